From an optimization exercise on the open Yosys and OpenROAD flow, aimed at small area; shortcuts taken in it are not production practice. RTL that was checked went through simulation tests only; none was proved equivalent to the original. Order is by start time. A run may have started before the one above it ended, and the first run may already hold edits. Not every run is shown, and edits may drop behaviour that the tests do not exercise. No functional check of the RTL was part of runs 5 to 8. The clock input has no modelled driver; a real chip could not lean on it and would need a root buffer or a full tree.

### config.mk
export PLATFORM = sky130hd
export DESIGN_NAME = ParkingController
export DESIGN_NICKNAME = ParkingController
export VERILOG_FILES = /design/flow/design.v
export SDC_FILE = /design/flow/constraint.sdc
export NUM_CORES = 4
export LEC_CHECK = 0
export CAP_MARGIN = 20
export CORE_MARGIN = 2
export CORE_UTILIZATION = 40
export SLEW_MARGIN = 20
### constraint.sdc
create_clock -name core_clock -period 35.0 [get_ports {clk}]
set_input_delay 7.0000 -clock core_clock [delete_from_list [all_inputs] [get_ports {clk}]]
set_output_delay 7.0000 -clock core_clock [all_outputs]
set_load 0.01 [all_outputs]
### design.v
module ParkingController (
    input clk,
    input rst,
    input car_entered,
    input is_uni_car_entered,
    input car_exited,
    input is_uni_car_exited,
    output reg [9:0] uni_parked_cars,
    output reg [9:0] parked_cars,
    output reg [9:0] uni_vacated_space,
    output reg [9:0] vacated_space,
    output uni_is_vacated_space,
    output is_vacated_space
);
integer second;
integer total_others_space;
assign uni_is_vacated_space = (uni_vacated_space > 0);
assign is_vacated_space = (vacated_space > 0);
always @(posedge clk) begin
    if (rst) begin
        second  = 8 * 3600;
        uni_parked_cars = 0;
        parked_cars = 0;
        uni_vacated_space = 500;
        vacated_space = 200;
        total_others_space = 200;
    end
    else begin
    if (second % 3600 == 0)
        if (second == (24 + 8) * 3600) begin
            second  = 8 * 3600;
            total_others_space = 200;
            uni_vacated_space = 700 - total_others_space - uni_parked_cars;
            parked_cars = (parked_cars > total_others_space) ? total_others_space : parked_cars;
            vacated_space = total_others_space - parked_cars;            
        end
        else if (second == 13 * 3600 || second == 14 * 3600 || second == 15 * 3600)
            total_others_space = total_others_space + 50;
        else if (second == 16 * 3600)
            total_others_space = total_others_space + 150;
        uni_parked_cars = (uni_parked_cars > 700 - total_others_space) ? (700 - total_others_space) : uni_parked_cars;
        uni_vacated_space = 700 - total_others_space - uni_parked_cars;
        vacated_space = total_others_space - parked_cars;
    second = second + 1;
    if (car_entered) begin
        if (is_uni_car_entered && uni_vacated_space > 0) begin
            uni_parked_cars = uni_parked_cars + 1;
            uni_vacated_space = uni_vacated_space - 1;
        end
        else if (~is_uni_car_entered && vacated_space > 0) begin
            parked_cars = parked_cars + 1;
            vacated_space = vacated_space - 1;
        end
    end
    if (car_exited) begin
        if (is_uni_car_exited && uni_parked_cars > 0) begin
            uni_parked_cars = uni_parked_cars - 1;
            uni_vacated_space = uni_vacated_space + 1;
        end
        else if (~is_uni_car_exited && parked_cars > 0) begin
            parked_cars = parked_cars - 1;
            vacated_space = vacated_space + 1;
        end
    end
    end
end
endmodule
### run.sh
#!/bin/bash
# synth_recipe.tcl (not shown) runs the flow's synth.tcl, then flattens the netlist and writes it again
# the make line also repeats each setting of config.mk as NAME=value (left out here)
make -C /OpenROAD-flow-scripts/flow DESIGN_CONFIG=/design/flow/config.mk WORK_HOME=/design/flow/orfs CLKGATE_MAP_FILE= SYNTH_SCRIPT=/design/flow/synth_recipe.tcl finish
==> results of run 1 <==
metrics by stage:
stage                     instance area (um2)  util [%]  setup WS, ns
after global routing                    19000      42.9          3.29
after detailed placement                18700      42.2          5.72
after global placement                  18700      42.2          6.22
final                                   19000      42.9          5.49
after CTS                               19000      42.9          5.62
after floorplan                         18000         -         10.99
kinds of logic after synthesis:
| kind of cell | count (synthesis) |
|---|---|
| XOR/XNOR | 242 |
| multiplexers | 68 |
| AND/OR/NAND/NOR | 1111 |
| flip-flops | 104 |
| adder cells (fa/ha/maj) | 51 |
| buffers and inverters | 203 |
| AO/OA/AOI/OAI | 793 |
metal layers:
layer	vias to the layer above	share of wire, %	track usage (%)
li1	9652	-	-
met1	9521	45	31.5
met2	777	48	41.9
met3	86	5.3	2.02
met4	0	1.8	5.75
met5	-	0	0
state kept, by name (all words and copies together) (netlist names):
name / count
parked_cars: 10
second: 32
total_others_space: 32
uni_parked_cars: 10
uni_vacated_space: 10
vacated_space: 10
synth_stat cells (all sizes together), types with 35 or more instances:
library cell	n
a211oi	39
a21oi	156
a31oi	52
and3	44
buf	53
clkbuf	78
dfxtp	104
ha	35
inv	71
mux2i	55
nand2	234
nand3	108
nand4	51
nor2	296
nor3	108
nor4	55
o211ai	35
o21ai	142
or3	44
xnor2	165
xor2	76
worst paths after layout:
check	cells after the start	to	startpoint	slack, ns
setup / recovery	85	uni_parked_cars[1]	second[3]	5.49
hold / removal	2	second[30]	second[30]	0.56
setup reg to reg	85	uni_parked_cars[1]	second[3]	5.49
hold reg to reg	2	second[30]	second[30]	0.56
final cells by class:
cell class	instances	area, um2	share of cell area, %
inverters	72	270	1.42
well taps	592	741	3.89
clock inverters	6	73.8	0.388
flip-flops and latches	104	2080	10.9
multi-input cells	2265	15000	79.0
repair buffers	63	586	3.08
clock buffers	10	239	1.26
worst register-to-register path: cells and delay by family (launching register included):
family                   cells  cell delay (ns)
flip-flops                   1             0.46
buffers and inverters        6             1.06
multiplexers                 6             3.35
XOR/XNOR                     1             0.28
AND/OR/NAND/NOR             27            10.21
adder cells (fa/ha/maj)      4             0.97
AO/OA/AOI/OAI               41            13.11
==> metrics.md, run 1 <==
| Metric | Value |
|---|---|
| Share of cells above drive strength 1 | `6.43%` |
| Post-Synth Simple-Gate Area | `~31%` |
| Setup Fix Bufs, Post-CTS | `0` |
| Post-synthesis mux area share | `3.94%` |
| Htree depth | `3` |
| Number of synthesized flops with an enable pin | `0` |
| Post-synthesis share of cell area spent on full adders, half adders and majority gates | `3.44%` |
| Nature of the critical path endpoint | `flop` |
| FF+latch count, synth | `104` |
| Buf/Inv on CP | `6` |
| Avg Vias per Cell | `6.44` |
| Crit start category | `flop` |
| Max-Cap Viols | `0` |
| CTS Sinks | `104` |
| Min Tclk post-route | `slightly below 30 ns` |
| Skew final | `0.0116 ns` |
| Commonest non-fill, non-tap cell in the layout | `nor2_1` |
| Root Driver | `clkbuf_16` |
| Status | `timing/DRC/antenna clean` |
| HPWL Detailed | `44,600 um` |
| Slew HR | `28.3%` |
| Ys Warns | `1` |
| Core ar. | `~44,000 um2` |
| Wirelength per Cell | `18.6 um` |
| GRT Util Overall | `a little under a quarter` |
| Largest family of logic cells by synthesized area | `compound AO/OA/AOI/OAI gates` |
| RSZ-0062 raised after global routing | `no` |
| Slew at the pin closest to its max-slew limit | `about 1.1 ns` |
| Worst-Skew Late Latency | `0.37 ns` |
| Initial DRC Count | `1,860` |
| Post-detailed-route count of antenna-violating nets | `0` |
| Prevailing post-synth register cell | `dfxtp_1` |
| Antenna fix cells | `0` |
| Critical path's largest stage delay | `0.77 ns` |
| Top post-synthesis cells by area | `dfxtp_1, xnor2_1, nor2_1, nand2_1, a21oi_1` |
| Peak fanout along the critical path | `30` |
| CTS tree | `built` |
| Seq/Total Area, Yosys | `11.6%` |
| Cts bufs inserted | `9` |
| CTS Hold Bufs | `0` |
| Mean post-synth cell area | `between 6 and 7 um2` |
| Post-route DRC | `0` |
| CP delay by family, top | `compound AO/OA/AOI/OAI gates` |
| FP Rows | `77` |
| Die Ht | `216 um` |
| Final-layout fill cell count | `4,533` |
| Placed insts | `3,096` |
| Top cell type's share of synthesized area | `11.6%` |
| Crit path DAT | `roughly 30 ns` |
| Synthesized area | `about 18,000 um2` |
| Cell mode on critical path | `or4_1` |
| Placer Congestion | `0.922` |
| Commonest cells after routing, fill and taps aside | `nor2_1, nand2_1, xnor2_1` |
| Post-CTS sizing | `0` |
| Post-synthesis compound-gate area fraction | `33.0%` |
| Final std cells w/o fill | `3,112` |
| Final hold violations | `0` |
| Fin crit share | `84.3%` |
| Final hold slack | `0.555 ns` |
| IO Port Bufs | `47` |
| Total congestion overflow | `0` |
| Deepest clock path buffer count | `2` |
| Critical path type | `flop to flop` |
| Slew Limit Fails | `0` |
| Die area | `46,600 um2` |
| Min-delay worst type | `flop to flop` |
| CP max-delay cell | `mux2i_1` |
| Async SR Flop Fraction | `0%` |
| Max Freq | `0.0339 GHz` |
| Leading area contributor after synthesis | `dfxtp_1` |
| Pin count of the biggest net entering global routing | `80` |
| Area Growth Syn to Fin | `5.93%` |
| Die Wd | `216 um` |
| Final nets | `2,558` |
| Initial Utilization | `40.5%` |
| Post-Synth XOR/XNOR Area | `12.0%` |
| IO Count | `48` |
| Sum of negative setup slack | `0 ns` |
| Final setup viols | `0` |
| Yosys cell types | `130` |
| Initial antenna violation count | `0` |
| Gate count of the mapped netlist | `about 2,600` |
| Number of global-route vias before repair | `18,700` |
| First-pass GRT wire length | `about 95,000 um` |
| Vias | `20,000` |
| Worst-path clk slew | `about 0.080 ns` |
| DR pass1 iterations | `8` |
| Worst Path Required | `35.30 ns` |
| Routed Wire Length | `roughly 58,000 um` |
Power of run 1 is not shown: the default activity estimate is doubtful for this run.
==> run 2, diff against run 1 <==
==> design.v (replaced) <==
module ParkingController (
    input clk,
    input rst,
    input car_entered,
    input is_uni_car_entered,
    input car_exited,
    input is_uni_car_exited,
    output [9:0] uni_parked_cars,
    output [9:0] parked_cars,
    output [9:0] uni_vacated_space,
    output [9:0] vacated_space,
    output uni_is_vacated_space,
    output is_vacated_space
);
reg [11:0] s;
reg [4:0]  g;
reg [8:0]  q, p;
function [8:0] rsub;
    input [8:0] k, x;
    integer i;
    reg b;
    begin
        b = 1'b0;
        for (i = 0; i < 9; i = i + 1) begin
            rsub[i] = k[i] ^ x[i] ^ b;
            b = (~k[i] & (x[i] | b)) | (x[i] & b);
        end
    end
endfunction
function [8:0] rud;
    input [8:0] x;
    input up, dn;
    integer i;
    reg c;
    begin
        c = up;
        for (i = 0; i < 9; i = i + 1) begin
            rud[i] = x[i] ^ dn ^ c;
            c = (x[i] & dn) | (x[i] & c) | (dn & c);
        end
    end
endfunction
function lt;
    input [8:0] x, k;
    integer i;
    reg eq;
    begin
        lt = 1'b0;
        eq = 1'b1;
        for (i = 8; i >= 0; i = i - 1) begin
            lt = lt | (eq & k[i] & ~x[i]);
            eq = eq & ~(k[i] ^ x[i]);
        end
    end
endfunction
function [11:0] inc12;
    input [11:0] x;
    integer i;
    reg c;
    begin
        c = 1'b1;
        for (i = 0; i < 12; i = i + 1) begin
            inc12[i] = x[i] ^ c;
            c = x[i] & c;
        end
    end
endfunction
wire swrap = &{s[11:9], s[3:0]};    
wire h12 = ~g[4] & (g[3:0] == 4'd12);
wire h13 = ~g[4] & (g[3:0] == 4'd13);
wire h14 = ~g[4] & (g[3:0] == 4'd14);
wire h15 = ~g[4] & (g[3:0] == 4'd15);
wire [8:0] c_d = g[4] ? 9'd500 : h13 ? 9'd250 : h14 ? 9'd300 : h15 ? 9'd350 : 9'd200;
wire [8:0] u_d = g[4] ? 9'd200 : h13 ? 9'd450 : h14 ? 9'd400 : h15 ? 9'd350 : 9'd500;
wire [8:0] fu = rsub(u_d, q);
wire [8:0] fo = rsub(c_d, p);
wire nzu = |fu;
wire nzo = |fo;
wire tu50  = swrap & (h12 | h13 | h14);
wire tu150 = swrap & h15;
wire tu300 = swrap & (&g);
wire [8:0] un = h12 ? 9'd450 : h13 ? 9'd400 : h14 ? 9'd350 : 9'd200;
wire eu = car_entered & is_uni_car_entered;
wire eo = car_entered & ~is_uni_car_entered;
wire xu = car_exited & is_uni_car_exited;
wire xo = car_exited & ~is_uni_car_exited;
wire u_clamp = (tu50 & lt(fu, 9'd50)) | (tu150 & lt(fu, 9'd150));
wire u_ok = tu50 ? ~lt(fu, 9'd51) : tu150 ? ~lt(fu, 9'd151) : (nzu | tu300);
wire u_inc = eu & u_ok;
wire u_up = u_inc & ~xu;
wire u_dn = ~u_inc & xu & (|q);
wire o_clamp = tu300 & lt(fo, 9'd300);
wire o_ok = tu300 ? ~lt(fo, 9'd301) : (nzo | swrap & (h12 | h13 | h14 | h15));
wire o_inc = eo & o_ok;
wire o_up = o_inc & ~xo;
wire o_dn = ~o_inc & xo & (|p);
wire [8:0] un_x = un - {8'd0, xu};
always @(posedge clk) begin
    if (rst) begin
        s <= 12'd3599;
        g <= 5'd7;
        q <= 9'd0;
        p <= 9'd0;
    end else begin
        s <= swrap ? 12'd0 : inc12(s);
        if (swrap) g <= (g + 5'd1) | {1'b0, &g, 3'b0};
        q <= u_clamp ? un_x : rud(q, u_up, u_dn);
        p <= o_clamp ? (xo ? 9'd199 : 9'd200) : rud(p, o_up, o_dn);
    end
end
assign uni_parked_cars = {1'b0, q};
assign parked_cars = {1'b0, p};
assign uni_vacated_space = {1'b0, fu};
assign vacated_space = {1'b0, fo};
assign uni_is_vacated_space = nzu;
assign is_vacated_space = nzo;
endmodule
--- a/config.mk
+++ b/config.mk
@@ -6,4 +6,5 @@
 export NUM_CORES = 4
 export LEC_CHECK = 0
+export ABC_AREA = 1
 export CAP_MARGIN = 20
 export CORE_MARGIN = 2
==> run 2 against run 1 <==
Against the previous run:
- still clean
- synthesized cell count decreased by 86%
- sequential share of layout area increased by 9.1 points
- count of clock-buffer cells in the layout decreased by 4
- cell area decreased by 82%
- utilization increased by 5.8 points
- wire length decreased by 89%
- maximum frequency increased by 140%
- via count decreased by 88%
- non-clock buffer count decreased by 20
- highest routed layer unchanged
==> metrics.md, run 2 <==
| Metric | Value |
|---|---|
| Status | `timing/DRC/antenna clean` |
| Die Ht | `89.5 um (-59%)` |
| Pin count of the biggest net entering global routing | `24 (-70%)` |
| Post-route DRC | `0 (unchanged)` |
| Placer Congestion | `0.848 (-8.0%)` |
| Worst-Skew Late Latency | `0.29 ns (-0.08 ns)` |
| Max-Cap Viols | `0 (unchanged)` |
| Top-count cell post-synth | `inv_1` |
| Commonest cells after routing, fill and taps aside | `inv_1, nand2_1, nor2_1` |
| IO Count | `48 (unchanged)` |
| Synthesized area | `2920 um2 (-84%)` |
| Top reg by flops | `s` |
| Die Wd | `89.5 um (-59%)` |
| Core ar. | `7180 um2 (-84%)` |
| Cts bufs inserted | `5 (-4)` |
| First-pass GRT wire length | `10,900 um (-89%)` |
| Share of cells above drive strength 1 | `10.6% (+4.2 points)` |
| Prevailing post-synth register cell | `dfxtp_1` |
| Ys Warns | `1 (unchanged)` |
| Critical path type | `flop to output port` |
| Top post-synthesis cells by area | `dfxtp_1, fa_1, inv_1, ha_1, nand2_1` |
| GRT Util Overall | `17.7% (-6.2 points)` |
| CTS Hold Bufs | `0 (unchanged)` |
| Crit path DAT | `5.54 ns (-24.27 ns)` |
| Worst-path clk slew | `0.07 ns (about the same)` |
| Fin crit share | `35.8% (-49 points)` |
| Cells on worst reg2reg path | `40 (-53%)` |
| Worst Path Required | `28.00 ns (-7.30 ns)` |
| Nature of the critical path endpoint | `output port` |
| Number of synthesized flops with an enable pin | `0 (unchanged)` |
| HPWL Detailed | `5160 um (-88%)` |
| CTS Sinks | `35 (-66%)` |
| FP Rows | `31 (-60%)` |
| Crit start category | `flop` |
| Synth cell count leaders | `inv_1, nand2_1, nor2_1, dfxtp_1, fa_1` |
| Leading area contributor after synthesis | `dfxtp_1` |
| Post-CTS sizing | `0 (unchanged)` |
| Post-detailed-route count of antenna-violating nets | `0 (unchanged)` |
| Total congestion overflow | `0 (unchanged)` |
| Final setup viols | `0 (unchanged)` |
| Top cell type's share of synthesized area | `24.0% (+12 points)` |
| Min Tclk post-route | `12.54 ns (-16.98 ns)` |
| Mean post-synth cell area | `8.09 um2 (+16%)` |
| Slew at the pin closest to its max-slew limit | `0.945 ns (-0.122 ns)` |
| RSZ-0062 raised after global routing | `no` |
| Root Driver | `clkbuf_8` |
| Avg Vias per Cell | `4.60 (-29%)` |
| CTS tree | `built` |
| Commonest non-fill, non-tap cell in the layout | `inv_1` |
| Final hold violations | `0 (unchanged)` |
| Max FFs per register | `12` |
| Async SR Flop Fraction | `0% (unchanged)` |
| Routed Wire Length | `6250 um (-89%)` |
| FF+latch count, synth | `35 (-66%)` |
| Slew HR | `36.8% (+8.4 points)` |
| Peak fanout along the critical path | `5 (-83%)` |
| Htree depth | `2 (-1)` |
| Initial DRC Count | `90 (-95%)` |
| Slew Limit Fails | `0 (unchanged)` |
| Wirelength per Cell | `12.4 um (-33%)` |
| Final nets | `458 (-82%)` |
| Deepest clock path buffer count | `2 (unchanged)` |
| Setup Fix Bufs, Post-CTS | `0 (unchanged)` |
| DR pass1 iterations | `4 (-4)` |
| Vias | `2,312 (-88%)` |
| Skew final | `0.00942 ns (-0.00214 ns)` |
| Area Growth Syn to Fin | `19.7%` |
| Max Freq | `0.0798 GHz (+140%)` |
| Worst hold path depth | `1 (-1)` |
| Seq/Total Area, Yosys | `24.0% (+12 points)` |
| Min-delay worst type | `flop to flop` |
| Sum of negative setup slack | `0 ns (unchanged)` |
| IO Port Bufs | `43 (-8.5%)` |
| Antenna fix cells | `0 (unchanged)` |
| R2R Setup Slk | `26.11 ns (+20.62 ns)` |
| Yosys cell types | `35 (-73%)` |
| Initial Utilization | `40.7% (+0.18 points)` |
| Gate count of the mapped netlist | `361 (-86%)` |
| Initial antenna violation count | `0 (unchanged)` |
| Number of global-route vias before repair | `2,381 (-87%)` |
| Die area | `8000 um2 (-83%)` |
-- run 2: cell types whose count changed after synthesis, moves of 99 or more --
cell	change
o21ai_0	-100
xnor2_1	-158
nand2_1	-177
nor2_1	-251
nor3_1	-99
a21oi_1	-141
-- run 2: routing by layer --
layer	routed length (um)	vias up	part of all wire [%]	GRT usage, %
met1	2930	1072	47	23.4
met4	102	0	1.6	4.88
met5	0	-	0	0
met3	251	10	4.0	3.32
met2	2960	51	47	29.6
li1	-	1179	-	-
-- run 2: layout make-up --
class                   count  area [um2]
fillers                   725        3680
multi-input cells         247        1890
flip-flops and latches     35         701
repair buffers             43         430
inverters                  71         267
well taps                  99         124
clock buffers               6        72.6
clock inverters             2        12.5
-- run 2: critical path, cell delays in order, from the launching register on --
cell,delay (ns)
dfxtp_1,0.40
ha_1,0.19
inv_1,0.06
nor2_1,0.16
ha_1,0.26
inv_1,0.14
nor2_1,0.12
inv_1,0.06
a21oi_1,0.34
fa_1,0.25
inv_1,0.05
fa_1,0.38
fa_1,0.37
inv_1,0.07
fa_1,0.16
inv_1,0.05
fa_1,0.36
inv_1,0.08
fa_1,0.19
fa_1,0.44
nor2_1,0.20
nand2_1,0.10
nor4_1,0.26
nand2_1,0.09
clkdlybuf4s50_1,0.48
-- run 2: cells by family (layout without fill, tap and decap cells) --
family | after synthesis | after routing | synth area share, %
simple gates | 151 | 151 | 25.6
flops | 35 | 35 | 24.0
fa+ha+maj | 49 | 49 | 28.7
buf+inv | 82 | 122 | 11.7
other cells | 1 | 4 | 0.128
compound gates | 34 | 34 | 7.20
xor+xnor | 9 | 9 | 2.70
-- run 2: final timing paths --
path                                         end  start
worst min register to register              s[0]   s[0]
worst min-delay path                        s[0]   s[0]
worst max register to register              q[8]   g[0]
worst max-delay path            is_vacated_space   g[0]
-- run 2: metrics by stage --
stage               instances  hold slack [ns]  util (%)  area (um2)  setup slack, ns
floorplan                 364            0.430         -        2930            23.55
global placement          495            0.451      47.5        3410            23.00
detailed placement        495            0.498      47.5        3410            22.82
CTS                       503            0.509      48.7        3500            22.47
global route              503            0.564      48.7        3500            21.95
finish                    503            0.499      48.7        3500            22.46
Power of run 2 is not shown: the default activity estimate is doubtful for this run.
==> run 3, diff against run 2 <==
==> flow/run.sh (new file) <==
#!/bin/bash
bash standard.sh > standard.log 2>&1
==> standard.sh (new file) <==
#!/bin/bash
# synth_recipe.tcl (not shown) runs the flow's synth.tcl, then flattens the netlist and writes it again
# the make line also repeats each setting of config.mk as NAME=value (left out here)
make -C /OpenROAD-flow-scripts/flow DESIGN_CONFIG=/design/flow/config.mk WORK_HOME=/design/flow/orfs CLKGATE_MAP_FILE= SYNTH_SCRIPT=/design/flow/synth_recipe.tcl "${@:-finish}"
removed: run.sh
==> run 3 against run 2 <==
Against the previous run:
- maximum frequency did not move
- non-clock buffer count did not move
- first-iteration DRC count did not move
==> metrics.md, run 3 <==
| Metric | Value |
|---|---|
| Status | `timing/DRC/antenna clean` |
| Total congestion overflow | `0 (unchanged)` |
| Final std cells w/o fill | `503 (unchanged)` |
| Die Wd | `89.5 um (unchanged)` |
| Antenna fix cells | `0 (unchanged)` |
| Placer Congestion | `0.848 (unchanged)` |
| Top-count cell post-synth | `inv_1` |
| Ys Warns | `1 (unchanged)` |
| Nature of the critical path endpoint | `output port` |
| Final hold slack | `0.499 ns (unchanged)` |
| Initial antenna violation count | `0 (unchanged)` |
| Top cell type's share of synthesized area | `24.0% (unchanged)` |
| Final nets | `458 (unchanged)` |
| Area Growth Syn to Fin | `19.7% (unchanged)` |
| Htree depth | `2 (unchanged)` |
| Deepest clock path buffer count | `2 (unchanged)` |
| Post-CTS sizing | `0 (unchanged)` |
| Critical path launch point | `g[0]` |
| Root Driver | `clkbuf_8` |
| Top reg by flops | `s` |
| Worst Path Required | `28.00 ns (about the same)` |
| Routed Wire Length | `6250 um (unchanged)` |
| Final hold violations | `0 (unchanged)` |
| Synth cell count leaders | `inv_1, nand2_1, nor2_1, dfxtp_1, fa_1` |
| Die Ht | `89.5 um (unchanged)` |
| Slew HR | `36.8% (unchanged)` |
| Setup Fix Bufs, Post-CTS | `0 (unchanged)` |
| Pin count of the biggest net entering global routing | `24 (unchanged)` |
| Placed insts | `495 (unchanged)` |
| Worst-Skew Late Latency | `0.29 ns (about the same)` |
| Max-Cap Viols | `0 (unchanged)` |
| Cts bufs inserted | `5 (unchanged)` |
| Core ar. | `7180 um2 (unchanged)` |
| Fin crit share | `35.8% (unchanged)` |
| Peak fanout along the critical path | `5 (unchanged)` |
| Slew at the pin closest to its max-slew limit | `0.945 ns (unchanged)` |
| Synthesized area | `2920 um2 (unchanged)` |
| Capturing point of the worst reg2reg path | `q[8]` |
| Sum of negative setup slack | `0 ns (unchanged)` |
| IO Port Bufs | `43 (unchanged)` |
| Top post-synthesis cells by area | `dfxtp_1, fa_1, inv_1, ha_1, nand2_1` |
| Seq/Total Area, Yosys | `24.0% (unchanged)` |
| CTS Hold Bufs | `0 (unchanged)` |
| Vias | `2,312 (unchanged)` |
| FP Rows | `31 (unchanged)` |
| Post-route DRC | `0 (unchanged)` |
| RSZ-0062 raised after global routing | `no` |
| First-pass GRT wire length | `10,900 um (unchanged)` |
| Mean post-synth cell area | `8.09 um2 (unchanged)` |
| Crit start category | `flop` |
| Leading area contributor after synthesis | `dfxtp_1` |
| Reg-to-reg startpoint | `g[0]` |
| Crit path DAT | `5.54 ns (about the same)` |
| Worst-path clk slew | `0.07 ns (about the same)` |
| Cells on worst reg2reg path | `40 (unchanged)` |
| Number of synthesized flops with an enable pin | `0 (unchanged)` |
| Initial Utilization | `40.7% (unchanged)` |
| Critical path type | `flop to output port` |
| Max FFs per register | `12 (unchanged)` |
| R2R Setup Slk | `26.11 ns (about the same)` |
| Post-detailed-route count of antenna-violating nets | `0 (unchanged)` |
| DR pass1 iterations | `4 (unchanged)` |
| Async SR Flop Fraction | `0% (unchanged)` |
| Max Freq | `0.0798 GHz (unchanged)` |
| Slew Limit Fails | `0 (unchanged)` |
| HPWL Detailed | `5160 um (unchanged)` |
| CTS Sinks | `35 (unchanged)` |
| Initial DRC Count | `90 (unchanged)` |
| Final setup viols | `0 (unchanged)` |
| Die area | `8000 um2 (unchanged)` |
| Share of cells above drive strength 1 | `10.6% (unchanged)` |
| IO Count | `48 (unchanged)` |
| Prevailing post-synth register cell | `dfxtp_1` |
| FF+latch count, synth | `35 (unchanged)` |
| Gate count of the mapped netlist | `361 (unchanged)` |
| Min-delay worst type | `flop to flop` |
| Skew final | `0.00942 ns (unchanged)` |
| Wirelength per Cell | `12.4 um (unchanged)` |
| Commonest non-fill, non-tap cell in the layout | `inv_1` |
| CP endpoint | `is_vacated_space` |
| CTS tree | `built` |
| Min Tclk post-route | `12.54 ns (unchanged)` |
| Number of global-route vias before repair | `2,381 (unchanged)` |
| GRT Util Overall | `17.7% (unchanged)` |
| Commonest cells after routing, fill and taps aside | `inv_1, nand2_1, nor2_1` |
| Yosys cell types | `35 (unchanged)` |
| Avg Vias per Cell | `4.60 (unchanged)` |
==> run 3: cell counts in the layout (fill, tap and decap cells not counted) <==
Identical to the previous run, type by type.
==> run 3: through the flow <==
| stage | setup WS [ns] | area (um2) | util, % |
|---|---|---|---|
| 6_report | 22.46 | 3500 | 48.7 |
| 5_1_grt | 21.95 | 3500 | 48.7 |
| 4_1_cts | 22.47 | 3500 | 48.7 |
| 3_5_place_dp | 22.82 | 3410 | 47.5 |
| 3_3_place_gp | 23.00 | 3410 | 47.5 |
| 2_1_floorplan | 23.55 | 2930 | - |
==> run 3: cell families (layout without fill, tap and decap cells) <==
| group | count (synthesis) | in the layout | share of synthesized area [%] |
|---|---|---|---|
| AO/OA/AOI/OAI | 34 | 34 | 7.20 |
| XOR/XNOR | 9 | 9 | 2.70 |
| adder cells (fa/ha/maj) | 49 | 49 | 28.7 |
| buffers and inverters | 82 | 122 | 11.7 |
| flip-flops | 35 | 35 | 24.0 |
| other | 1 | 4 | 0.128 |
| AND/OR/NAND/NOR | 151 | 151 | 25.6 |
==> run 3: metal layers <==
metal  GRT usage [%]  vias up  routed length (um)
li1                -     1179                   -
met4            4.88        0                 102
met2            29.6       51                2960
met1            23.4     1072                2930
met5               0        -                   0
met3            3.32       10                 251
==> run 3: cell type report <==
type	count	area, um2
clock buffer	6	72.6
clock inverter	2	12.5
fill	725	3680
inverter	71	267
multi-input combinational	247	1890
sequential	35	701
tap	99	124
timing repair buffer	43	430
==> run 3: critical path, stage by stage, from the launching register on <==
cell and delay [ns]:
dfxtp_1 0.40, ha_1 0.19, inv_1 0.06, nor2_1 0.16
ha_1 0.26, inv_1 0.14, nor2_1 0.12, inv_1 0.06
a21oi_1 0.34, fa_1 0.25, inv_1 0.05, fa_1 0.38
fa_1 0.37, inv_1 0.07, fa_1 0.16, inv_1 0.05
fa_1 0.36, inv_1 0.08, fa_1 0.19, fa_1 0.44
nor2_1 0.20, nand2_1 0.10, nor4_1 0.26, nand2_1 0.09
clkdlybuf4s50_1 0.48
==> run 3: worst min path at each step <==
stage	slack, ns	startpoint	to	depth (start not counted)
floorplan	0.43	s[0]	s[0]	1
global placement	0.45	s[0]	s[0]	1
detailed placement	0.50	s[0]	s[0]	1
CTS	0.51	s[0]	s[0]	1
global route	0.56	s[0]	s[0]	1
finish	0.50	s[0]	s[0]	1
Power of run 3 is not shown: the default activity estimate is doubtful for this run.
==> run 4, diff against run 3 <==
==> flow/run.sh (replaced) <==
#!/bin/bash
# Standard ORFS layout with two changes: synthesis maps the logic with an
# area-oriented ABC script (flow/area.abc, no full-adder extraction), and the
# port buffers are buf_1 cells.
set -euo pipefail
W=$PWD
bash standard.sh SYNTH_SCRIPT=$W/flow/synth_wrap.tcl ADDER_MAP_FILE= \
  "BUFFER_PORTS_ARGS=-buffer_cell sky130_fd_sc_hd__buf_1" finish > $W/standard.log 2>&1
==> flow/area.abc (new file) <==
strash
dc2
&get -n
&deepsyn -T 15
&put
dch -f
amap
==> flow/synth_wrap.tcl (new file) <==
# The standard flow's synthesis script, with ABC's mapping script replaced by flow/area.abc
set my_flow_dir [file dirname [file normalize [info script]]]
proc abc {args} {
  global my_flow_dir
  set i [lsearch -exact $args -script]
  if { $i >= 0 } { lset args [expr {$i + 1}] $my_flow_dir/area.abc }
  yosys abc {*}$args
}
source [file join $my_flow_dir .. synth_recipe.tcl]
==> run 4 against run 3 <==
Against the previous run:
- sequential share of layout area grew 6.7 points
- cell area fell by 25%
- die area decreased by 20%
- synthesized cell count is 3.0% lower
- final cell count is 6.8% lower
- register-to-register slack better by 1.8 ns
- via count increased by 11%
- first-iteration DRC count grew to 3.9 times the previous value
- sequential cell count unchanged
- count of clock-buffer cells in the layout decreased by 1
- still clean on timing, DRC and antenna
==> metrics.md, run 4 <==
| Metric | Value |
|---|---|
| Critical Path Stages | `30 (+25%)` |
| Top reg by flops | `s` |
| Yosys cell types | `38 (+8.6%)` |
| DR pass1 iterations | `5 (+1)` |
| Leading area contributor after synthesis | `dfxtp_1` |
| Nature of the critical path endpoint | `output port` |
| Seq/Total Area, Yosys | `30.5% (+6.5 points)` |
| CP max-delay cell | `nor2_1` |
| Sum of negative setup slack | `0 ns (unchanged)` |
| Min-delay worst type | `flop to flop` |
| Cells on worst reg2reg path | `39 (-2.5%)` |
| Wirelength per Cell | `14.0 um (+13%)` |
| Synth cell count leaders | `nor2_1, clkinv_1, nand2_1, o21ai_0, dfxtp_1` |
| Pin count of the biggest net entering global routing | `18 (-25%)` |
| Synthesized area | `2300 um2 (-21%)` |
| FP Rows | `27 (-13%)` |
| GR Layer Usage met3 | `4.19% (+0.86 points)` |
| Met1 Resource Use GR | `29.8% (+6.4 points)` |
| Mean post-synth cell area | `6.56 um2 (-19%)` |
| Cell mode on critical path | `nand2_1` |
| Max-Cap Viols | `0 (unchanged)` |
| Met2 Resource Use GR | `32.5% (+2.9 points)` |
| Min Tclk post-route | `12.50 ns (-0.0323 ns)` |
| Top-count cell post-synth | `nor2_1` |
| Pre-CTS setup slack | `22.90 ns (+0.0716 ns)` |
| CP endpoint | `uni_is_vacated_space` |
| Number of global-route vias before repair | `2,206 (-7.3%)` |
| Final setup viols | `0 (unchanged)` |
| Area Growth Syn to Fin | `14.1%` |
| Capturing point of the worst reg2reg path | `q[7]` |
| Initial DRC Count | `348 (+290%)` |
| Prevailing post-synth register cell | `dfxtp_1` |
| Post-synthesis mux area share | `0% (unchanged)` |
| Buf/Inv on CP | `5 (-3)` |
| IO Port Bufs | `43 (unchanged)` |
| Post-Synth XOR/XNOR Area | `0% (-2.7 points)` |
| Status | `timing/DRC/antenna clean` |
| Cts bufs inserted | `5 (unchanged)` |
| Setup Fix Bufs, Post-CTS | `0 (unchanged)` |
| Final nets | `403 (-12%)` |
| Worst-path clk slew | `0.08 ns (about the same)` |
| FF+latch count, synth | `35 (unchanged)` |
| Vias | `2,570 (+11%)` |
| Number of synthesized flops with an enable pin | `0 (unchanged)` |
| Fin crit share | `35.7% (-0.092 points)` |
| Gate count of the mapped netlist | `350 (-3.0%)` |
| Worst Slack Setup Final | `22.50 ns (+0.0323 ns)` |
| CTS tree | `built` |
| Worst Path Required | `28.00 ns (about the same)` |
| Root Driver | `clkbuf_8` |
| Antenna fix cells | `0 (unchanged)` |
| Top post-synthesis cells by area | `dfxtp_1, nor2_1, o21ai_0, clkinv_1, nand2_1` |
| Htree depth | `2 (unchanged)` |
| Skew final | `0.00513 ns (-0.00429 ns)` |
| R2R Setup Slk | `27.89 ns (+1.78 ns)` |
| Post-detailed-route count of antenna-violating nets | `0 (unchanged)` |
| Die Ht | `79.8 um (-11%)` |
| Reg-to-reg startpoint | `g[4]` |
| Final hold violations | `0 (unchanged)` |
| Gr busiest metal | `met2` |
| Slew at the pin closest to its max-slew limit | `0.500 ns (-0.444 ns)` |
| Avg Vias per Cell | `5.48 (+19%)` |
| CTS Hold Bufs | `0 (unchanged)` |
| CP delay by family, top | `simple AND/OR/NAND/NOR gates` |
| Routed Wire Length | `6580 um (+5.4%)` |
| Slew HR | `66.5% (+30 points)` |
| Worst-Skew Late Latency | `0.29 ns (about the same)` |
| Post-CTS sizing | `0 (unchanged)` |
| Slew Limit Fails | `0 (unchanged)` |
| Post-synthesis compound-gate area fraction | `31.0% (+24 points)` |
| First-pass GRT wire length | `10,600 um (-2.4%)` |
| HPWL Detailed | `5150 um (about the same)` |
| Critical path type | `flop to output port` |
| Deepest clock path buffer count | `2 (unchanged)` |
| Share of cells above drive strength 1 | `1.76% (-8.9 points)` |
| IO Count | `48 (unchanged)` |
| RSZ-0062 raised after global routing | `no` |
| Crit start category | `flop` |
| Critical path launch point | `g[4]` |
| Peak fanout along the critical path | `8 (+3)` |
| GRT Util Overall | `21.3% (+3.6 points)` |
| Initial Utilization | `41.5% (+0.75 points)` |
| Die Wd | `79.8 um (-11%)` |
| Commonest cells after routing, fill and taps aside | `nor2_1, clkinv_1, nand2_1, buf_1, o21ai_0` |
| Final std cells w/o fill | `469 (-6.8%)` |
| CTS Sinks | `35 (unchanged)` |
| Max Freq | `0.0800 GHz (+0.26%)` |
| Die area | `6360 um2 (-20%)` |
| Placer Congestion | `0.922 (+8.8%)` |
| Initial antenna violation count | `0 (unchanged)` |
| Largest family of logic cells by synthesized area | `compound AO/OA/AOI/OAI gates` |
| Placed insts | `462 (-6.7%)` |
| Core ar. | `5540 um2 (-23%)` |
| Ys Warns | `1 (unchanged)` |
| Async SR Flop Fraction | `0% (unchanged)` |
| Total congestion overflow | `0 (unchanged)` |
| Critical path's largest stage delay | `0.43 ns (-0.05 ns)` |
| Max FFs per register | `12 (unchanged)` |
| Crit path DAT | `5.50 ns (-0.04 ns)` |
| Post-synthesis share of cell area spent on full adders, half adders and majority gates | `0% (-29 points)` |
| Commonest non-fill, non-tap cell in the layout | `nor2_1` |
| Top cell type's share of synthesized area | `30.5% (+6.5 points)` |
| Post-route DRC | `0 (unchanged)` |
| Post-Synth Simple-Gate Area | `28.4% (+2.8 points)` |
==> run 4: cell count changes in the layout (fill, tap and decap cells not counted), sizes merged, moves of 10 or more <==
cell           previous run  this run
clkdlybuf4s50            43         0
nand2                    71        43
fa                       30         0
ha                       19         0
nor2                     49        61
inv                      71         0
nand3                    15         5
buf                       0        43
clkinv                    1        49
o21ai                    19        40
==> run 4: how the worst min path moves through the flow <==
stage | from | slack [ns] | to | depth (start not counted)
6_report | s[0] | 0.41 | s[0] | 1
5_1_grt | s[0] | 0.45 | s[0] | 1
4_1_cts | s[0] | 0.41 | s[0] | 1
3_5_place_dp | s[0] | 0.39 | s[0] | 1
3_3_place_gp | s[0] | 0.39 | s[0] | 1
2_1_floorplan | s[0] | 0.38 | s[0] | 1
==> run 4: cell families after synthesis <==
logic type | Yosys count
simple gates | 148
flops | 35
buf+inv | 55
other cells | 1
compound gates | 111
==> run 4: per-layer routing <==
metal	wire length [um]	up-vias
met5	0	-
met2	2860	119
met4	138	0
met3	461	13
li1	-	1322
met1	3120	1116
==> run 4: area by class of cell <==
| cell class | instances | area, um2 |
|---|---|---|
| Clock buffer | 5 | 68.8 |
| Clock inverter | 2 | 37.5 |
| Fill cell | 604 | 2920 |
| Inverter | 49 | 184 |
| Multi-Input combinational cell | 263 | 1380 |
| Sequential cell | 35 | 701 |
| Tap cell | 72 | 90.1 |
| Timing Repair Buffer | 43 | 161 |
==> run 4: per-stage QoR <==
| step | hold WS (ns) | instance area (um2) | util [%] |
|---|---|---|---|
| 2_1_floorplan | 0.376 | 2310 | - |
| 3_3_place_gp | 0.389 | 2510 | 45.4 |
| 3_5_place_dp | 0.393 | 2510 | 45.4 |
| 4_1_cts | 0.409 | 2620 | 47.3 |
| 5_1_grt | 0.446 | 2620 | 47.3 |
| 6_report | 0.406 | 2620 | 47.3 |
Power of run 4 is not shown: the default activity estimate is doubtful for this run.
==> run 5, diff against run 4 <==
==> design.v (replaced) <==
module ParkingController (
    input clk,
    input rst,
    input car_entered,
    input is_uni_car_entered,
    input car_exited,
    input is_uni_car_exited,
    output [9:0] uni_parked_cars,
    output [9:0] parked_cars,
    output [9:0] uni_vacated_space,
    output [9:0] vacated_space,
    output uni_is_vacated_space,
    output is_vacated_space
);
reg [11:0] s;
reg [4:0]  g;
reg [8:0]  q, p;    
function [8:0] rsub;
    input [8:0] k, x;
    integer i;
    reg b;
    begin
        b = 1'b0;
        for (i = 0; i < 9; i = i + 1) begin
            rsub[i] = k[i] ^ x[i] ^ b;
            b = (~k[i] & (x[i] | b)) | (x[i] & b);
        end
    end
endfunction
function [8:0] rud;
    input [8:0] x;
    input up, dn;
    integer i;
    reg c;
    begin
        c = up;
        for (i = 0; i < 9; i = i + 1) begin
            rud[i] = x[i] ^ dn ^ c;
            c = (x[i] & dn) | (x[i] & c) | (dn & c);
        end
    end
endfunction
function le;
    input [8:0] x, k;
    integer i;
    reg eq;
    begin
        le = 1'b0;
        eq = 1'b1;
        for (i = 8; i >= 0; i = i - 1) begin
            le = le | (eq & k[i] & ~x[i]);
            eq = eq & ~(k[i] ^ x[i]);
        end
        le = le | eq;
    end
endfunction
wire swrap = (s & 12'd1919) == (12'd2989 & 12'd1919);
wire h12 = ~g[4] & g[2] & ~g[1] & ~g[0];
wire h13 = ~g[4] & g[2] & ~g[1] & g[0];
wire h14 = ~g[4] & g[2] & g[1] & ~g[0];
wire h15 = ~g[4] & g[3] & g[2] & g[1] & g[0];
wire [8:0] c_d = g[4] ? 9'd500 : h13 ? 9'd250 : h14 ? 9'd300 : h15 ? 9'd350 : 9'd200;
wire [8:0] u_d = g[4] ? 9'd200 : h13 ? 9'd450 : h14 ? 9'd400 : h15 ? 9'd350 : 9'd500;
wire [8:0] fu = rsub(u_d, q);
wire [8:0] fo = rsub(c_d, p);
wire nzu = |fu;
wire nzo = |fo;
wire tday = swrap & (h12 | h13 | h14 | h15);   
wire tnew = swrap & (&g);                        
wire [8:0] un = h12 ? 9'd450 : h13 ? 9'd400 : h14 ? 9'd350 : 9'd200;
wire eu = car_entered & is_uni_car_entered;
wire eo = car_entered & ~is_uni_car_entered;
wire xu = car_exited & is_uni_car_exited;
wire xo = car_exited & ~is_uni_car_exited;
wire u_sel = tday & (h15 ? le(fu, 9'd150) : le(fu, 9'd50));
wire u_inc = eu & (nzu | tnew);
wire u_up = u_inc & ~xu;
wire u_dn = ~u_inc & xu & (|q);
wire o_sel = tnew & le(fo, 9'd300);
wire o_inc = eo & (nzo | tday);
wire o_up = o_inc & ~xo;
wire o_dn = ~o_inc & xo & (|p);
always @(posedge clk) begin
    if (rst) begin
        s <= 12'd2989;
        g <= 5'd7;
        q <= 9'd0;
        p <= 9'd0;
    end else begin
        s <= {s[10:0], s[11] ^ s[5] ^ s[2] ^ s[0] ^ swrap};
        if (swrap) g <= (g + 5'd1) | {1'b0, &g, 3'b0};
        q <= u_sel ? un - {8'd0, xu} : rud(q, u_up, u_dn);
        p <= o_sel ? 9'd200 - {8'd0, xo} : rud(p, o_up, o_dn);
    end
end
assign uni_parked_cars = {1'b0, q};
assign parked_cars = {1'b0, p};
assign uni_vacated_space = {1'b0, fu};
assign vacated_space = {1'b0, fo};
assign uni_is_vacated_space = nzu;
assign is_vacated_space = nzo;
endmodule
==> flow/run.sh (replaced) <==
#!/bin/bash
# Standard ORFS layout with these changes: synthesis maps the logic with an
# area-oriented ABC script (flow/area.abc, no full-adder extraction), the port
# buffers are buf_1 cells, and clock tree synthesis uses small buffers and no
# dummy loads.
set -euo pipefail
W=$PWD
bash standard.sh SYNTH_SCRIPT=$W/flow/synth_wrap.tcl ADDER_MAP_FILE= \
  "BUFFER_PORTS_ARGS=-buffer_cell sky130_fd_sc_hd__buf_1" \
  "CTS_ARGS=-sink_clustering_enable -repair_clock_nets -dont_use_dummy_load -buf_list sky130_fd_sc_hd__clkbuf_4" \
  finish > $W/standard.log 2>&1
==> run 5 against run 4 <==
Against the previous run:
- count of clock-buffer cells in the layout unchanged
- die area shrank 3.6%
- sequential share of layout area increased by 1.7 points
- first-iteration DRC count is 57% lower
- cell area is 5.9% lower
- largest cell class unchanged
==> metrics.md, run 5 <==
| Metric | Value |
|---|---|
| Slew HR | `52.9% (-14 points)` |
| Slew at the pin closest to its max-slew limit | `0.706 ns (+0.206 ns)` |
| Max FFs per register | `12 (unchanged)` |
| Total congestion overflow | `0 (unchanged)` |
| Seq/Total Area, Yosys | `31.7% (+1.2 points)` |
| Worst-path clk slew | `0.12 ns (+0.04 ns)` |
| Critical path launch point | `g[0]` |
| Final nets | `393 (-2.5%)` |
| Async SR Flop Fraction | `0% (unchanged)` |
| Cts bufs inserted | `5 (unchanged)` |
| Fin crit share | `34.3% (-1.4 points)` |
| Ys Warns | `1 (unchanged)` |
| Top cell type's share of synthesized area | `31.7% (+1.2 points)` |
| Final-layout fill cell count | `590 (-2.3%)` |
| Share of cells above drive strength 1 | `1.30% (-0.46 points)` |
| Cells on worst reg2reg path | `34 (-13%)` |
| Nature of the critical path endpoint | `output port` |
| Min-delay worst type | `flop to flop` |
| Routed Wire Length | `6070 um (-7.9%)` |
| Die Wd | `78.3 um (-1.8%)` |
| FP Rows | `27 (unchanged)` |
| Htree depth | `2 (unchanged)` |
| Cell mode on critical path | `nor2_1` |
| Skew final | `0.0290 ns (+0.0238 ns)` |
| Post-CTS sizing | `0 (unchanged)` |
| Sum of negative setup slack | `0 ns (unchanged)` |
| Max Freq | `0.0833 GHz (+4.1%)` |
| R2R Setup Slk | `28.65 ns (+0.76 ns)` |
| Number of synthesized flops with an enable pin | `0 (unchanged)` |
| Critical path type | `flop to output port` |
| Area Growth Syn to Fin | `11.5%` |
| Worst-Skew Late Latency | `0.34 ns (+0.05 ns)` |
| HPWL Detailed | `4830 um (-6.3%)` |
| Footprint of the multi-input gates | `1270 um2 (-8.2%)` |
| Synth cell count leaders | `nor2_1, clkinv_1, dfxtp_1, o21ai_0, nand2_1` |
| Final hold violations | `0 (unchanged)` |
| Pin count of the biggest net entering global routing | `19 (+1)` |
| Number of global-route vias before repair | `2,089 (-5.3%)` |
| Post-detailed-route count of antenna-violating nets | `0 (unchanged)` |
| Commonest non-fill, non-tap cell in the layout | `nor2_1` |
| CTS Hold Bufs | `0 (unchanged)` |
| Crit path DAT | `5.01 ns (-0.49 ns)` |
| Setup Fix Bufs, Post-CTS | `0 (unchanged)` |
| Mean post-synth cell area | `6.50 um2 (-0.93%)` |
| Core ar. | `5410 um2 (-2.4%)` |
| Leading area contributor after synthesis | `dfxtp_1` |
| Top post-synthesis cells by area | `dfxtp_1, nor2_1, clkinv_1, o21ai_0, a21oi_1` |
| Placed insts | `452 (-2.2%)` |
| Critical path's largest stage delay | `0.42 ns (about the same)` |
| Status | `timing/DRC/antenna clean` |
| Top-count cell post-synth | `nor2_1` |
| Top reg by flops | `s` |
| Initial DRC Count | `149 (-57%)` |
| Initial Utilization | `40.9% (-0.56 points)` |
| Avg Vias per Cell | `5.39 (-1.7%)` |
| Commonest cells after routing, fill and taps aside | `nor2_1, clkinv_1, buf_1` |
| Slew Limit Fails | `0 (unchanged)` |
| Peak fanout along the critical path | `6 (-2)` |
| Final hold slack | `0.424 ns (+0.0183 ns)` |
| Wirelength per Cell | `13.3 um (-5.4%)` |
| CTS Sinks | `35 (unchanged)` |
| Max-Cap Viols | `0 (unchanged)` |
| Crit start category | `flop` |
| First-pass GRT wire length | `9990 um (-6.1%)` |
| Antenna fix cells | `0 (unchanged)` |
| Die area | `6140 um2 (-3.6%)` |
| Synthesized area | `2210 um2 (-3.8%)` |
| Reg-to-reg startpoint | `g[0]` |
| Root Driver | `clkbuf_4` |
| Initial antenna violation count | `0 (unchanged)` |
| Yosys cell types | `31 (-18%)` |
| Min Tclk post-route | `12.01 ns (-0.495 ns)` |
| CP max-delay cell | `o21ai_0` |
| Deepest clock path buffer count | `2 (unchanged)` |
| Die Ht | `78.3 um (-1.8%)` |
| CP endpoint | `uni_is_vacated_space` |
| GRT Util Overall | `20.6% (-0.74 points)` |
| IO Count | `48 (unchanged)` |
| RSZ-0062 raised after global routing | `no` |
| FF+latch count, synth | `35 (unchanged)` |
| IO Port Bufs | `43 (unchanged)` |
| CTS tree | `built` |
| Worst Path Required | `28.00 ns (about the same)` |
| Gate count of the mapped netlist | `340 (-2.9%)` |
| Placer Congestion | `0.903 (-2.1%)` |
| Prevailing post-synth register cell | `dfxtp_1` |
| Register Area | `701 um2 (unchanged)` |
| Capturing point of the worst reg2reg path | `q[8]` |
| Final std cells w/o fill | `457 (-2.6%)` |
| Vias | `2,462 (-4.2%)` |
| Final setup viols | `0 (unchanged)` |
| Post-route DRC | `0 (unchanged)` |
| DR pass1 iterations | `4 (-1)` |
run 5: cell types whose count changed in the layout (fill, tap and decap cells not counted), moves of 4 or more:
cell and change:
nor3_1 +8, o21a_1 -4, nor2_1 +6, clkbuf_4 +5, clkbuf_8 -5, and3_1 -4, clkinv_1 +7, a21oi_1 +12
o22ai_1 +4, nand2_1 -16, o21ai_0 -12
run 5: worst max-delay path: cells and delay by family (launching register included):
family / cells / cell delay (ns)
buffers and inverters: 8 / 1.16
AND/OR/NAND/NOR: 12 / 1.60
AO/OA/AOI/OAI: 8 / 1.59
flip-flops: 1 / 0.36
run 5: how the worst min path moves through the flow:
| stage | from | end | depth (start not counted) |
|---|---|---|---|
| finish | s[5] | s[6] | 2 |
| CTS | s[5] | s[6] | 2 |
| detailed placement | s[7] | s[8] | 1 |
| global placement | s[7] | s[8] | 1 |
| floorplan | s[7] | s[8] | 1 |
| global route | s[5] | s[6] | 2 |
run 5: kinds of logic (layout without fill, tap and decap cells):
kind of cell,count (synthesis),in the layout,share of synthesized area [%]
and+or+nand+nor,140,140,28.0
AOI/OAI and AO/OA,102,102,28.6
buffers and inverters,62,104,11.5
DFF,35,35,31.7
other,1,4,0.170
run 5: cell type report:
| class | instances | share of cell area [%] |
|---|---|---|
| Multi-Input combinational cell | 246 | 51.3 |
| Sequential cell | 35 | 28.4 |
| Inverter | 56 | 8.52 |
| Timing Repair Buffer | 43 | 6.54 |
| Tap cell | 72 | 3.65 |
| Clock buffer | 5 | 1.52 |
run 5: metal layers:
metal  GRT usage (%)  routed length (um)  vias up
met5               0                   0        -
met4            8.07                 126        0
li1                -                   -     1290
met2            32.4                2720       76
met3            3.56                 316       12
met1            28.0                2900     1084
run 5: through the flow:
| stage | util (%) | cell area, um2 | setup WS, ns |
|---|---|---|---|
| floorplan | - | 2220 | 24.19 |
| global placement | 44.9 | 2430 | 23.45 |
| detailed placement | 44.9 | 2430 | 23.43 |
| CTS | 45.6 | 2470 | 23.05 |
| global route | 45.6 | 2470 | 22.26 |
| finish | 45.6 | 2470 | 22.99 |
Power of run 5 is not shown: the default activity estimate is doubtful for this run.
==> run 6, diff against run 5 <==
--- a/flow/run.sh
+++ b/flow/run.sh
@@ -8,4 +8,4 @@
 bash standard.sh SYNTH_SCRIPT=$W/flow/synth_wrap.tcl ADDER_MAP_FILE= \
   "BUFFER_PORTS_ARGS=-buffer_cell sky130_fd_sc_hd__buf_1" \
-  "CTS_ARGS=-sink_clustering_enable -repair_clock_nets -dont_use_dummy_load -buf_list sky130_fd_sc_hd__clkbuf_4" \
+  "CTS_ARGS=-sink_clustering_enable -repair_clock_nets -dont_use_dummy_load -buf_list sky130_fd_sc_hd__clkbuf_4 -sink_clustering_size 12 -sink_clustering_max_diameter 200" \
   finish > $W/standard.log 2>&1
==> run 6 against run 5 <==
Against the previous run:
- clock skew unchanged
- final cell count unchanged
- still clean on timing, DRC and antenna
- count of clock-buffer cells in the layout unchanged
- critical path type unchanged
==> metrics.md, run 6 <==
| Metric | Value |
|---|---|
| Initial Utilization | `40.9% (unchanged)` |
| Critical path type | `flop to output port` |
| Final nets | `393 (unchanged)` |
| Post-detailed-route count of antenna-violating nets | `0 (unchanged)` |
| Total congestion overflow | `0 (unchanged)` |
| Critical path's largest stage delay | `0.42 ns (about the same)` |
| Die Wd | `78.3 um (unchanged)` |
| Critical path launch point | `g[0]` |
| Max Freq | `0.0833 GHz (unchanged)` |
| Reg-to-reg startpoint | `g[0]` |
| Core ar. | `5410 um2 (unchanged)` |
| Initial DRC Count | `149 (unchanged)` |
| Top cell type's share of synthesized area | `31.7% (unchanged)` |
| Cell mode on critical path | `nor2_1` |
| Min Tclk post-route | `12.01 ns (unchanged)` |
| Skew final | `0.0290 ns (unchanged)` |
| Antenna fix cells | `0 (unchanged)` |
| Seq/Total Area, Yosys | `31.7% (unchanged)` |
| GRT Util Overall | `20.6% (unchanged)` |
| Fin crit share | `34.3% (unchanged)` |
| Final setup viols | `0 (unchanged)` |
| CP max-delay cell | `o21ai_0` |
| Mean post-synth cell area | `6.50 um2 (unchanged)` |
| Share of cells above drive strength 1 | `1.30% (unchanged)` |
| Crit start category | `flop` |
| Synthesized area | `2210 um2 (unchanged)` |
| R2R Setup Slk | `28.65 ns (about the same)` |
| Worst-Skew Late Latency | `0.34 ns (about the same)` |
| Die area | `6140 um2 (unchanged)` |
| Routed Wire Length | `6070 um (unchanged)` |
| Initial antenna violation count | `0 (unchanged)` |
| Footprint of the multi-input gates | `1270 um2 (unchanged)` |
| Placed instance area | `2430 um2 (unchanged)` |
| Crit path DAT | `5.01 ns (about the same)` |
| Final-layout fill cell count | `590 (unchanged)` |
| Commonest cells after routing, fill and taps aside | `nor2_1, clkinv_1, buf_1` |
| Yosys cell types | `31 (unchanged)` |
| FF+latch count, synth | `35 (unchanged)` |
| Number of global-route vias before repair | `2,089 (unchanged)` |
| Gate count of the mapped netlist | `340 (unchanged)` |
| CTS Hold Bufs | `0 (unchanged)` |
| Final hold violations | `0 (unchanged)` |
| DR pass1 iterations | `4 (unchanged)` |
| Die Ht | `78.3 um (unchanged)` |
| Nature of the critical path endpoint | `output port` |
| Htree depth | `2 (unchanged)` |
| Root Driver | `clkbuf_4` |
| Setup Fix Bufs, Post-CTS | `0 (unchanged)` |
| Wirelength per Cell | `13.3 um (unchanged)` |
| Synth cell count leaders | `nor2_1, clkinv_1, dfxtp_1, o21ai_0, nand2_1` |
| Area Growth Syn to Fin | `11.5% (unchanged)` |
| FP Rows | `27 (unchanged)` |
| Prevailing post-synth register cell | `dfxtp_1` |
| Post-CTS sizing | `0 (unchanged)` |
| Register Area | `701 um2 (unchanged)` |
| Ys Warns | `1 (unchanged)` |
| First-pass GRT wire length | `9990 um (unchanged)` |
| Slew Limit Fails | `0 (unchanged)` |
| Min-delay worst type | `flop to flop` |
| Top post-synthesis cells by area | `dfxtp_1, nor2_1, clkinv_1, o21ai_0, a21oi_1` |
| Worst Path Required | `28.00 ns (about the same)` |
| CTS Sinks | `35 (unchanged)` |
| Final hold slack | `0.424 ns (unchanged)` |
| Top reg by flops | `s` |
| Peak fanout along the critical path | `6 (unchanged)` |
| Final design utilization | `45.6% (unchanged)` |
| Cells on worst reg2reg path | `34 (unchanged)` |
| Max-Cap Viols | `0 (unchanged)` |
| Vias | `2,462 (unchanged)` |
| Commonest non-fill, non-tap cell in the layout | `nor2_1` |
| Min-delay src | `s[5]` |
| Capturing point of the worst reg2reg path | `q[8]` |
| Number of synthesized flops with an enable pin | `0 (unchanged)` |
| Cell area after layout | `2470 um2 (unchanged)` |
| RSZ-0062 raised after global routing | `no` |
| Max FFs per register | `12 (unchanged)` |
| Avg Vias per Cell | `5.39 (unchanged)` |
| IO Port Bufs | `43 (unchanged)` |
| Worst-path clk slew | `0.12 ns (about the same)` |
| Deepest clock path buffer count | `2 (unchanged)` |
| CTS tree | `built` |
| CP endpoint | `uni_is_vacated_space` |
| Sum of negative setup slack | `0 ns (unchanged)` |
| Top-count cell post-synth | `nor2_1` |
| Cts bufs inserted | `5 (unchanged)` |
| Pin count of the biggest net entering global routing | `19 (unchanged)` |
| IO Count | `48 (unchanged)` |
| Slew HR | `52.9% (unchanged)` |
| Post-route DRC | `0 (unchanged)` |
| HPWL Detailed | `4830 um (unchanged)` |
| Slew at the pin closest to its max-slew limit | `0.706 ns (unchanged)` |
| Async SR Flop Fraction | `0% (unchanged)` |
| Placer Congestion | `0.903 (unchanged)` |
| Leading area contributor after synthesis | `dfxtp_1` |
| Status | `timing/DRC/antenna clean` |
run 6: metal layers:
layer	global-route usage (%)	routed length [um]	vias up
met2	32.4	2720	76
li1	-	-	1290
met4	8.07	126	0
met5	0	0	-
met3	3.56	316	12
met1	28.0	2900	1084
run 6: cell families after synthesis:
family,Yosys count,share of synthesized area (%)
compound gates,102,28.6
buf+inv,62,11.5
flops,35,31.7
other cells,1,0.170
simple gates,140,28.0
run 6: critical path: cells and delay by family (launching register included):
family / cells / cell delay (ns)
and+or+nand+nor: 12 / 1.60
buffers and inverters: 8 / 1.16
DFF: 1 / 0.36
AOI/OAI and AO/OA: 8 / 1.59
run 6: final cells by class:
type	instances	share of cell area [%]
multi-input combinational	246	51.3
sequential	35	28.4
inverter	56	8.52
timing repair buffer	43	6.54
tap	72	3.65
clock buffer	5	1.52
run 6: worst min-delay path by stage:
stage	endpoint	slack [ns]	cells after the start
2_1_floorplan	s[8]	0.39	1
3_3_place_gp	s[8]	0.40	1
3_5_place_dp	s[8]	0.40	1
4_1_cts	s[6]	0.43	2
5_1_grt	s[6]	0.45	2
6_report	s[6]	0.42	2
run 6: stage by stage:
stage               cells  setup slack, ns
global placement      452            23.45
detailed placement    452            23.43
CTS                   457            23.05
global route          457            22.26
floorplan             343            24.19
finish                457            22.99
Power of run 6 is not shown: the default activity estimate is doubtful for this run.
==> run 7, diff against run 6 <==
--- a/flow/run.sh
+++ b/flow/run.sh
@@ -8,4 +8,4 @@
 bash standard.sh SYNTH_SCRIPT=$W/flow/synth_wrap.tcl ADDER_MAP_FILE= \
   "BUFFER_PORTS_ARGS=-buffer_cell sky130_fd_sc_hd__buf_1" \
-  "CTS_ARGS=-sink_clustering_enable -repair_clock_nets -dont_use_dummy_load -buf_list sky130_fd_sc_hd__clkbuf_4 -sink_clustering_size 12 -sink_clustering_max_diameter 200" \
+  "CTS_ARGS=-sink_clustering_enable -repair_clock_nets -dont_use_dummy_load -buf_list sky130_fd_sc_hd__clkbuf_8 -sink_clustering_size 20 -sink_clustering_max_diameter 200" \
   finish > $W/standard.log 2>&1
==> run 7 against run 6 <==
Against the previous run:
- clock skew down 0.011 ns
- global-route usage up 0.12 points
- register-to-register slack about the same
- critical path depth unchanged
- via count up 0.12%
- final cell count unchanged
- sequential share of layout area down 0.36 points
- wire length up 0.99%
- sequential cell count unchanged
==> metrics.md, run 7 <==
| Metric | Value |
|---|---|
| Die Ht | `78.3 um (unchanged)` |
| Max FFs per register | `12 (unchanged)` |
| Total congestion overflow | `0 (unchanged)` |
| CTS Hold Bufs | `0 (unchanged)` |
| CTS tree | `built` |
| Critical path launch point | `g[0]` |
| Yosys cell types | `31 (unchanged)` |
| IO Port Bufs | `43 (unchanged)` |
| Top reg by flops | `s` |
| Post-route DRC | `0 (unchanged)` |
| Async SR Flop Fraction | `0% (unchanged)` |
| Initial DRC Count | `156 (+4.7%)` |
| Synthesized area | `2210 um2 (unchanged)` |
| FF+latch count, synth | `35 (unchanged)` |
| Post-detailed-route count of antenna-violating nets | `0 (unchanged)` |
| Final hold violations | `0 (unchanged)` |
| Top cell type's share of synthesized area | `31.7% (unchanged)` |
| First-pass GRT wire length | `10,000 um (+0.27%)` |
| FP Rows | `27 (unchanged)` |
| DR pass1 iterations | `4 (unchanged)` |
| Avg Vias per Cell | `5.39 (+0.12%)` |
| Htree depth | `2 (unchanged)` |
| Max-Cap Viols | `0 (unchanged)` |
| Synth cell count leaders | `nor2_1, clkinv_1, dfxtp_1, o21ai_0, nand2_1` |
| Number of global-route vias before repair | `2,114 (+1.2%)` |
| Leading area contributor after synthesis | `dfxtp_1` |
| Max Freq | `0.0837 GHz (+0.53%)` |
| Min Tclk post-route | `11.94 ns (-0.0631 ns)` |
| GRT Util Overall | `20.7% (+0.12 points)` |
| Worst-path clk slew | `0.07 ns (-0.05 ns)` |
| Nature of the critical path endpoint | `output port` |
| Mean post-synth cell area | `6.50 um2 (unchanged)` |
| Area Growth Syn to Fin | `13.0%` |
| Critical Path Stages | `28 (unchanged)` |
| Final design utilization | `46.2% (+0.58 points)` |
| Worst Slack Setup Final | `23.06 ns (+0.0631 ns)` |
| Final setup viols | `0 (unchanged)` |
| Sum of negative setup slack | `0 ns (unchanged)` |
| Setup Fix Bufs, Post-CTS | `0 (unchanged)` |
| Final-layout fill cell count | `590 (unchanged)` |
| Peak fanout along the critical path | `6 (unchanged)` |
| Crit path DAT | `4.94 ns (-0.07 ns)` |
| Status | `timing/DRC/antenna clean` |
| Worst hold path depth | `1 (-1)` |
| Prevailing post-synth register cell | `dfxtp_1` |
| Slew HR | `53.7% (+0.72 points)` |
| Cell mode on critical path | `nor2_1` |
| R2R Setup Slk | `28.65 ns (about the same)` |
| Commonest cells after routing, fill and taps aside | `nor2_1, clkinv_1, buf_1` |
| Ys Warns | `1 (unchanged)` |
| Post-CTS sizing | `0 (unchanged)` |
| Deepest clock path buffer count | `2 (unchanged)` |
| Seq/Total Area, Yosys | `31.7% (unchanged)` |
| Buf/Inv on CP | `8 (unchanged)` |
| Initial antenna violation count | `0 (unchanged)` |
| Placer Congestion | `0.903 (unchanged)` |
| Final nets | `393 (unchanged)` |
| Slew at the pin closest to its max-slew limit | `0.695 ns (-0.0108 ns)` |
| Pre-CTS setup slack | `23.43 ns (unchanged)` |
| Min-delay src | `s[7]` |
| Routed Wire Length | `6130 um (+0.99%)` |
| Commonest non-fill, non-tap cell in the layout | `nor2_1` |
| Pin count of the biggest net entering global routing | `19 (unchanged)` |
| Core ar. | `5410 um2 (unchanged)` |
| Fin crit share | `34.1% (-0.18 points)` |
| Skew final | `0.0176 ns (-0.0114 ns)` |
| CTS Sinks | `35 (unchanged)` |
| Gate count of the mapped netlist | `340 (unchanged)` |
| Critical path's largest stage delay | `0.42 ns (about the same)` |
| Slew Limit Fails | `0 (unchanged)` |
| Cells on worst reg2reg path | `34 (unchanged)` |
| Vias | `2,465 (+0.12%)` |
| Worst Path Required | `28.00 ns (about the same)` |
| CP delay by family, top | `simple AND/OR/NAND/NOR gates` |
| Share of cells above drive strength 1 | `1.30% (unchanged)` |
| Wirelength per Cell | `13.4 um (+0.99%)` |
| Top post-synthesis cells by area | `dfxtp_1, nor2_1, clkinv_1, o21ai_0, a21oi_1` |
| CP max-delay cell | `o21ai_0` |
| IO Count | `48 (unchanged)` |
| RSZ-0062 raised after global routing | `no` |
| Crit start category | `flop` |
| Number of synthesized flops with an enable pin | `0 (unchanged)` |
| Worst-Skew Late Latency | `0.28 ns (-0.06 ns)` |
| Final hold slack | `0.423 ns (-0.00176 ns)` |
| Min-delay worst type | `flop to flop` |
| Antenna fix cells | `0 (unchanged)` |
| Register Area | `701 um2 (unchanged)` |
| Top-count cell post-synth | `nor2_1` |
| Reg-to-reg startpoint | `g[0]` |
| Critical path type | `flop to output port` |
| Die Wd | `78.3 um (unchanged)` |
| Footprint of the multi-input gates | `1270 um2 (unchanged)` |
| Cts bufs inserted | `5 (unchanged)` |
| HPWL Detailed | `4830 um (unchanged)` |
| Die area | `6140 um2 (unchanged)` |
| Initial Utilization | `40.9% (unchanged)` |
| Root Driver | `clkbuf_8` |
==> run 7: cell type report <==
| class | count | area share (%) |
|---|---|---|
| flip-flops and latches | 35 | 28.1 |
| well taps | 72 | 3.61 |
| clock buffers | 5 | 2.76 |
| repair buffers | 43 | 6.46 |
| multi-input cells | 246 | 50.7 |
| inverters | 56 | 8.42 |
==> run 7: logic make-up after synthesis <==
family | count (synthesis) | synth area share (%)
AND/OR/NAND/NOR | 140 | 28.0
AO/OA/AOI/OAI | 102 | 28.6
buffers and inverters | 62 | 11.5
flip-flops | 35 | 31.7
other | 1 | 0.170
==> run 7: path summary, 6_finish.rpt <==
check                          to
max reg2reg                  q[8]
min reg2reg                  s[8]
max          uni_is_vacated_space
min                          s[8]
==> run 7: per-layer routing <==
metal	wire, um	vias to the layer above	track usage [%]
met5	0	-	0
met4	100	0	8.07
met1	2910	1096	27.7
met3	317	10	4.25
met2	2800	78	32.8
li1	-	1281	-
==> run 7: metrics by stage <==
step / std cells / area, um2
floorplan: 343 / 2220
global route: 457 / 2500
detailed placement: 452 / 2430
CTS: 457 / 2500
finish: 457 / 2500
global placement: 452 / 2430
==> run 7: worst register-to-register path, delay by kind of cell, from the launching register on <==
kind                   cells  cell delay (ns)
and+or+nand+nor           16             2.27
buffers and inverters      6             0.82
DFF                        1             0.35
AOI/OAI and AO/OA         12             2.79
Power of run 7 is not shown: the default activity estimate is doubtful for this run.
==> run 8, diff against run 7 <==
--- a/flow/run.sh
+++ b/flow/run.sh
@@ -8,4 +8,4 @@
 bash standard.sh SYNTH_SCRIPT=$W/flow/synth_wrap.tcl ADDER_MAP_FILE= \
   "BUFFER_PORTS_ARGS=-buffer_cell sky130_fd_sc_hd__buf_1" \
-  "CTS_ARGS=-sink_clustering_enable -repair_clock_nets -dont_use_dummy_load -buf_list sky130_fd_sc_hd__clkbuf_8 -sink_clustering_size 20 -sink_clustering_max_diameter 200" \
+  "CTS_ARGS=-sink_clustering_enable -repair_clock_nets -dont_use_dummy_load -buf_list sky130_fd_sc_hd__clkbuf_16 -sink_clustering_size 40 -sink_clustering_max_diameter 500" \
   finish > $W/standard.log 2>&1
==> run 8 against run 7 <==
Against the previous run:
- worst hold slack worse by 0.0043 ns
- final cell count stayed put
- sequential cell count stayed put
- area after synthesis did not move
- count of clock-buffer cells in the layout stayed put
- critical path type unchanged
- first-iteration DRC count decreased by 21%
- worst setup slack gained 0.0057 ns
- non-clock buffer count did not move
- highest routed layer unchanged
==> metrics.md, run 8 <==
| Metric | Value |
|---|---|
| Post-CTS sizing | `0 (unchanged)` |
| Pin count of the biggest net entering global routing | `19 (unchanged)` |
| Initial DRC Count | `123 (-21%)` |
| Cts bufs inserted | `5 (unchanged)` |
| Min-delay src | `s[7]` |
| Post-route DRC | `0 (unchanged)` |
| Worst-path clk slew | `0.06 ns (about the same)` |
| Deepest clock path buffer count | `2 (unchanged)` |
| CTS Sinks | `35 (unchanged)` |
| Final setup viols | `0 (unchanged)` |
| Max-Cap Viols | `0 (unchanged)` |
| Cell mode on critical path | `nor2_1` |
| Number of synthesized flops with an enable pin | `0 (unchanged)` |
| Number of global-route vias before repair | `2,098 (-0.76%)` |
| IO Port Bufs | `43 (unchanged)` |
| Final std cells w/o fill | `457 (unchanged)` |
| Top cell type's share of synthesized area | `31.7% (unchanged)` |
| GRT Util Overall | `20.7% (+0.049 points)` |
| Slew Limit Fails | `0 (unchanged)` |
| Slew at the pin closest to its max-slew limit | `0.722 ns (+0.0272 ns)` |
| Antenna fix cells | `0 (unchanged)` |
| Die area | `6140 um2 (unchanged)` |
| Placer Congestion | `0.903 (unchanged)` |
| Worst hold path depth | `1 (unchanged)` |
| CP max-delay cell | `o21ai_0` |
| First-pass GRT wire length | `10,100 um (+0.42%)` |
| Min-delay worst type | `flop to flop` |
| Async SR Flop Fraction | `0% (unchanged)` |
| Placed insts | `452 (unchanged)` |
| Die Wd | `78.3 um (unchanged)` |
| Initial antenna violation count | `0 (unchanged)` |
| Fin crit share | `34.1% (about the same)` |
| Post-detailed-route count of antenna-violating nets | `0 (unchanged)` |
| Met2 Resource Use GR | `32.9% (+0.17 points)` |
| Gate count of the mapped netlist | `340 (unchanged)` |
| Skew final | `0.0133 ns (-0.00431 ns)` |
| Root Driver | `clkbuf_16` |
| Min Tclk post-route | `11.94 ns (-0.00570 ns)` |
| Destination of the worst hold path | `s[8]` |
| Final hold violations | `0 (unchanged)` |
| Die Ht | `78.3 um (unchanged)` |
| Commonest non-fill, non-tap cell in the layout | `nor2_1` |
| Met1 Resource Use GR | `27.9% (+0.21 points)` |
| Critical path's largest stage delay | `0.42 ns (about the same)` |
| R2R Setup Slk | `28.62 ns (-0.03 ns)` |
| Worst Path Required | `28.00 ns (about the same)` |
| Slew HR | `51.8% (-1.8 points)` |
| Routed Wire Length | `6140 um (+0.18%)` |
| CTS tree | `built` |
| Wirelength per Cell | `13.4 um (+0.18%)` |
| Commonest cells after routing, fill and taps aside | `nor2_1, clkinv_1, buf_1` |
| Peak fanout along the critical path | `6 (unchanged)` |
| IO Count | `48 (unchanged)` |
| Avg Vias per Cell | `5.41 (+0.28%)` |
| Capturing point of the worst reg2reg path | `q[8]` |
| Prevailing post-synth register cell | `dfxtp_1` |
| Leading area contributor after synthesis | `dfxtp_1` |
| Synth cell count leaders | `nor2_1, clkinv_1, dfxtp_1, o21ai_0, nand2_1` |
| Max FFs per register | `12 (unchanged)` |
| Reg-to-reg startpoint | `g[0]` |
| GR Layer Usage met3 | `3.91% (-0.34 points)` |
| FP Rows | `27 (unchanged)` |
| FF+latch count, synth | `35 (unchanged)` |
| Vias | `2,472 (+0.28%)` |
| CTS Hold Bufs | `0 (unchanged)` |
| RSZ-0062 raised after global routing | `no` |
| DR pass1 iterations | `5 (+1)` |
| Critical path type | `flop to output port` |
| Worst-Skew Late Latency | `0.28 ns (about the same)` |
| Gr busiest metal | `met2` |
| Status | `timing/DRC/antenna clean` |
| Core ar. | `5410 um2 (unchanged)` |
| Setup Fix Bufs, Post-CTS | `0 (unchanged)` |
| Nature of the critical path endpoint | `output port` |
| Crit path DAT | `4.94 ns (about the same)` |
| Area Growth Syn to Fin | `15.5%` |
| Yosys cell types | `31 (unchanged)` |
| Htree depth | `2 (unchanged)` |
| Sum of negative setup slack | `0 ns (unchanged)` |
| Total congestion overflow | `0 (unchanged)` |
| Ys Warns | `1 (unchanged)` |
| Seq/Total Area, Yosys | `31.7% (unchanged)` |
| Cells on worst reg2reg path | `34 (unchanged)` |
| Top-count cell post-synth | `nor2_1` |
| Crit start category | `flop` |
| Synthesized area | `2210 um2 (unchanged)` |
| Top post-synthesis cells by area | `dfxtp_1, nor2_1, clkinv_1, o21ai_0, a21oi_1` |
| HPWL Detailed | `4830 um (unchanged)` |
| Max Freq | `0.0838 GHz (about the same)` |
| Share of cells above drive strength 1 | `1.30% (unchanged)` |
| Mean post-synth cell area | `6.50 um2 (unchanged)` |
| Final nets | `393 (unchanged)` |
| Top reg by flops | `s` |
| Initial Utilization | `40.9% (unchanged)` |
## run 8: changes by cell type in the layout (fill, tap and decap cells not counted)
| cell | previous run | this run |
|---|---|---|
| clkbuf_8 | 5 | 0 |
| clkbuf_16 | 0 | 5 |
## run 8: layer usage
metal  share of wire (%)  wire, um  vias to the layer above
met4                 1.7       104                        0
met3                 5.0       309                        9
li1                    -         -                     1284
met5                   0         0                        -
met1                  48      2940                     1099
met2                  45      2780                       80
## run 8: layout make-up
class,instances,area (um2)
clock buffers,5,125
multi-input cells,246,1270
repair buffers,43,161
flip-flops and latches,35,701
inverters,56,210
fillers,583,2850
well taps,72,90.1
## run 8: worst max-delay path by stage
stage                     start                    to  cells after the start
after floorplan            g[1]  uni_is_vacated_space                     27
after global placement     g[0]  uni_is_vacated_space                     28
after detailed placement   g[0]  uni_is_vacated_space                     28
after CTS                  g[0]  uni_is_vacated_space                     28
after global routing       g[1]  uni_is_vacated_space                     28
final                      g[0]  uni_is_vacated_space                     28
## run 8: kinds of logic (layout without fill, tap and decap cells)
kind of cell / after synthesis / after routing / share of synthesized area (%)
buffers and inverters: 62 / 104 / 11.5
DFF: 35 / 35 / 31.7
other: 1 / 4 / 0.170
AOI/OAI and AO/OA: 102 / 102 / 28.6
and+or+nand+nor: 140 / 140 / 28.0
## run 8: worst max-delay path, delay by kind of cell, from the launching register on
kind,cells,cell delay (ns)
compound gates,8,1.59
flops,1,0.35
buf+inv,8,1.12
simple gates,12,1.60
## run 8: metrics by stage
| step | util, % | setup slack, ns | area (um2) | hold slack (ns) |
|---|---|---|---|---|
| after floorplan | - | 24.19 | 2220 | 0.391 |
| after global placement | 44.9 | 23.45 | 2430 | 0.403 |
| after detailed placement | 44.9 | 23.43 | 2430 | 0.404 |
| after CTS | 47.2 | 23.11 | 2550 | 0.423 |
| after global routing | 47.2 | 22.36 | 2550 | 0.459 |
| final | 47.2 | 23.06 | 2550 | 0.418 |
Power of run 8 is not shown: the default activity estimate is doubtful for this run.
==> run 9, diff against run 8 <==
--- a/design.v
+++ b/design.v
@@ -39,4 +39,5 @@
             c = (x[i] & dn) | (x[i] & c) | (dn & c);
         end
+        if (dn & ~c) rud = 9'd0;
     end
 endfunction
@@ -55,5 +56,5 @@
     end
 endfunction
-wire swrap = (s & 12'd1919) == (12'd2989 & 12'd1919);
+wire swrap = (s & 12'd1919) == (12'd263 & 12'd1919);
 wire h12 = ~g[4] & g[2] & ~g[1] & ~g[0];
 wire h13 = ~g[4] & g[2] & ~g[1] & g[0];
@@ -76,17 +77,17 @@
 wire u_inc = eu & (nzu | tnew);
 wire u_up = u_inc & ~xu;
-wire u_dn = ~u_inc & xu & (|q);
+wire u_dn = ~u_inc & xu;
 wire o_sel = tnew & le(fo, 9'd300);
 wire o_inc = eo & (nzo | tday);
 wire o_up = o_inc & ~xo;
-wire o_dn = ~o_inc & xo & (|p);
+wire o_dn = ~o_inc & xo;
 always @(posedge clk) begin
     if (rst) begin
-        s <= 12'd2989;
+        s <= 12'd263;
         g <= 5'd7;
         q <= 9'd0;
         p <= 9'd0;
     end else begin
-        s <= {s[10:0], s[11] ^ s[5] ^ s[2] ^ s[0] ^ swrap};
+        s <= {~s[10:0], s[11] ^ s[5] ^ s[2] ^ s[0] ^ swrap};
         if (swrap) g <= (g + 5'd1) | {1'b0, &g, 3'b0};
         q <= u_sel ? un - {8'd0, xu} : rud(q, u_up, u_dn);
--- a/flow/run.sh
+++ b/flow/run.sh
@@ -8,4 +8,4 @@
 bash standard.sh SYNTH_SCRIPT=$W/flow/synth_wrap.tcl ADDER_MAP_FILE= \
   "BUFFER_PORTS_ARGS=-buffer_cell sky130_fd_sc_hd__buf_1" \
-  "CTS_ARGS=-sink_clustering_enable -repair_clock_nets -dont_use_dummy_load -buf_list sky130_fd_sc_hd__clkbuf_16 -sink_clustering_size 40 -sink_clustering_max_diameter 500" \
+  "CTS_ARGS=-sink_clustering_enable -repair_clock_nets -dont_use_dummy_load -buf_list sky130_fd_sc_hd__clkbuf_4" \
   finish > $W/standard.log 2>&1
==> run 9 against run 8 <==
Against the previous run:
- still clean on timing, DRC and antenna
- worst hold slack got worse by 0.040 ns
- critical path depth fell by 8
- cell area fell by 6.5%
- first-iteration DRC count fell by 38%
- via count fell by 7.8%
- area after synthesis fell by 3.7%
- critical endpoint is now is_vacated_space
==> metrics.md, run 9 <==
| Metric | Value |
|---|---|
| Post-route DRC | `0 (unchanged)` |
| Number of global-route vias before repair | `2,051 (-2.2%)` |
| Initial Utilization | `41.7% (+0.77 points)` |
| Commonest cells after routing, fill and taps aside | `nor2_1, clkinv_1, buf_1` |
| Max-Cap Viols | `0 (unchanged)` |
| Skew final | `0.0215 ns (+0.00823 ns)` |
| Footprint of the multi-input gates | `1220 um2 (-3.6%)` |
| Post-synthesis compound-gate area fraction | `27.1% (-1.5 points)` |
| Mean post-synth cell area | `6.41 um2 (-1.4%)` |
| Leading area contributor after synthesis | `dfxtp_1` |
| IO Count | `48 (unchanged)` |
| Worst-Skew Late Latency | `0.34 ns (+0.06 ns)` |
| CTS Hold Bufs | `0 (unchanged)` |
| Top post-synthesis cells by area | `dfxtp_1, nor2_1, o21ai_0, clkinv_1, nand2_1` |
| Deepest clock path buffer count | `2 (unchanged)` |
| Wirelength per Cell | `12.6 um (-6.1%)` |
| FF+latch count, synth | `35 (unchanged)` |
| Gate count of the mapped netlist | `332 (-2.4%)` |
| Vias | `2,278 (-7.8%)` |
| Post-CTS sizing | `0 (unchanged)` |
| Max FFs per register | `12 (unchanged)` |
| Commonest non-fill, non-tap cell in the layout | `nor2_1` |
| Seq/Total Area, Yosys | `32.9% (+1.2 points)` |
| Fin crit share | `34.6% (+0.47 points)` |
| Post-synthesis share of cell area spent on full adders, half adders and majority gates | `0% (unchanged)` |
| Pin count of the biggest net entering global routing | `15 (-4)` |
| Initial DRC Count | `76 (-38%)` |
| Min Tclk post-route | `12.11 ns (+0.166 ns)` |
| Root Driver | `clkbuf_4` |
| Htree depth | `2 (unchanged)` |
| Routed Wire Length | `5650 um (-7.9%)` |
| Die area | `5920 um2 (-3.5%)` |
| Post-synthesis mux area share | `0% (unchanged)` |
| Total congestion overflow | `0 (unchanged)` |
| Worst Path Required | `28.00 ns (about the same)` |
| Critical path type | `flop to output port` |
| Ys Warns | `1 (unchanged)` |
| Final setup viols | `0 (unchanged)` |
| Top reg by flops | `s` |
| Die Ht | `76.9 um (-1.8%)` |
| Prevailing post-synth register cell | `dfxtp_1` |
| Initial antenna violation count | `0 (unchanged)` |
| HPWL Detailed | `4470 um (-7.6%)` |
| Cts bufs inserted | `5 (unchanged)` |
| Slew HR | `57.9% (+6.0 points)` |
| Top-count cell post-synth | `nor2_1` |
| First-pass GRT wire length | `9440 um (-6.2%)` |
| Setup Fix Bufs, Post-CTS | `0 (unchanged)` |
| Core ar. | `5110 um2 (-5.5%)` |
| Max Freq | `0.0826 GHz (-1.4%)` |
| Post-Synth XOR/XNOR Area | `0% (unchanged)` |
| Die Wd | `76.9 um (-1.8%)` |
| Peak fanout along the critical path | `5 (-1)` |
| RSZ-0062 raised after global routing | `no` |
| GRT Util Overall | `19.8% (-0.97 points)` |
| Yosys cell types | `32 (+3.2%)` |
| Status | `timing/DRC/antenna clean` |
| Share of cells above drive strength 1 | `1.59% (+0.29 points)` |
| Worst-path clk slew | `0.12 ns (+0.06 ns)` |
| Sum of negative setup slack | `0 ns (unchanged)` |
| Slew at the pin closest to its max-slew limit | `0.626 ns (-0.0965 ns)` |
| Final-layout fill cell count | `559 (-4.1%)` |
| Largest family of logic cells by synthesized area | `simple AND/OR/NAND/NOR gates` |
| Placer Congestion | `0.962 (+6.6%)` |
| Top cell type's share of synthesized area | `32.9% (+1.2 points)` |
| Final hold violations | `0 (unchanged)` |
| Final nets | `386 (-1.8%)` |
| Number of synthesized flops with an enable pin | `0 (unchanged)` |
| Async SR Flop Fraction | `0% (unchanged)` |
| Min-delay worst type | `flop to flop` |
| Synthesized area | `2130 um2 (-3.7%)` |
| Worst Slack Setup Final | `22.89 ns (-0.166 ns)` |
| Pre-CTS setup slack | `23.30 ns (-0.123 ns)` |
| Avg Vias per Cell | `5.08 (-6.0%)` |
| Nature of the critical path endpoint | `output port` |
| Slew Limit Fails | `0 (unchanged)` |
| Post-Synth Simple-Gate Area | `29.6% (+1.6 points)` |
| CTS Sinks | `35 (unchanged)` |
| Crit start category | `flop` |
| FP Rows | `26 (-3.7%)` |
| IO Port Bufs | `43 (unchanged)` |
| Post-detailed-route count of antenna-violating nets | `0 (unchanged)` |
| DR pass1 iterations | `4 (-1)` |
| Register Area | `701 um2 (unchanged)` |
| Synth cell count leaders | `nor2_1, clkinv_1, nand2_1, o21ai_0, dfxtp_1` |
| Crit path DAT | `5.11 ns (+0.17 ns)` |
| Area Growth Syn to Fin | `12.2%` |
| CTS tree | `built` |
| Antenna fix cells | `0 (unchanged)` |
run 9: changes by cell type after synthesis, moves of 4 or more:
cell / delta
or4_1: -4
a22oi_1: -4
or2_0: -6
o21ai_0: +13
a21oi_1: -4
clkinv_1: -10
nand2_1: +14
nor3_1: -6
nor2_1: +6
run 9: path summary, 6_finish.rpt:
kind	start	end	slack, ns	cells after the start
max	g[1]	is_vacated_space	22.89	20
min	s[7]	s[8]	0.38	1
max reg2reg	g[1]	p[0]	28.13	29
min reg2reg	s[7]	s[8]	0.38	1
run 9: layout make-up:
type,instances,area share (%)
clock buffer,5,1.57
inverter,46,7.23
multi-input combinational,248,51.1
sequential,35,29.3
tap,70,3.67
timing repair buffer,44,7.07
run 9: cells by family after synthesis:
family          count (synthesis)
compound gates                 97
simple gates                  147
buf+inv                        52
other cells                     1
flops                          35
run 9: per-stage QoR:
step           cells  hold slack [ns]  cell area [um2]  util, %
4_1_cts          448            0.380             2390     46.8
3_3_place_gp     443            0.347             2350     46.0
3_5_place_dp     443            0.350             2350     46.0
2_1_floorplan    335            0.343             2140        -
5_1_grt          448            0.393             2390     46.8
6_report         448            0.379             2390     46.8
run 9: layer usage:
| metal | GRT usage, % | vias up | part of all wire, % |
|---|---|---|---|
| met2 | 31.8 | 52 | 45 |
| met4 | 7.64 | 0 | 1.8 |
| met3 | 4.71 | 10 | 5.0 |
| li1 | - | 1240 | - |
| met1 | 25.5 | 976 | 48 |
| met5 | 0 | - | 0 |
run 9: worst max-delay path, stage by stage (launching register included):
cell	delay, ns
dfxtp_1	0.38
clkinv_1	0.20
nor2_1	0.29
clkinv_1	0.22
nor2_1	0.15
nor3_1	0.10
nand2_1	0.10
nand2_1	0.11
nor2_1	0.19
clkinv_1	0.11
o21ai_0	0.32
clkinv_1	0.15
nor4_1	0.36
a211oi_1	0.12
a21oi_1	0.26
a21oi_1	0.13
o22ai_1	0.26
o21ai_0	0.23
or3_1	0.40
or4b_1	0.56
buf_1	0.16
Power of run 9 is not shown: the default activity estimate is doubtful for this run.
==> run 10, diff against run 9 <==
--- a/design.v
+++ b/design.v
@@ -83,14 +83,12 @@
 wire o_dn = ~o_inc & xo;
 always @(posedge clk) begin
+    q <= (u_sel | rst) ? (un - {8'd0, xu}) & {9{~rst}} : rud(q, u_up, u_dn);
+    p <= (o_sel | rst) ? (9'd200 - {8'd0, xo}) & {9{~rst}} : rud(p, o_up, o_dn);
     if (rst) begin
         s <= 12'd263;
         g <= 5'd7;
-        q <= 9'd0;
-        p <= 9'd0;
     end else begin
         s <= {~s[10:0], s[11] ^ s[5] ^ s[2] ^ s[0] ^ swrap};
         if (swrap) g <= (g + 5'd1) | {1'b0, &g, 3'b0};
-        q <= u_sel ? un - {8'd0, xu} : rud(q, u_up, u_dn);
-        p <= o_sel ? 9'd200 - {8'd0, xo} : rud(p, o_up, o_dn);
     end
 end
--- a/flow/run.sh
+++ b/flow/run.sh
@@ -8,4 +8,4 @@
 bash standard.sh SYNTH_SCRIPT=$W/flow/synth_wrap.tcl ADDER_MAP_FILE= \
   "BUFFER_PORTS_ARGS=-buffer_cell sky130_fd_sc_hd__buf_1" \
-  "CTS_ARGS=-sink_clustering_enable -repair_clock_nets -dont_use_dummy_load -buf_list sky130_fd_sc_hd__clkbuf_4" \
+  "CTS_ARGS=-sink_clustering_enable -repair_clock_nets -dont_use_dummy_load -buf_list sky130_fd_sc_hd__clkbuf_4 -sink_clustering_levels 1" \
   finish > $W/standard.log 2>&1
==> run 10 against run 9 <==
Against the previous run:
- wire length shrank 0.25%
- worst hold slack gained 0.0066 ns
- register-to-register slack lost 0.85 ns
- critical path type unchanged
- sequential cell count is the same
- die area grew 2.4%
- clock skew grew 0.019 ns
- first-iteration DRC count grew 76%
- non-clock buffer count grew 1
- global-route usage grew 0.40 points
- largest cell class unchanged
- area after synthesis grew 2.6%
- count of clock-buffer cells in the layout is the same
==> metrics.md, run 10 <==
| Metric | Value |
|---|---|
| Avg Vias per Cell | `5.24 (+3.1%)` |
| Placed instance area | `2410 um2 (+2.7%)` |
| Commonest cells after routing, fill and taps aside | `o21ai_0, nor2_1, clkinv_1` |
| Post-detailed-route count of antenna-violating nets | `0 (unchanged)` |
| Die Wd | `77.9 um (+1.2%)` |
| Final hold violations | `0 (unchanged)` |
| Share of cells above drive strength 1 | `1.87% (+0.28 points)` |
| Final-layout fill cell count | `554 (-0.89%)` |
| Final std cells w/o fill | `445 (-0.67%)` |
| IO Port Bufs | `43 (unchanged)` |
| Seq/Total Area, Yosys | `32.1% (-0.83 points)` |
| FP Rows | `26 (unchanged)` |
| Initial antenna violation count | `0 (unchanged)` |
| First-pass GRT wire length | `9860 um (+4.5%)` |
| Pin count of the biggest net entering global routing | `15 (unchanged)` |
| Initial Utilization | `42.2% (+0.54 points)` |
| Cell mode on critical path | `nand2_1` |
| Initial DRC Count | `134 (+76%)` |
| Htree depth | `2 (unchanged)` |
| Nature of the critical path endpoint | `output port` |
| Critical path type | `flop to output port` |
| Placed insts | `440 (-0.68%)` |
| Min-delay worst type | `flop to flop` |
| Prevailing post-synth register cell | `dfxtp_1` |
| Post-route DRC | `0 (unchanged)` |
| Slew at the pin closest to its max-slew limit | `0.711 ns (+0.0856 ns)` |
| Crit path DAT | `4.81 ns (-0.30 ns)` |
| Max Freq | `0.0847 GHz (+2.5%)` |
| Max-Cap Viols | `0 (unchanged)` |
| Cell Chain, Critical Path | `clkinv_1, nand2_1, nor2_1, nand2_1, clkinv_1, nor2_1, clkinv_1, nor2_1, clkinv_1, o22ai_1, clkinv_1, a22oi_1, nand2_1, o21ai_0, nand2_1, o21ai_0, nand2_1, o21ai_0, nand2_1, o21ai_0, o21ai_0, or2_0, or4_1, buf_1` |
| Top cell type's share of synthesized area | `32.1% (-0.83 points)` |
| Number of global-route vias before repair | `2,106 (+2.7%)` |
| Placer Congestion | `0.914 (-5.0%)` |
| DR pass1 iterations | `4 (unchanged)` |
| Yosys cell types | `27 (-16%)` |
| Buf/Inv on CP | `6 (+1)` |
| Final setup viols | `0 (unchanged)` |
| Cell area after layout | `2450 um2 (+2.6%)` |
| Min Tclk post-route | `11.81 ns (-0.295 ns)` |
| Synthesized area | `2180 um2 (+2.6%)` |
| Wirelength per Cell | `12.7 um (+0.42%)` |
| Die area | `6070 um2 (+2.4%)` |
| Synth cell count leaders | `o21ai_0, nor2_1, clkinv_1, nand2_1, dfxtp_1` |
| Worst-path clk slew | `0.12 ns (about the same)` |
| Setup Fix Bufs, Post-CTS | `0 (unchanged)` |
| Final nets | `383 (-0.78%)` |
| Crit start category | `flop` |
| Deepest clock path buffer count | `2 (unchanged)` |
| Top-count cell post-synth | `o21ai_0` |
| Antenna fix cells | `0 (unchanged)` |
| Root Driver | `clkbuf_4` |
| Fin crit share | `33.7% (-0.84 points)` |
| Cts bufs inserted | `5 (unchanged)` |
| Mean post-synth cell area | `6.66 um2 (+3.8%)` |
| CTS tree | `built` |
| HPWL Detailed | `4560 um (+2.1%)` |
| Worst Path Required | `28.00 ns (about the same)` |
| Core ar. | `5170 um2 (+1.3%)` |
| Top reg by flops | `s` |
| Worst-Skew Late Latency | `0.34 ns (about the same)` |
| Slew Limit Fails | `0 (unchanged)` |
| Peak fanout along the critical path | `7 (+2)` |
| Max FFs per register | `12 (unchanged)` |
| Final hold slack | `0.385 ns (+0.00659 ns)` |
| GRT Util Overall | `20.2% (+0.40 points)` |
| Vias | `2,334 (+2.5%)` |
| Commonest non-fill, non-tap cell in the layout | `o21ai_0` |
| Ys Warns | `1 (unchanged)` |
| Top post-synthesis cells by area | `dfxtp_1, o21ai_0, nor2_1, a22oi_1, clkinv_1` |
| RSZ-0062 raised after global routing | `no` |
| Area Growth Syn to Fin | `12.3% (about the same)` |
| Sum of negative setup slack | `0 ns (unchanged)` |
| Routed Wire Length | `5640 um (-0.25%)` |
| Die Ht | `77.9 um (+1.2%)` |
| Gate count of the mapped netlist | `328 (-1.2%)` |
| FF+latch count, synth | `35 (unchanged)` |
| IO Count | `48 (unchanged)` |
| Post-CTS sizing | `0 (unchanged)` |
| Slew HR | `52.2% (-5.7 points)` |
| CTS Hold Bufs | `0 (unchanged)` |
| Register Area | `701 um2 (unchanged)` |
| Number of synthesized flops with an enable pin | `0 (unchanged)` |
| CP max-delay cell | `or4_1` |
| Critical path's largest stage delay | `0.54 ns (-0.02 ns)` |
| CTS Sinks | `35 (unchanged)` |
| Skew final | `0.0401 ns (+0.0186 ns)` |
| Footprint of the multi-input gates | `1280 um2 (+5.1%)` |
| CP delay by family, top | `simple AND/OR/NAND/NOR gates` |
| Total congestion overflow | `0 (unchanged)` |
| Async SR Flop Fraction | `0% (unchanged)` |
| Leading area contributor after synthesis | `dfxtp_1` |
| Status | `timing/DRC/antenna clean` |
## run 10: area by class of cell
cell class | count | share of cell area [%]
multi-input combinational | 246 | 52.4
clock buffer | 5 | 1.53
sequential | 35 | 28.6
inverter | 44 | 6.74
timing repair buffer | 45 | 7.20
tap | 70 | 3.57
## run 10: path summary, 6_finish.rpt
check	startpoint	slack [ns]	end	cells after the start
worst max-delay path	g[4]	23.19	is_vacated_space	24
worst min-delay path	s[7]	0.39	s[8]	1
worst max register to register	g[4]	27.28	p[3]	43
worst min register to register	s[7]	0.39	s[8]	1
## run 10: kinds of logic (layout without fill, tap and decap cells)
logic type / Yosys count / in the layout / synth area share (%)
DFF: 35 / 35 / 32.1
buffers and inverters: 50 / 94 / 9.63
other: 1 / 4 / 0.172
and+or+nand+nor: 113 / 113 / 22.3
AOI/OAI and AO/OA: 129 / 129 / 35.8
## run 10: per-layer routing
metal | global-route usage [%] | part of all wire, % | vias up
li1 | - | - | 1261
met1 | 28.0 | 49 | 1006
met2 | 31.8 | 44 | 57
met3 | 3.49 | 5.4 | 10
met4 | 6.07 | 1.8 | 0
met5 | 0 | 0 | -
## run 10: stage by stage
step | setup WS (ns) | util [%]
2_1_floorplan | 24.40 | -
3_3_place_gp | 23.53 | 46.7
3_5_place_dp | 23.57 | 46.7
4_1_cts | 23.19 | 47.4
5_1_grt | 22.55 | 47.4
6_report | 23.19 | 47.4
## run 10: worst register-to-register path: cells and delay by family, from the launching register on
family	cells	cell delay [ns]
simple gates	20	3.35
compound gates	17	2.57
buf+inv	6	1.23
flops	1	0.44
Power of run 10 is not shown: the default activity estimate is doubtful for this run.
==> run 11, diff against run 10 <==
--- a/flow/run.sh
+++ b/flow/run.sh
@@ -8,4 +8,4 @@
 bash standard.sh SYNTH_SCRIPT=$W/flow/synth_wrap.tcl ADDER_MAP_FILE= \
   "BUFFER_PORTS_ARGS=-buffer_cell sky130_fd_sc_hd__buf_1" \
-  "CTS_ARGS=-sink_clustering_enable -repair_clock_nets -dont_use_dummy_load -buf_list sky130_fd_sc_hd__clkbuf_4 -sink_clustering_levels 1" \
+  "CTS_ARGS=-repair_clock_nets -dont_use_dummy_load -buf_list sky130_fd_sc_hd__clkbuf_4" \
   finish > $W/standard.log 2>&1
==> run 11 against run 10 <==
Against the previous run:
- worst setup slack is the same
- wire length is the same
- synthesized cell count is the same
- non-clock buffer count is the same
- cell area is the same
- global-route usage is the same
- sequential share of layout area is the same
- critical path type unchanged
- largest cell class unchanged
- highest routed layer unchanged
==> metrics.md, run 11 <==
| Metric | Value |
|---|---|
| Worst Path Required | `28.00 ns (about the same)` |
| Synthesized area | `2180 um2 (unchanged)` |
| Number of synthesized flops with an enable pin | `0 (unchanged)` |
| Min-delay src | `s[7]` |
| Seq/Total Area, Yosys | `32.1% (unchanged)` |
| CP delay by family, top | `simple AND/OR/NAND/NOR gates` |
| Commonest cells after routing, fill and taps aside | `o21ai_0, nor2_1, clkinv_1` |
| Nature of the critical path endpoint | `output port` |
| CP endpoint | `is_vacated_space` |
| Gate count of the mapped netlist | `328 (unchanged)` |
| Status | `timing/DRC/antenna clean` |
| Sum of negative setup slack | `0 ns (unchanged)` |
| Final-layout fill cell count | `554 (unchanged)` |
| IO Port Bufs | `43 (unchanged)` |
| CTS Sinks | `35 (unchanged)` |
| Final hold violations | `0 (unchanged)` |
| Placer Congestion | `0.914 (unchanged)` |
| Leading area contributor after synthesis | `dfxtp_1` |
| Slew at the pin closest to its max-slew limit | `0.711 ns (unchanged)` |
| Ys Warns | `1 (unchanged)` |
| RSZ-0062 raised after global routing | `no` |
| CP max-delay cell | `or4_1` |
| Worst hold path depth | `1 (unchanged)` |
| Slew Limit Fails | `0 (unchanged)` |
| Max-Cap Viols | `0 (unchanged)` |
| Root Driver | `clkbuf_4` |
| Post-detailed-route count of antenna-violating nets | `0 (unchanged)` |
| Met2 Resource Use GR | `31.8% (unchanged)` |
| Fin crit share | `33.7% (unchanged)` |
| Slew HR | `52.2% (unchanged)` |
| Cells on worst reg2reg path | `43 (unchanged)` |
| Final design utilization | `47.4% (unchanged)` |
| FF+latch count, synth | `35 (unchanged)` |
| Htree depth | `2 (unchanged)` |
| Prevailing post-synth register cell | `dfxtp_1` |
| Final hold slack | `0.385 ns (unchanged)` |
| Initial antenna violation count | `0 (unchanged)` |
| Cts bufs inserted | `5 (unchanged)` |
| Vias | `2,334 (unchanged)` |
| Worst-Skew Late Latency | `0.34 ns (about the same)` |
| DR pass1 iterations | `4 (unchanged)` |
| Buf/Inv on CP | `6 (unchanged)` |
| Critical path launch point | `g[4]` |
| Die area | `6070 um2 (unchanged)` |
| Area Growth Syn to Fin | `12.3% (unchanged)` |
| Min-delay worst type | `flop to flop` |
| IO Count | `48 (unchanged)` |
| Avg Vias per Cell | `5.24 (unchanged)` |
| Initial DRC Count | `134 (unchanged)` |
| Cell mode on critical path | `nand2_1` |
| Post-CTS sizing | `0 (unchanged)` |
| Met1 Resource Use GR | `28.0% (unchanged)` |
| Max Freq | `0.0847 GHz (unchanged)` |
| Mean post-synth cell area | `6.66 um2 (unchanged)` |
| Skew final | `0.0401 ns (unchanged)` |
| Crit start category | `flop` |
| Critical path type | `flop to output port` |
| Critical path's largest stage delay | `0.54 ns (about the same)` |
| CTS tree | `built` |
| R2R Setup Slk | `27.28 ns (about the same)` |
| HPWL Detailed | `4560 um (unchanged)` |
| Min Tclk post-route | `11.81 ns (unchanged)` |
| Post-route DRC | `0 (unchanged)` |
| Top-count cell post-synth | `o21ai_0` |
| Die Wd | `77.9 um (unchanged)` |
| Synth cell count leaders | `o21ai_0, nor2_1, clkinv_1, nand2_1, dfxtp_1` |
| Commonest non-fill, non-tap cell in the layout | `o21ai_0` |
| Share of cells above drive strength 1 | `1.87% (unchanged)` |
| Final nets | `383 (unchanged)` |
| Crit path DAT | `4.81 ns (about the same)` |
| Final setup viols | `0 (unchanged)` |
| Pre-CTS setup slack | `23.57 ns (unchanged)` |
| Async SR Flop Fraction | `0% (unchanged)` |
| Antenna fix cells | `0 (unchanged)` |
| Yosys cell types | `27 (unchanged)` |
| Gr busiest metal | `met2` |
| Capturing point of the worst reg2reg path | `p[3]` |
| Top reg by flops | `s` |
| CTS Hold Bufs | `0 (unchanged)` |
| Worst Slack Setup Final | `23.19 ns (unchanged)` |
| Wirelength per Cell | `12.7 um (unchanged)` |
| Top post-synthesis cells by area | `dfxtp_1, o21ai_0, nor2_1, a22oi_1, clkinv_1` |
| Die Ht | `77.9 um (unchanged)` |
| Worst-path clk slew | `0.12 ns (about the same)` |
| Number of global-route vias before repair | `2,106 (unchanged)` |
| Pin count of the biggest net entering global routing | `15 (unchanged)` |
| First-pass GRT wire length | `9860 um (unchanged)` |
| Reg-to-reg startpoint | `g[4]` |
| Total congestion overflow | `0 (unchanged)` |
| Initial Utilization | `42.2% (unchanged)` |
| FP Rows | `26 (unchanged)` |
| Core ar. | `5170 um2 (unchanged)` |
| Top cell type's share of synthesized area | `32.1% (unchanged)` |
| Max FFs per register | `12 (unchanged)` |
| Deepest clock path buffer count | `2 (unchanged)` |
| Cell Chain, Critical Path | `clkinv_1, nand2_1, nor2_1, nand2_1, clkinv_1, nor2_1, clkinv_1, nor2_1, clkinv_1, o22ai_1, clkinv_1, a22oi_1, nand2_1, o21ai_0, nand2_1, o21ai_0, nand2_1, o21ai_0, nand2_1, o21ai_0, o21ai_0, or2_0, or4_1, buf_1` |
| Peak fanout along the critical path | `7 (unchanged)` |
| GR Layer Usage met3 | `3.49% (unchanged)` |
| Critical Path Stages | `24 (unchanged)` |
| Setup Fix Bufs, Post-CTS | `0 (unchanged)` |
| Routed Wire Length | `5640 um (unchanged)` |
| GRT Util Overall | `20.2% (unchanged)` |
-- run 11: worst register-to-register path: cells and delay by family, from the launching register on --
family,cells,cell delay (ns)
buffers and inverters,6,1.23
AND/OR/NAND/NOR,20,3.35
flip-flops,1,0.44
AO/OA/AOI/OAI,17,2.57
-- run 11: worst min path at each step --
stage	to
5_1_grt	s[8]
3_5_place_dp	s[8]
2_1_floorplan	s[8]
4_1_cts	s[8]
3_3_place_gp	s[8]
6_report	s[8]
-- run 11: per-stage QoR --
stage	instances	area (um2)
after CTS	445	2450
after detailed placement	440	2410
after global placement	440	2410
after floorplan	331	2190
final	445	2450
after global routing	445	2450
-- run 11: layer usage --
metal  part of all wire (%)  up-vias
met5                      0        -
met4                    1.8        0
met3                    5.4       10
met2                     44       57
met1                     49     1006
li1                       -     1261
-- run 11: cells by family after synthesis --
kind of cell	Yosys count	share of synthesized area, %
other	1	0.172
buffers and inverters	50	9.63
AO/OA/AOI/OAI	129	35.8
flip-flops	35	32.1
AND/OR/NAND/NOR	113	22.3
-- run 11: area by class of cell --
cell class	count	area [um2]	share of cell area, %
inverter	44	165	6.74
sequential	35	701	28.6
multi-input combinational	246	1280	52.4
timing repair buffer	45	176	7.20
tap	70	87.6	3.57
clock buffer	5	37.5	1.53
Power of run 11 is not shown: the default activity estimate is doubtful for this run.
==> run 12, diff against run 11 <==
==> flow/run.sh (replaced) <==
#!/bin/bash
# Standard ORFS layout with these changes: synthesis maps the logic with an
# set of area-oriented ABC scripts (flow/abc_*.abc, best one kept; no
# full-adder extraction), the port
# buffers are buf_1 cells, and clock tree synthesis uses small buffers and no
# dummy loads.
set -euo pipefail
W=$PWD
bash standard.sh SYNTH_SCRIPT=$W/flow/synth_wrap.tcl ADDER_MAP_FILE= \
  "BUFFER_PORTS_ARGS=-buffer_cell sky130_fd_sc_hd__buf_1" \
  "CTS_ARGS=-sink_clustering_enable -repair_clock_nets -dont_use_dummy_load -buf_list sky130_fd_sc_hd__clkbuf_4" \
  finish > $W/standard.log 2>&1
==> flow/abc_dc1.abc (new file) <==
strash
dc2
&get -n
&deepsyn -J 100 -S 11
&put
dch -f
amap
==> flow/abc_dc2.abc (new file) <==
strash
dc2
&get -n
&deepsyn -J 100 -S 12
&put
dch -f
amap
==> flow/abc_dc3.abc (new file) <==
strash
dc2
&get -n
&deepsyn -J 100 -S 13
&put
dch -f
amap
==> flow/abc_dc4.abc (new file) <==
strash
dc2
&get -n
&deepsyn -J 100 -S 14
&put
dch -f
amap
==> flow/abc_dc5.abc (new file) <==
strash
dc2
&get -n
&deepsyn -J 100 -S 15
&put
dch -f
amap
==> flow/abc_dc6.abc (new file) <==
strash
dc2
&get -n
&deepsyn -J 100 -S 16
&put
dch -f
amap
==> flow/abc_rs1.abc (new file) <==
strash
balance
rewrite
refactor
balance
rewrite
rewrite -z
balance
refactor -z
rewrite -z
balance
&get -n
&deepsyn -J 100 -S 21
&put
dch -f
amap
==> flow/abc_rs2.abc (new file) <==
strash
balance
rewrite
refactor
balance
rewrite
rewrite -z
balance
refactor -z
rewrite -z
balance
&get -n
&deepsyn -J 100 -S 22
&put
dch -f
amap
==> flow/abc_rs3.abc (new file) <==
strash
balance
rewrite
refactor
balance
rewrite
rewrite -z
balance
refactor -z
rewrite -z
balance
&get -n
&deepsyn -J 100 -S 23
&put
dch -f
amap
==> flow/abc_s1.abc (new file) <==
strash
&get -n
&deepsyn -J 100 -S 1
&put
dch -f
amap
==> flow/abc_s2.abc (new file) <==
strash
&get -n
&deepsyn -J 100 -S 2
&put
dch -f
amap
==> flow/abc_s3.abc (new file) <==
strash
&get -n
&deepsyn -J 100 -S 3
&put
dch -f
amap
==> flow/abc_s4.abc (new file) <==
strash
&get -n
&deepsyn -J 100 -S 4
&put
dch -f
amap
==> flow/abc_s5.abc (new file) <==
strash
&get -n
&deepsyn -J 100 -S 5
&put
dch -f
amap
==> flow/abc_s6.abc (new file) <==
strash
&get -n
&deepsyn -J 100 -S 6
&put
dch -f
amap
==> flow/synth_wrap.tcl (replaced) <==
# The standard flow's synthesis script, with the final ABC mapping replaced: the logic is
# mapped with each of the scripts flow/abc_*.abc in turn and the mapping with
# the smallest cell area is kept.
set my_flow_dir [file dirname [file normalize [info script]]]
proc my_area { lib } {
  set st [tee -q -s result.string stat -liberty $lib]
  if { [regexp {Chip area for module[^:]*:\s*([0-9.]+)} $st -> a] } { return $a }
  return 1e99
}
proc abc {args} {
  global my_flow_dir
  set i [lsearch -exact $args -script]
  set li [lsearch -exact $args -liberty]
  set lib [lindex $args [expr {$li + 1}]]
  set best 1e99
  set best_name ""
  design -save my_pre_abc
  foreach s [lsort [glob $my_flow_dir/abc_*.abc]] {
    design -load my_pre_abc
    set a $args
    lset a [expr {$i + 1}] $s
    if { [catch { yosys abc {*}$a }] } { continue }
    set area [my_area $lib]
    puts "MY_ABC [file tail $s] area $area"
    if { $area < $best } {
      set best $area
      set best_name [file tail $s]
      design -save my_best_abc
    }
  }
  design -load my_best_abc
  puts "MY_ABC best $best_name area $best"
}
source [file join $my_flow_dir .. synth_recipe.tcl]
removed: flow/area.abc
==> run 12 against run 11 <==
Against the previous run:
- area after synthesis shrank 4.1%
- synthesized cell count shrank 4.3%
- first-iteration DRC count down 11%
- sequential share of layout area is 1.3 points higher
- worst setup slack worse by 0.53 ns
- clock skew down 0.0061 ns
- final cell count decreased by 3.6%
- critical endpoint unchanged
- largest cell class unchanged
==> metrics.md, run 12 <==
| Metric | Value |
|---|---|
| Mean post-synth cell area | `6.67 um2 (+0.15%)` |
| DR pass1 iterations | `4 (unchanged)` |
| Final nets | `367 (-4.2%)` |
| Initial Utilization | `41.2% (-0.96 points)` |
| Top cell type's share of synthesized area | `33.5% (+1.4 points)` |
| Min Tclk post-route | `12.34 ns (+0.531 ns)` |
| Die Ht | `76.3 um (-2.0%)` |
| Area Growth Syn to Fin | `12.1%` |
| Setup Fix Bufs, Post-CTS | `0 (unchanged)` |
| CTS tree | `built` |
| Sum of negative setup slack | `0 ns (unchanged)` |
| CTS Sinks | `35 (unchanged)` |
| Skew final | `0.0340 ns (-0.00606 ns)` |
| Max FFs per register | `12 (unchanged)` |
| Commonest cells after routing, fill and taps aside | `nor2_1, buf_1, clkinv_1, nand2_1, dfxtp_1` |
| Routed Wire Length | `5730 um (+1.6%)` |
| First-pass GRT wire length | `9850 um (about the same)` |
| Die Wd | `76.3 um (-2.0%)` |
| Max Freq | `0.0810 GHz (-4.3%)` |
| Worst-Skew Late Latency | `0.35 ns (about the same)` |
| Critical path type | `flop to output port` |
| FP Rows | `26 (unchanged)` |
| Leading area contributor after synthesis | `dfxtp_1` |
| CP max-delay cell | `o311ai_0` |
| GR Layer Usage met3 | `4.27% (+0.78 points)` |
| Crit start category | `flop` |
| Peak fanout along the critical path | `6 (-1)` |
| CP delay by family, top | `simple AND/OR/NAND/NOR gates` |
| Number of synthesized flops with an enable pin | `0 (unchanged)` |
| Slew at the pin closest to its max-slew limit | `0.617 ns (-0.0940 ns)` |
| Initial antenna violation count | `0 (unchanged)` |
| Pin count of the biggest net entering global routing | `15 (unchanged)` |
| Worst Path Required | `28.00 ns (about the same)` |
| Root Driver | `clkbuf_4` |
| Number of global-route vias before repair | `2,087 (-0.90%)` |
| Post-detailed-route count of antenna-violating nets | `0 (unchanged)` |
| IO Port Bufs | `43 (unchanged)` |
| IO Count | `48 (unchanged)` |
| Final hold violations | `0 (unchanged)` |
| Cts bufs inserted | `5 (unchanged)` |
| Placer Congestion | `0.854 (-6.6%)` |
| Final setup viols | `0 (unchanged)` |
| FF+latch count, synth | `35 (unchanged)` |
| Met2 Resource Use GR | `33.2% (+1.4 points)` |
| Core ar. | `5070 um2 (-1.9%)` |
| Post-CTS sizing | `0 (unchanged)` |
| Buf/Inv on CP | `6 (unchanged)` |
| Htree depth | `2 (unchanged)` |
| Antenna fix cells | `0 (unchanged)` |
| Slew HR | `58.5% (+6.3 points)` |
| Die area | `5830 um2 (-3.9%)` |
| Ys Warns | `1 (unchanged)` |
| Max-Cap Viols | `0 (unchanged)` |
| Async SR Flop Fraction | `0% (unchanged)` |
| Synth cell count leaders | `nor2_1, clkinv_1, nand2_1, dfxtp_1, o21ai_0` |
| Met1 Resource Use GR | `27.9% (-0.13 points)` |
| Vias | `2,305 (-1.2%)` |
| Deepest clock path buffer count | `2 (unchanged)` |
| GRT Util Overall | `21.0% (+0.78 points)` |
| Post-route DRC | `0 (unchanged)` |
| Commonest non-fill, non-tap cell in the layout | `nor2_1` |
| Nature of the critical path endpoint | `output port` |
| Share of cells above drive strength 1 | `1.39% (-0.47 points)` |
| Initial DRC Count | `119 (-11%)` |
| CTS Hold Bufs | `0 (unchanged)` |
| Avg Vias per Cell | `5.37 (+2.4%)` |
| Synthesized area | `2090 um2 (-4.1%)` |
| Total congestion overflow | `0 (unchanged)` |
| Status | `timing/DRC/antenna clean` |
| RSZ-0062 raised after global routing | `no` |
| Worst-path clk slew | `0.12 ns (about the same)` |
| Slew Limit Fails | `0 (unchanged)` |
| Wirelength per Cell | `13.3 um (+5.4%)` |
| Prevailing post-synth register cell | `dfxtp_1` |
| Top post-synthesis cells by area | `dfxtp_1, nor2_1, o21ai_0, clkinv_1, nand2_1` |
| Gr busiest metal | `met2` |
| Crit path DAT | `5.34 ns (+0.53 ns)` |
| Yosys cell types | `32 (+19%)` |
| Seq/Total Area, Yosys | `33.5% (+1.4 points)` |
| Top-count cell post-synth | `nor2_1` |
| HPWL Detailed | `4540 um (-0.34%)` |
| Top reg by flops | `s` |
| Final-layout fill cell count | `570 (+2.9%)` |
| Critical path's largest stage delay | `0.46 ns (-0.08 ns)` |
| Gate count of the mapped netlist | `314 (-4.3%)` |
| Min-delay worst type | `flop to flop` |
| Fin crit share | `35.3% (+1.5 points)` |
| Cell mode on critical path | `nor2_1` |
## run 12: changes by cell type in the layout (fill, tap and decap cells not counted), moves of 6 or more
cell      change
nor2_1       +11
clkinv_1      -6
o21ai_0      -24
a22oi_1      -17
o21a_1        -8
o22ai_1       +7
a21oi_1       +6
## run 12: path summary, 6_finish.rpt
| path | from | end | slack, ns | cells after the start |
|---|---|---|---|---|
| worst max-delay path | g[1] | is_vacated_space | 22.66 | 29 |
| worst min-delay path | s[6] | s[7] | 0.38 | 1 |
| worst max register to register | g[1] | p[8] | 27.41 | 39 |
| worst min register to register | s[6] | s[7] | 0.38 | 1 |
## run 12: final cells by class
cell class	count	area (um2)	area share, %
multi-input cells	238	1220	51.8
flip-flops and latches	35	701	29.9
repair buffers	43	161	6.88
inverters	38	143	6.08
well taps	70	87.6	3.73
clock buffers	5	37.5	1.60
## run 12: per-layer routing
metal / vias to the layer above / share of wire, %
met5: - / 0
met4: 0 / 1.9
met3: 12 / 5.7
met2: 53 / 46
met1: 1040 / 46
li1: 1200 / -
## run 12: kinds of logic (layout without fill, tap and decap cells)
family,after synthesis,in the layout,share of synthesized area [%]
AO/OA/AOI/OAI,103,103,30.2
flip-flops,35,35,33.5
buffers and inverters,44,86,8.97
AND/OR/NAND/NOR,130,130,26.8
XOR/XNOR,1,1,0.418
other,1,4,0.179
## run 12: per-stage QoR
stage / cells / util (%) / cell area, um2 / hold WS [ns] / setup slack, ns
global route: 429 / 46.2 / 2350 / 0.387 / 21.93
global placement: 424 / 45.5 / 2310 / 0.367 / 23.40
detailed placement: 424 / 45.5 / 2310 / 0.364 / 23.09
floorplan: 317 / - / 2100 / 0.352 / 23.81
CTS: 429 / 46.2 / 2350 / 0.371 / 22.67
finish: 429 / 46.2 / 2350 / 0.377 / 22.66
Power of run 12 is not shown: the default activity estimate is doubtful for this run.
==> run 13, diff against run 12 <==
--- a/config.mk
+++ b/config.mk
@@ -9,4 +9,5 @@
 export CAP_MARGIN = 20
 export CORE_MARGIN = 2
-export CORE_UTILIZATION = 40
+export CORE_UTILIZATION = 70
+export PLACE_DENSITY = 0.8
 export SLEW_MARGIN = 20
==> run 13 against run 12 <==
Against the previous run:
- still clean
- area after synthesis is the same
- synthesized cell count unchanged
- sequential cell count unchanged
- wire length decreased by 6.8%
- count of clock-buffer cells in the layout stayed put
- register-to-register slack improved by 0.03 ns
- first-iteration DRC count increased by 34%
- cell area fell by 2.1%
- worst hold slack worse by 0.022 ns
- global-route usage rose by 12 points
- critical endpoint unchanged
==> metrics.md, run 13 <==
| Metric | Value |
|---|---|
| Buf/Inv on CP | `6 (unchanged)` |
| Antenna fix cells | `0 (unchanged)` |
| Root Driver | `clkbuf_4` |
| Die area | `3440 um2 (-41%)` |
| Setup Fix Bufs, Post-CTS | `0 (unchanged)` |
| FF+latch count, synth | `35 (unchanged)` |
| Core ar. | `2810 um2 (-45%)` |
| Top post-synthesis cells by area | `dfxtp_1, nor2_1, o21ai_0, clkinv_1, nand2_1` |
| Placer Congestion | `0.967 (+13%)` |
| Footprint of the multi-input gates | `1220 um2 (unchanged)` |
| Nature of the critical path endpoint | `output port` |
| GRT Util Overall | `33.0% (+12 points)` |
| Initial antenna violation count | `0 (unchanged)` |
| Final hold violations | `0 (unchanged)` |
| Max Freq | `0.0810 GHz (about the same)` |
| Slew at the pin closest to its max-slew limit | `0.611 ns (-0.00613 ns)` |
| Max-Cap Viols | `0 (unchanged)` |
| RSZ-0062 raised after global routing | `no` |
| CTS tree | `built` |
| Deepest clock path buffer count | `2 (unchanged)` |
| Commonest non-fill, non-tap cell in the layout | `nor2_1` |
| Status | `timing/DRC/antenna clean` |
| Peak fanout along the critical path | `6 (unchanged)` |
| IO Port Bufs | `43 (unchanged)` |
| Number of synthesized flops with an enable pin | `0 (unchanged)` |
| Pre-CTS setup slack | `23.15 ns (+0.0641 ns)` |
| Skew final | `0.0386 ns (+0.00458 ns)` |
| Commonest cells after routing, fill and taps aside | `nor2_1, buf_1, clkinv_1, nand2_1, dfxtp_1` |
| Synth cell count leaders | `nor2_1, clkinv_1, nand2_1, dfxtp_1, o21ai_0` |
| Register Area | `701 um2 (unchanged)` |
| Mean post-synth cell area | `6.67 um2 (unchanged)` |
| Critical path's largest stage delay | `0.44 ns (-0.02 ns)` |
| Final nets | `367 (unchanged)` |
| Top cell type's share of synthesized area | `33.5% (unchanged)` |
| Post-route DRC | `0 (unchanged)` |
| Seq/Total Area, Yosys | `33.5% (unchanged)` |
| Post-CTS sizing | `0 (unchanged)` |
| First-pass GRT wire length | `8720 um (-11%)` |
| Area Growth Syn to Fin | `9.74%` |
| Worst-path clk slew | `0.12 ns (about the same)` |
| Ys Warns | `1 (unchanged)` |
| Crit start category | `flop` |
| Initial Utilization | `74.6% (+33 points)` |
| CP delay by family, top | `simple AND/OR/NAND/NOR gates` |
| Worst Path Required | `28.00 ns (about the same)` |
| CTS Hold Bufs | `0 (unchanged)` |
| Top reg by flops | `s` |
| Share of cells above drive strength 1 | `1.39% (unchanged)` |
| HPWL Detailed | `4220 um (-7.1%)` |
| Min-delay worst type | `flop to flop` |
| Leading area contributor after synthesis | `dfxtp_1` |
| Slew HR | `58.9% (+0.41 points)` |
| Cts bufs inserted | `5 (unchanged)` |
| Fin crit share | `35.3% (about the same)` |
| Vias | `2,395 (+3.9%)` |
| Cell area after layout | `2300 um2 (-2.1%)` |
| DR pass1 iterations | `23 (+19)` |
| Synthesized area | `2090 um2 (unchanged)` |
| Placed instance area | `2260 um2 (-2.1%)` |
| Sum of negative setup slack | `0 ns (unchanged)` |
| IO Count | `48 (unchanged)` |
| Final setup viols | `0 (unchanged)` |
| Top-count cell post-synth | `nor2_1` |
| Async SR Flop Fraction | `0% (unchanged)` |
| Routed Wire Length | `5340 um (-6.8%)` |
| Slew Limit Fails | `0 (unchanged)` |
| Critical path type | `flop to output port` |
| Total congestion overflow | `0 (unchanged)` |
| Pin count of the biggest net entering global routing | `15 (unchanged)` |
| Post-detailed-route count of antenna-violating nets | `0 (unchanged)` |
| Cell mode on critical path | `nor2_1` |
| Min Tclk post-route | `12.34 ns (+0.00220 ns)` |
| Htree depth | `2 (unchanged)` |
| Final-layout fill cell count | `218 (-62%)` |
| Avg Vias per Cell | `6.14 (+14%)` |
| Die Wd | `58.7 um (-23%)` |
| Die Ht | `58.7 um (-23%)` |
| Gate count of the mapped netlist | `314 (unchanged)` |
| Crit path DAT | `5.34 ns (about the same)` |
| CTS Sinks | `35 (unchanged)` |
| Worst-Skew Late Latency | `0.35 ns (about the same)` |
| Yosys cell types | `32 (unchanged)` |
| Number of global-route vias before repair | `2,040 (-2.3%)` |
| Max FFs per register | `12 (unchanged)` |
| CP max-delay cell | `o311ai_0` |
| Wirelength per Cell | `13.7 um (+2.5%)` |
| Prevailing post-synth register cell | `dfxtp_1` |
| Worst Slack Setup Final | `22.66 ns (-0.00220 ns)` |
| FP Rows | `19 (-27%)` |
| Initial DRC Count | `160 (+34%)` |
## run 13: cells by family after synthesis
family,after synthesis,synth area share [%]
AOI/OAI and AO/OA,103,30.2
xor gates and xnor gates,1,0.418
buffers and inverters,44,8.97
DFF,35,33.5
other,1,0.179
and+or+nand+nor,130,26.8
## run 13: per-layer routing
| layer | wire (um) | track usage (%) | up-vias |
|---|---|---|---|
| li1 | - | - | 1201 |
| met1 | 2240 | 43.4 | 1040 |
| met2 | 2420 | 50.6 | 139 |
| met3 | 589 | 9.89 | 15 |
| met4 | 94 | 14.0 | 0 |
| met5 | 0 | 0 | - |
## run 13: stage by stage
| stage | hold slack [ns] | util [%] | std cells |
|---|---|---|---|
| final | 0.354 | 81.9 | 390 |
| after CTS | 0.361 | 81.9 | 390 |
| after global routing | 0.376 | 81.9 | 390 |
| after detailed placement | 0.370 | 80.6 | 385 |
| after global placement | 0.365 | 80.6 | 385 |
| after floorplan | 0.352 | - | 317 |
## run 13: area by class of cell
| type | count | share of cell area [%] |
|---|---|---|
| multi-input cells | 238 | 52.9 |
| flip-flops and latches | 35 | 30.5 |
| repair buffers | 43 | 7.03 |
| inverters | 38 | 6.21 |
| well taps | 31 | 1.69 |
| clock buffers | 5 | 1.63 |
## run 13: path summary, 6_finish.rpt
check                           start                to  slack [ns]  cells after the start
worst max-delay path             g[1]  is_vacated_space       22.66                     29
worst min-delay path             s[1]              s[2]        0.35                      1
worst max register to register   g[1]              p[0]       27.44                     39
worst min register to register   s[1]              s[2]        0.35                      1
Power of run 13 is not shown: the default activity estimate is doubtful for this run.
==> run 14, diff against run 13 <==
==> flow/run.sh (replaced) <==
#!/bin/bash
# Standard ORFS layout with these changes:
# - synthesis maps the logic with each of the area-oriented ABC scripts
#   flow/abc_*.abc and keeps the smallest result (no full-adder extraction);
# - the port buffers are buf_1 cells;
# - the constant outputs share the one tie cell synthesis gives them;
# - clock tree synthesis uses clkbuf_4 cells and no dummy loads.
set -euo pipefail
W=$PWD
bash standard.sh SYNTH_SCRIPT=$W/flow/synth_wrap.tcl ADDER_MAP_FILE= \
  "BUFFER_PORTS_ARGS=-buffer_cell sky130_fd_sc_hd__buf_1" SKIP_REPAIR_TIE_FANOUT=1 \
  "CTS_ARGS=-sink_clustering_enable -repair_clock_nets -dont_use_dummy_load -buf_list sky130_fd_sc_hd__clkbuf_4" \
  finish > $W/standard.log 2>&1
--- a/config.mk
+++ b/config.mk
@@ -9,5 +9,5 @@
 export CAP_MARGIN = 20
 export CORE_MARGIN = 2
-export CORE_UTILIZATION = 70
+export CORE_UTILIZATION = 40
 export PLACE_DENSITY = 0.8
 export SLEW_MARGIN = 20
==> run 14 against run 13 <==
Against the previous run:
- final cell count increased by 9.2%
- first-iteration DRC count down 3.1%
- worst hold slack better by 0.024 ns
- clock skew down 0.0083 ns
- register-to-register slack lost 0.07 ns
- count of clock-buffer cells in the layout did not move
- maximum frequency shrank 0.61%
- sequential share of layout area shrank 0.49 points
- critical endpoint unchanged
- critical path depth stayed put
- via count is 1.8% lower
==> metrics.md, run 14 <==
| Metric | Value |
|---|---|
| Initial DRC Count | `155 (-3.1%)` |
| CTS Hold Bufs | `0 (unchanged)` |
| Die Wd | `76.3 um (+30%)` |
| Post-synthesis compound-gate area fraction | `30.2% (unchanged)` |
| Crit path DAT | `5.42 ns (+0.08 ns)` |
| Post-detailed-route count of antenna-violating nets | `0 (unchanged)` |
| Number of global-route vias before repair | `2,159 (+5.8%)` |
| Wirelength per Cell | `13.0 um (-4.7%)` |
| Cells on worst reg2reg path | `39 (unchanged)` |
| HPWL Detailed | `4340 um (+2.9%)` |
| Routed Wire Length | `5560 um (+4.0%)` |
| Final setup viols | `0 (unchanged)` |
| Async SR Flop Fraction | `0% (unchanged)` |
| RSZ-0062 raised after global routing | `no` |
| CP max-delay cell | `o311ai_0` |
| Post-Synth Simple-Gate Area | `26.8% (unchanged)` |
| Die Ht | `76.3 um (+30%)` |
| Avg Vias per Cell | `5.52 (-10%)` |
| Register Area | `701 um2 (unchanged)` |
| Nature of the critical path endpoint | `output port` |
| Top reg by flops | `s` |
| Min-delay worst type | `flop to flop` |
| Number of synthesized flops with an enable pin | `0 (unchanged)` |
| Top cell type's share of synthesized area | `33.5% (unchanged)` |
| Root Driver | `clkbuf_4` |
| Max-Cap Viols | `0 (unchanged)` |
| CTS tree | `built` |
| Crit start category | `flop` |
| Deepest clock path buffer count | `2 (unchanged)` |
| Mean post-synth cell area | `6.67 um2 (unchanged)` |
| R2R Setup Slk | `27.37 ns (-0.07 ns)` |
| Max FFs per register | `12 (unchanged)` |
| FF+latch count, synth | `35 (unchanged)` |
| Initial Utilization | `41.2% (-33 points)` |
| Footprint of the multi-input gates | `1200 um2 (-0.93%)` |
| Yosys cell types | `32 (unchanged)` |
| Cts bufs inserted | `5 (unchanged)` |
| Top post-synthesis cells by area | `dfxtp_1, nor2_1, o21ai_0, clkinv_1, nand2_1` |
| Critical path's largest stage delay | `0.51 ns (+0.07 ns)` |
| Top-count cell post-synth | `nor2_1` |
| Status | `timing/DRC/antenna clean` |
| Vias | `2,351 (-1.8%)` |
| Critical path launch point | `g[1]` |
| Share of cells above drive strength 1 | `1.40% (+0.012 points)` |
| Commonest cells after routing, fill and taps aside | `nor2_1, buf_1, clkinv_1, nand2_1, dfxtp_1` |
| Critical path type | `flop to output port` |
| Pre-CTS setup slack | `23.05 ns (-0.0977 ns)` |
| Area Growth Syn to Fin | `11.5%` |
| Prevailing post-synth register cell | `dfxtp_1` |
| Core ar. | `5070 um2 (+81%)` |
| DR pass1 iterations | `4 (-83%)` |
| Cell mode on critical path | `nor2_1` |
| CTS Sinks | `35 (unchanged)` |
| Skew final | `0.0304 ns (-0.00826 ns)` |
| Pin count of the biggest net entering global routing | `15 (unchanged)` |
| Post-CTS sizing | `0 (unchanged)` |
| Commonest non-fill, non-tap cell in the layout | `nor2_1` |
| Initial antenna violation count | `0 (unchanged)` |
| Fin crit share | `35.5% (+0.22 points)` |
| Slew HR | `58.9% (about the same)` |
| Synth cell count leaders | `nor2_1, clkinv_1, nand2_1, dfxtp_1, o21ai_0` |
| Die area | `5830 um2 (+69%)` |
| Final nets | `364 (-0.82%)` |
| Leading area contributor after synthesis | `dfxtp_1` |
| Antenna fix cells | `0 (unchanged)` |
| Gate count of the mapped netlist | `314 (unchanged)` |
| Slew Limit Fails | `0 (unchanged)` |
| Slew at the pin closest to its max-slew limit | `0.611 ns (-0.000281 ns)` |
| Ys Warns | `1 (unchanged)` |
| Total congestion overflow | `0 (unchanged)` |
| Worst Path Required | `28.00 ns (about the same)` |
| IO Port Bufs | `43 (unchanged)` |
| Post-synthesis mux area share | `0% (unchanged)` |
| Worst Slack Setup Final | `22.58 ns (-0.0761 ns)` |
| Largest family of logic cells by synthesized area | `compound AO/OA/AOI/OAI gates` |
| Post-Synth XOR/XNOR Area | `0.418% (unchanged)` |
| Seq/Total Area, Yosys | `33.5% (unchanged)` |
| Worst-path clk slew | `0.12 ns (about the same)` |
| Final-layout fill cell count | `565 (+160%)` |
| Setup Fix Bufs, Post-CTS | `0 (unchanged)` |
| Peak fanout along the critical path | `6 (unchanged)` |
| Max Freq | `0.0805 GHz (-0.61%)` |
| FP Rows | `26 (+7)` |
| Post-synthesis share of cell area spent on full adders, half adders and majority gates | `0% (unchanged)` |
| Sum of negative setup slack | `0 ns (unchanged)` |
| First-pass GRT wire length | `9410 um (+7.9%)` |
| CP endpoint | `is_vacated_space` |
| Capturing point of the worst reg2reg path | `p[0]` |
| Synthesized area | `2090 um2 (unchanged)` |
| Reg-to-reg startpoint | `g[1]` |
| Placer Congestion | `0.970 (+0.34%)` |
| Post-route DRC | `0 (unchanged)` |
| Min-delay src | `s[9]` |
| Worst-Skew Late Latency | `0.35 ns (about the same)` |
| GRT Util Overall | `19.7% (-13 points)` |
| Min Tclk post-route | `12.42 ns (+0.0761 ns)` |
| Final hold violations | `0 (unchanged)` |
| IO Count | `48 (unchanged)` |
| Htree depth | `2 (unchanged)` |
[run 14: cell types whose count changed in the layout (fill, tap and decap cells not counted)]
cell	delta
conb_1	-3
[run 14: per-stage QoR]
stage	cell area, um2	util (%)	hold slack (ns)	std cells
after floorplan	2090	-	0.352	314
after global placement	2300	45.3	0.366	421
after detailed placement	2300	45.3	0.373	421
after CTS	2330	46.0	0.387	426
after global routing	2330	46.0	0.406	426
final	2330	46.0	0.379	426
[run 14: worst min-delay path by stage]
| stage | slack [ns] | endpoint | depth (start not counted) |
|---|---|---|---|
| after floorplan | 0.35 | s[8] | 1 |
| after global placement | 0.37 | s[8] | 1 |
| after detailed placement | 0.37 | s[2] | 1 |
| after CTS | 0.39 | s[4] | 1 |
| after global routing | 0.41 | s[10] | 1 |
| final | 0.38 | s[10] | 1 |
[run 14: cell families (layout without fill, tap and decap cells)]
kind of cell    after synthesis  in the layout
other cells                   1              1
flops                        35             35
xor+xnor                      1              1
simple gates                130            130
buf+inv                      44             86
compound gates              103            103
[run 14: worst max-delay path, delay by kind of cell, from the launching register on]
| family | cells | cell delay [ns] |
|---|---|---|
| AND/OR/NAND/NOR | 15 | 2.38 |
| AO/OA/AOI/OAI | 8 | 1.53 |
| buffers and inverters | 6 | 0.77 |
| flip-flops | 1 | 0.42 |
[run 14: per-layer routing]
layer	routed length (um)	vias up	share of wire, %	global-route usage (%)
li1	-	1201	-	-
met1	2530	1046	46	23.8
met2	2490	83	45	31.9
met3	370	21	6.7	5.69
met4	165	0	3.0	10.0
met5	0	-	0	0
[run 14: area by class of cell]
type                            count  area share [%]
Clock buffer                        5            1.61
Inverter                           38            6.11
Multi-Input combinational cell    235            51.6
Sequential cell                    35            30.0
Tap cell                           70            3.75
Timing Repair Buffer               43            6.91
Power of run 14 is not shown: the default activity estimate is doubtful for this run.
==> run 15, diff against run 14 <==
--- a/flow/run.sh
+++ b/flow/run.sh
@@ -5,9 +5,11 @@
 # - the port buffers are buf_1 cells;
 # - the constant outputs share the one tie cell synthesis gives them;
-# - clock tree synthesis uses clkbuf_4 cells and no dummy loads.
+# - clock tree synthesis uses clkbuf_4 cells and no dummy loads, and the
+#   tree's root buffer is removed (flow/post_cts.tcl).
 set -euo pipefail
 W=$PWD
 bash standard.sh SYNTH_SCRIPT=$W/flow/synth_wrap.tcl ADDER_MAP_FILE= \
   "BUFFER_PORTS_ARGS=-buffer_cell sky130_fd_sc_hd__buf_1" SKIP_REPAIR_TIE_FANOUT=1 \
+  POST_CTS_TCL=$W/flow/post_cts.tcl \
   "CTS_ARGS=-sink_clustering_enable -repair_clock_nets -dont_use_dummy_load -buf_list sky130_fd_sc_hd__clkbuf_4" \
   finish > $W/standard.log 2>&1
==> flow/post_cts.tcl (new file) <==
set block [ord::get_db_block]
set root [$block findInst clkbuf_0_clk]
if { $root != "NULL" } {
  set in_net [[$root findITerm A] getNet]
  set out_net [[$root findITerm X] getNet]
  set loads {}
  foreach it [$out_net getITerms] {
    if { [$it getInst] != $root } { lappend loads $it }
  }
  if { [llength $loads] <= 4 && [llength [$out_net getBTerms]] == 0 } {
    foreach it $loads {
      $it disconnect
      $it connect $in_net
    }
    odb::dbInst_destroy $root
    odb::dbNet_destroy $out_net
    puts "post_cts: removed clock root buffer, clock port drives [llength $loads] buffers"
  }
}
estimate_parasitics -placement
==> run 15 against run 14 <==
Against the previous run:
- worst setup slack gained 0.19 ns
- die area is the same
- count of clock-buffer cells in the layout shrank 1
- critical endpoint unchanged
- highest routed layer unchanged
- clock skew shrank 0.0013 ns
- worst hold slack gained 0.0016 ns
- utilization shrank 0.15 points
- cell area shrank 0.32%
- synthesized cell count is the same
- first-iteration DRC count grew 32%
- area after synthesis is the same
- global-route usage shrank 0.40 points
- maximum frequency grew 1.6%
==> metrics.md, run 15 <==
| Metric | Value |
|---|---|
| Min Tclk post-route | `12.23 ns (-0.191 ns)` |
| Yosys cell types | `32 (unchanged)` |
| Seq/Total Area, Yosys | `33.5% (unchanged)` |
| Sum of negative setup slack | `0 ns (unchanged)` |
| Max Freq | `0.0818 GHz (+1.6%)` |
| Wirelength per Cell | `13.0 um (-0.54%)` |
| Top cell type's share of synthesized area | `33.5% (unchanged)` |
| Final hold slack | `0.380 ns (+0.00165 ns)` |
| Commonest non-fill, non-tap cell in the layout | `nor2_1` |
| Peak fanout along the critical path | `6 (unchanged)` |
| Die Wd | `76.3 um (unchanged)` |
| Final setup viols | `0 (unchanged)` |
| Top-count cell post-synth | `nor2_1` |
| First-pass GRT wire length | `9360 um (-0.51%)` |
| Fin crit share | `34.9% (-0.55 points)` |
| Core ar. | `5070 um2 (unchanged)` |
| Initial Utilization | `41.2% (unchanged)` |
| CTS Sinks | `35 (unchanged)` |
| Final std cells w/o fill | `425 (-0.23%)` |
| Crit path DAT | `5.23 ns (-0.19 ns)` |
| Min-delay worst type | `flop to flop` |
| FP Rows | `26 (unchanged)` |
| Critical path's largest stage delay | `0.51 ns (about the same)` |
| Total congestion overflow | `0 (unchanged)` |
| Gate count of the mapped netlist | `314 (unchanged)` |
| Met1 Resource Use GR | `23.7% (-0.15 points)` |
| Mean post-synth cell area | `6.67 um2 (unchanged)` |
| Final hold violations | `0 (unchanged)` |
| Placer Congestion | `0.970 (unchanged)` |
| Die Ht | `76.3 um (unchanged)` |
| Met2 Resource Use GR | `31.6% (-0.27 points)` |
| Vias | `2,340 (-0.47%)` |
| Prevailing post-synth register cell | `dfxtp_1` |
| Commonest cells after routing, fill and taps aside | `nor2_1, buf_1, clkinv_1, nand2_1, dfxtp_1` |
| Pin count of the biggest net entering global routing | `15 (unchanged)` |
| Worst-Skew Late Latency | `0.17 ns (-0.18 ns)` |
| HPWL Detailed | `4340 um (unchanged)` |
| Slew HR | `59.4% (+0.54 points)` |
| Slew Limit Fails | `0 (unchanged)` |
| Critical path type | `flop to output port` |
| Post-route DRC | `0 (unchanged)` |
| Skew final | `0.0290 ns (-0.00132 ns)` |
| Share of cells above drive strength 1 | `1.13% (-0.28 points)` |
| Final nets | `363 (-0.27%)` |
| Routed Wire Length | `5510 um (-0.77%)` |
| FF+latch count, synth | `35 (unchanged)` |
| Placed insts | `421 (unchanged)` |
| Initial antenna violation count | `0 (unchanged)` |
| Slew at the pin closest to its max-slew limit | `0.603 ns (-0.00797 ns)` |
| Ys Warns | `1 (unchanged)` |
| Gr busiest metal | `met2` |
| Top reg by flops | `s` |
| Number of synthesized flops with an enable pin | `0 (unchanged)` |
| Max FFs per register | `12 (unchanged)` |
| Max-Cap Viols | `0 (unchanged)` |
| Synthesized area | `2090 um2 (unchanged)` |
| Antenna fix cells | `0 (unchanged)` |
| Status | `timing/DRC/antenna clean` |
| GRT Util Overall | `19.3% (-0.40 points)` |
| Number of global-route vias before repair | `2,159 (unchanged)` |
| IO Port Bufs | `43 (unchanged)` |
| RSZ-0062 raised after global routing | `no` |
| Cell mode on critical path | `nor2_1` |
| Top post-synthesis cells by area | `dfxtp_1, nor2_1, o21ai_0, clkinv_1, nand2_1` |
| Post-detailed-route count of antenna-violating nets | `0 (unchanged)` |
| Async SR Flop Fraction | `0% (unchanged)` |
| Worst Path Required | `28.00 ns (about the same)` |
| CP max-delay cell | `o311ai_0` |
| Leading area contributor after synthesis | `dfxtp_1` |
| Area Growth Syn to Fin | `11.2%` |
| DR pass1 iterations | `4 (unchanged)` |
| GR Layer Usage met3 | `5.09% (-0.59 points)` |
| IO Count | `48 (unchanged)` |
| Synth cell count leaders | `nor2_1, clkinv_1, nand2_1, dfxtp_1, o21ai_0` |
| Die area | `5830 um2 (unchanged)` |
| Initial DRC Count | `205 (+32%)` |
| Crit start category | `flop` |
| Worst-path clk slew | `0.11 ns (about the same)` |
| Avg Vias per Cell | `5.51 (-0.23%)` |
| Nature of the critical path endpoint | `output port` |
[run 15: cell families after synthesis]
| group | Yosys count | share of synthesized area (%) |
|---|---|---|
| XOR/XNOR | 1 | 0.418 |
| other | 1 | 0.179 |
| AND/OR/NAND/NOR | 130 | 26.8 |
| buffers and inverters | 44 | 8.97 |
| AO/OA/AOI/OAI | 103 | 30.2 |
| flip-flops | 35 | 33.5 |
[run 15: path summary, 6_finish.rpt]
kind	from	to	slack (ns)	cells past startpoint
setup reg to reg	g[1]	p[0]	27.37	39
setup / recovery	g[1]	is_vacated_space	22.77	29
hold / removal	s[9]	s[10]	0.38	1
hold reg to reg	s[9]	s[10]	0.38	1
[run 15: layout make-up]
class / count / area (um2)
clock buffers: 4 / 30.0
fillers: 567 / 2750
inverters: 38 / 143
multi-input cells: 235 / 1200
flip-flops and latches: 35 / 701
well taps: 70 / 87.6
repair buffers: 43 / 161
[run 15: metrics by stage]
stage | worst slack (ns) | cell area [um2] | util (%)
global route | 22.14 | 2330 | 45.9
detailed placement | 23.05 | 2300 | 45.3
floorplan | 23.81 | 2090 | -
finish | 22.77 | 2330 | 45.9
global placement | 23.46 | 2300 | 45.3
[run 15: critical path, delay by kind of cell (launching register included)]
| kind | cells | cell delay, ns |
|---|---|---|
| buf+inv | 6 | 0.77 |
| compound gates | 8 | 1.53 |
| flops | 1 | 0.42 |
| simple gates | 15 | 2.36 |
[run 15: layer usage]
layer  vias to the layer above  wire [um]
li1                       1202          -
met4                         0        160
met1                      1041       2520
met2                        78       2490
met3                        19        338
met5                         -          0
Power of run 15 is not shown: the default activity estimate is doubtful for this run.

==> what the ideal ports hide <==
How much do the figures lean on ideal ports? The routed layouts below were timed once more, with nothing changed but the port constraints.
Step 1, drivers: a clkbuf_16 drives clk and a buf_2 each remaining input, both assumed.
Step 2 moves the port delays by t, midway between the first and last clock arrival at a register: inputs arrive t later, outputs are due t later. That takes back most of the time a late clock gives input paths.
Slacks: ideal / step 1 / step 2; pairs: ideal / step 1.
| run | t, ns | setup WS [ns] | worst hold slack (ns) |
|---|---|---|---|
| run 1 | 0.413 | 5.487 / 5.487 / 5.487 | 0.555 / 0.555 / 0.555 |
| run 2 | 0.314 | 22.465 / 22.436 / 22.749 | 0.499 / 0.499 / 0.499 |
| run 3 | 0.314 | 22.465 / 22.436 / 22.749 | 0.499 / 0.499 / 0.499 |
| run 4 | 0.314 | 22.497 / 22.469 / 22.782 | 0.406 / 0.406 / 0.406 |
| run 5 | 0.347 | 22.992 / 22.967 / 23.314 | 0.424 / 0.424 / 0.424 |
| run 6 | 0.347 | 22.992 / 22.967 / 23.314 | 0.424 / 0.424 / 0.424 |
| run 7 | 0.303 | 23.055 / 23.027 / 23.331 | 0.423 / 0.423 / 0.423 |
| run 8 | 0.302 | 23.061 / 23.027 / 23.330 | 0.418 / 0.418 / 0.418 |
| run 9 | 0.352 | 22.895 / 22.870 / 23.222 | 0.379 / 0.379 / 0.379 |
| run 10 | 0.348 | 23.189 / 23.164 / 23.512 | 0.385 / 0.385 / 0.385 |
| run 11 | 0.348 | 23.189 / 23.164 / 23.512 | 0.385 / 0.385 / 0.385 |
| run 12 | 0.363 | 22.658 / 22.631 / 22.994 | 0.377 / 0.377 / 0.377 |
| run 13 | 0.357 | 22.656 / 22.631 / 22.987 | 0.354 / 0.354 / 0.354 |
| run 14 | 0.356 | 22.580 / 22.554 / 22.910 | 0.379 / 0.379 / 0.379 |
| run 15 | 0.199 | 22.771 / 22.729 / 22.927 | 0.380 / 0.380 / 0.380 |
After both steps setup and hold are still met in every run listed.
